Source: an optimization exercise on an open RTL-to-GDS flow (aim: a short achievable clock period and few clock cycles). Production flows keep margins and buffers that such runs may drop.
Function was checked by simulation only, so behaviour that the tests miss may differ from the original.
Order is by start time. A run may have started before the one above it ended, and the first run may already hold edits.
Some runs may be left out. An edit can pass the tests and still lose a function that they never use.
Power figures rest on the tool's default switching activity, not on a simulated workload.

==> design/flow/design.v <==
`timescale 1ns / 1ps
module rv32i_pc #(
    parameter int WIDTH = 32
) (
    input logic clk,
    rst,
    i_pc_sel,
    input logic [WIDTH-1:0] i_jump_target,
    output logic [WIDTH-1:0] o_pc, o_pc_plus_4
);
    assign o_pc_plus_4 = o_pc + 32'd4;
    always_ff @(posedge clk) begin
        if (rst) o_pc <= 32'd0;
        else o_pc <= (i_pc_sel) ? i_jump_target : o_pc_plus_4;
    end
endmodule
`timescale 1ns / 1ps
module rv32i_decoder (
    input logic [31:0] i_inst,
    output logic [4:0] o_rs1_addr,
    output logic [4:0] o_rs2_addr,
    output logic [4:0] o_rd_addr,
    output logic [31:0] o_imm,
    output logic [2:0] o_funct3,
    output logic [6:0] o_opcode,
    output logic [5-1:0] o_alu_op,
    output logic [5-1:0] o_branch_op
);
    logic [31:0] imm;
    logic [ 6:0] o_funct7;
    always_comb begin
        o_opcode   = i_inst[6:0];
        o_funct3   = i_inst[14:12];
        o_funct7   = i_inst[31:25];
        o_rs1_addr = i_inst[19:15];
        o_rs2_addr = i_inst[24:20];
        o_rd_addr  = i_inst[11:7];
    end
    always_comb begin
        unique case (o_opcode)
            7'b0110111, 7'b0010111: imm = {i_inst[31], i_inst[30:12], {12{1'b0}}};   
            7'b0010011, 7'b0000011, 7'b1100111:
            imm = {{21{i_inst[31]}}, i_inst[30:20]};   
            7'b0100011: imm = {{21{i_inst[31]}}, i_inst[30:25], i_inst[11:7]};   
            7'b1100011:
            imm = {{20{i_inst[31]}}, i_inst[7], i_inst[30:25], i_inst[11:8], 1'b0};   
            7'b1101111:
            imm = {{12{i_inst[31]}}, i_inst[19:12], i_inst[20], i_inst[30:21], 1'b0};   
            7'b1110011, 7'b0001111: imm = 0;
            default: imm = 0;
        endcase
    end
    assign o_imm = imm;
    always_comb begin
        unique case (o_opcode)
            7'b0110011, 7'b0010011: begin
                unique case (o_funct3)
                    3'b000:
                    o_alu_op = (o_funct7[5] && (o_opcode == 7'b0110011)) ? 5'd1 : 5'd0;
                    3'b001: o_alu_op = 5'd7;
                    3'b010: o_alu_op = 5'd2;
                    3'b011: o_alu_op = 5'd3;
                    3'b100: o_alu_op = 5'd4;
                    3'b101: o_alu_op = (o_funct7[5]) ? 5'd9 : 5'd8;
                    3'b110: o_alu_op = 5'd5;
                    3'b111: o_alu_op = 5'd6;
                    default: o_alu_op = 5'd0;   
                endcase
            end
            7'b0110111:   o_alu_op = 5'd16;   
            7'b0010111: o_alu_op = 5'd0;   
            default:       o_alu_op = 5'd0;   
        endcase
    end
    always_comb begin
        if (o_opcode == 7'b1100011) begin
            unique case (o_funct3)
                3'b000:  o_branch_op = 5'd10;
                3'b001: o_branch_op = 5'd11;
                3'b100:  o_branch_op = 5'd12;
                3'b101:  o_branch_op = 5'd13;
                3'b110: o_branch_op = 5'd14;
                3'b111: o_branch_op = 5'd15;
                default:     o_branch_op = 5'd0;   
            endcase
        end else o_branch_op = 'd0;   
    end
endmodule
`timescale 1ns / 1ps
module rv32i_cu (
    input logic [6:0] i_opcode,
    output logic o_reg_write_en,
    o_mem_write_en,
    o_mem_read_en,
    o_alu_src_a,
    o_do_branch,
    o_do_jump,
    output logic [1:0] o_wb_sel,
    output logic [1:0] o_alu_src_b
);
    always_comb begin : control_unit
        o_reg_write_en = 0;
        o_mem_write_en = 0;
        o_mem_read_en  = 0;
        o_do_branch    = 0;
        o_do_jump      = 0;
        o_wb_sel       = 2'b00;
        o_alu_src_a    = 1'b0;
        o_alu_src_b    = 2'b00;
        unique case (i_opcode)
            7'b0110011: begin
                o_alu_src_a    = 1'b0;
                o_alu_src_b    = 2'b00;
                o_reg_write_en = 1;
                o_wb_sel       = 2'b00;
            end
            7'b0010011: begin
                o_alu_src_a    = 1'b0;
                o_alu_src_b    = 2'b01;
                o_reg_write_en = 1;
                o_wb_sel       = 2'b00;
            end
            7'b1100011: begin
                o_alu_src_a    = 1'b1;
                o_alu_src_b    = 2'b01;
                o_do_branch    = 1;
            end
            7'b1101111: begin
                o_alu_src_a    = 1'b1;
                o_alu_src_b    = 2'b01;
                o_do_jump      = 1;
                o_reg_write_en = 1;
                o_wb_sel       = 2'b10;  
            end
            7'b1100111: begin
                o_alu_src_a    = 1'b0;
                o_alu_src_b    = 2'b01;
                o_do_jump      = 1;
                o_reg_write_en = 1;
                o_wb_sel       = 2'b10;  
            end
            7'b0110111: begin
                o_alu_src_b    = 2'b01;
                o_reg_write_en = 1;
                o_wb_sel       = 2'b00;  
            end
            7'b0010111: begin
                o_alu_src_a    = 1'b1;
                o_alu_src_b    = 2'b01;
                o_reg_write_en = 1;
                o_wb_sel       = 2'b00;  
            end
            7'b0100011: begin
                o_mem_write_en = 1;
                o_alu_src_a    = 1'b0;
                o_alu_src_b    = 2'b01;
            end
            7'b0000011: begin
                o_alu_src_a    = 1'b0;
                o_alu_src_b    = 2'b01;
                o_reg_write_en = 1;
                o_wb_sel       = 2'b01;  
            end
            default: begin
                o_reg_write_en = 0;
                o_mem_write_en = 0;
                o_mem_read_en  = 0;
                o_do_branch    = 0;
                o_do_jump      = 0;
                o_wb_sel       = 2'b00;  
                o_alu_src_a    = 1'b0;
                o_alu_src_b    = 2'b00;
            end
        endcase
    end
endmodule
`timescale 1ns / 1ps
module rv32i_basereg #(
    parameter int WIDTH = 32,
    parameter int ADDR_WIDTH = 5
) (
    input logic clk,
    rst,
    i_we,
    input logic [ADDR_WIDTH-1:0] i_rs1_addr,
    input logic [ADDR_WIDTH-1:0] i_rs2_addr,
    input logic [ADDR_WIDTH-1:0] i_rd_addr,
    input logic [WIDTH-1:0] i_rd_data,
    output logic [WIDTH-1:0] o_rs1_data,
    output logic [WIDTH-1:0] o_rs2_data
);
    logic [WIDTH-1:0] reg_file[0:31];   
    always_comb begin
        o_rs1_data  = reg_file[i_rs1_addr];
        o_rs2_data  = reg_file[i_rs2_addr];
    end
    always_ff @(posedge clk or posedge rst) begin
        if (rst) begin
            for (int i = 0; i < 32; i++) begin
                reg_file[i] <= 0;
            end
        end else if (i_we && i_rd_addr != 0) begin
            reg_file[i_rd_addr] <= i_rd_data;
        end
        reg_file[0] <= 0;  
    end
endmodule
`timescale 1ns / 1ps
module rv32i_alu #(
    parameter WIDTH = 32
) (
    output logic [WIDTH-1:0] o_result,
    input logic [5-1:0] i_alu_op,
    input logic i_alu_src_a,
    input logic [WIDTH-1:0] i_rs1_data,
    input logic [WIDTH-1:0] i_pc,
    input logic [1:0] i_alu_src_b,
    input logic [WIDTH-1:0] i_rs2_data,
    input logic [WIDTH-1:0] i_imm
);
    logic [WIDTH-1:0] rs1;
    logic [WIDTH-1:0] rs2;
    assign rs1 = (i_alu_src_a) ? i_pc : i_rs1_data;
    always_comb
        unique case (i_alu_src_b)
            2'b01: rs2 = i_imm;
            2'b10: rs2 = 32'd4;
            default:        rs2 = i_rs2_data;
        endcase
    logic [4:0] shamt;
    assign shamt = rs2[4:0];
    always_comb begin
        o_result      = 'd0;   
        unique case (i_alu_op)
            5'd0:  o_result = (rs1 + rs2);
            5'd1:  o_result = (rs1 - rs2);
            5'd7:  o_result = rs1 << shamt;
            5'd2:  o_result = {{WIDTH - 1{1'b0}}, ($signed(rs1) < $signed(rs2))};
            5'd3: o_result = {{WIDTH - 1{1'b0}}, (rs1 < rs2)};
            5'd4:  o_result = rs1 ^ rs2;
            5'd8:  o_result = (rs1 >> shamt);
            5'd9:  o_result = ($signed(rs1) >>> shamt);
            5'd5:   o_result = rs1 | rs2;
            5'd6:  o_result = rs1 & rs2;
            5'd16:  o_result = rs2;   
            default:   o_result = 0;   
        endcase
    end
endmodule
`timescale 1ns / 1ps
module rv32i_branch_unit #(
    parameter WIDTH = 32
) (
    output logic o_pc_sel,
    input logic [5-1:0] i_branch_op,
    input logic [WIDTH-1:0] i_rs1_data,
    input logic [WIDTH-1:0] i_rs2_data,
    input logic i_do_branch,
    i_do_jump
);
	logic o_take_branch;
    logic [WIDTH-1:0] rs1;
    logic [WIDTH-1:0] rs2;
    assign rs1 = i_rs1_data;
    assign rs2 = i_rs2_data;
    always_comb begin
        o_take_branch = 1'b0;   
        unique case (i_branch_op)
            5'd10:  o_take_branch = (rs1 == rs2);
            5'd11: o_take_branch = (rs1 != rs2);
            5'd12:  o_take_branch = ($signed(rs1) < $signed(rs2));
            5'd13:  o_take_branch = ($signed(rs1) >= $signed(rs2));
            5'd14: o_take_branch = (rs1 < rs2);
            5'd15: o_take_branch = (rs1 >= rs2);
            default:  o_take_branch = 1'b0;   
        endcase
    end
	assign o_pc_sel = (i_do_branch && o_take_branch) || i_do_jump;
endmodule
`timescale 1ns / 1ps
module rv32i_write_back_mux #(
    parameter WIDTH = 32
) (
    output logic [WIDTH-1:0] o_wb_data,
    input logic [WIDTH-1:0] i_alu_result,
    input logic [WIDTH-1:0] i_mem_data,
    input logic [WIDTH-1:0] i_pc_plus_4,
    input logic [1:0] i_wb_sel
    );
    always_comb begin
        unique case (i_wb_sel)
            2'b00: o_wb_data = i_alu_result;   
            2'b01: o_wb_data = i_mem_data;     
            2'b10:  o_wb_data = i_pc_plus_4;            
            default:     o_wb_data = 'd0;             
        endcase
    end
endmodule
`timescale 1ns / 1ps
module rv32i_data_mem #(
    parameter int WIDTH = 32,
    parameter int ADDR_WIDTH = 32
) (
    input logic i_dm_we,
    input logic [ADDR_WIDTH-1:0] i_dm_addr,
    input logic [WIDTH-1:0] i_dm_data_in,
    input logic [2:0] i_dm_func3,   
    output logic [WIDTH-1:0] o_dm_data_out,
    input logic [WIDTH-1:0] i_mem_rdata,    
    output logic [WIDTH-1:0] o_mem_wdata,
    output logic [3:0] o_mem_wmask
);
    logic [WIDTH-1:0] LOAD_w;
    logic [15:0] LOAD_hw;
    logic [7:0] LOAD_b;
    logic LOAD_sign;
    always_comb begin
        LOAD_w = i_mem_rdata;   
        LOAD_hw = i_dm_addr[1] ? LOAD_w[31:16] : LOAD_w[15:0];
        LOAD_b = i_dm_addr[0] ? LOAD_hw[15:8] : LOAD_hw[7:0];
        LOAD_sign = !i_dm_func3[2] ? (i_dm_func3[0] ? LOAD_hw[15] : LOAD_b[7]) : 1'b0;
        unique case (i_dm_func3)
            3'b000, 3'b100:
            o_dm_data_out = {{24{LOAD_sign}}, LOAD_b};   
            3'b001, 3'b101:
            o_dm_data_out = {{16{LOAD_sign}}, LOAD_hw};   
            3'b010: o_dm_data_out = LOAD_w;   
            default: o_dm_data_out = '0;   
        endcase
    end
    always_comb begin
        o_mem_wmask = 4'b0000;
        o_mem_wdata = i_dm_data_in;
        if (i_dm_we) begin
            unique case (i_dm_func3)
                3'b010: o_mem_wmask = 4'b1111;   
                3'b001: begin   
                    o_mem_wmask = i_dm_addr[1] ? 4'b1100 : 4'b0011;
                    o_mem_wdata = {2{i_dm_data_in[15:0]}};
                end
                3'b000: begin   
                    o_mem_wmask = 4'b0001 << i_dm_addr[1:0];
                    o_mem_wdata = {4{i_dm_data_in[7:0]}};
                end
                default: ;
            endcase
        end
    end
endmodule
`timescale 1ns / 1ps
module rv32i_core (
    input logic clk,
    rst,
    output logic [31:0] imem_addr,
    input logic [31:0] imem_rdata,
    output logic [31:0] dmem_addr,
    input logic [31:0] dmem_rdata,
    output logic [31:0] dmem_wdata,
    output logic [3:0] dmem_wmask
);
    localparam WIDTH = 32;
    logic [WIDTH-1:0] alu_result;
    logic pc_sel;
    logic [WIDTH-1:0] pc, pc_plus_4;
    rv32i_pc #(
        .WIDTH(WIDTH)
    ) pc_unit (
        .clk(clk),
        .rst(rst),
        .i_jump_target(alu_result),   
        .o_pc(pc),
        .o_pc_plus_4(pc_plus_4),
        .i_pc_sel(pc_sel)   
    );
    logic [WIDTH-1:0] inst;
    assign imem_addr = pc;
    assign inst = imem_rdata;
    logic [4:0] rs1_addr;
    logic [4:0] rs2_addr;
    logic [4:0] rd_addr;
    logic [31:0] imm;
    logic [2:0] funct3;
    logic [6:0] opcode;
    logic [5-1:0] alu_op, branch_op;
    rv32i_decoder decoder (
        .i_inst(inst),
        .o_rs1_addr(rs1_addr),
        .o_rs2_addr(rs2_addr),
        .o_rd_addr(rd_addr),
        .o_imm(imm),
        .o_funct3(funct3),
        .o_opcode(opcode),
        .o_alu_op(alu_op),
        .o_branch_op(branch_op)
    );
    logic reg_write_en;
    logic mem_write_en;
    logic mem_read_en;
    logic alu_src_a;
    logic do_branch, do_jump;
    logic [1:0] alu_src_b, wb_sel;
    rv32i_cu control_unit (
        .i_opcode(opcode),
        .o_reg_write_en(reg_write_en),
        .o_mem_write_en(mem_write_en),
        .o_mem_read_en(mem_read_en),
        .o_alu_src_a(alu_src_a),
        .o_alu_src_b(alu_src_b),
        .o_do_branch(do_branch),
        .o_do_jump(do_jump),
        .o_wb_sel(wb_sel)
    );
    logic [WIDTH-1:0] rs1_data;
    logic [WIDTH-1:0] rs2_data;
    logic [WIDTH-1:0] rd_data;
    rv32i_basereg #(
        .WIDTH(WIDTH)
    ) reg_file (
        .clk(clk),
        .rst(rst),
        .i_we(reg_write_en),
        .i_rs1_addr(rs1_addr),
        .i_rs2_addr(rs2_addr),
        .i_rd_addr(rd_addr),
        .i_rd_data(rd_data),
        .o_rs1_data(rs1_data),
        .o_rs2_data(rs2_data)
    );
    rv32i_alu #(
        .WIDTH(WIDTH)
    ) alu (
        .o_result(alu_result),
        .i_alu_op(alu_op),
        .i_alu_src_a(alu_src_a),
        .i_rs1_data(rs1_data),
        .i_pc(pc),
        .i_alu_src_b(alu_src_b),
        .i_rs2_data(rs2_data),
        .i_imm(imm)
    );
    rv32i_branch_unit #(
        .WIDTH(WIDTH)
    ) branch_unit (
        .o_pc_sel(pc_sel),
        .i_branch_op(branch_op),
        .i_rs1_data(rs1_data),
        .i_rs2_data(rs2_data),
        .i_do_branch(do_branch),
        .i_do_jump(do_jump)
    );
    logic [WIDTH-1:0] dm_data_out;
    rv32i_data_mem #(
        .WIDTH(WIDTH)
    ) data_mem (
        .i_dm_we(mem_write_en),
        .i_dm_addr(alu_result),
        .i_dm_data_in(rs2_data),
        .i_dm_func3(funct3),
        .o_dm_data_out(dm_data_out),
        .i_mem_rdata(dmem_rdata),
        .o_mem_wdata(dmem_wdata),
        .o_mem_wmask(dmem_wmask)
    );
    assign dmem_addr = alu_result;
    rv32i_write_back_mux #(
        .WIDTH(WIDTH)
    ) wb_mux (
        .o_wb_data(rd_data),
        .i_alu_result(alu_result),
        .i_mem_data(dm_data_out),
        .i_pc_plus_4(pc_plus_4),  
        .i_wb_sel(wb_sel)
    );
endmodule
==> design/flow/run.sh <==
#!/bin/bash
# synth_recipe.tcl (not shown) runs the flow's synth.tcl, then flattens the netlist and writes it again
# the make line also repeats each setting of config.mk as NAME=value (left out here)
make -C /OpenROAD-flow-scripts/flow DESIGN_CONFIG=/design/flow/config.mk WORK_HOME=/design/flow/orfs CLKGATE_MAP_FILE= SYNTH_SCRIPT=/design/flow/synth_recipe.tcl finish
==> design/flow/config.mk <==
export PLATFORM = sky130hd
export DESIGN_NAME = rv32i_core
export DESIGN_NICKNAME = rv32i_core
export VERILOG_FILES = /design/flow/design.v
export SDC_FILE = /design/flow/constraint.sdc
export NUM_CORES = 4
export LEC_CHECK = 0
export CAP_MARGIN = 20
export CORE_MARGIN = 2
export CORE_UTILIZATION = 40
export PLACE_DENSITY = 0.6
export SETUP_SLACK_MARGIN = 0.5
export SLEW_MARGIN = 20
==> design/flow/constraint.sdc <==
create_clock -name core_clock -period 13.0 [get_ports {clk}]
set_input_delay 2.6000 -clock core_clock [delete_from_list [all_inputs] [get_ports {clk}]]
set_output_delay 2.6000 -clock core_clock [all_outputs]
set_load 0.01 [all_outputs]
==> impl_metrics.toml, run 1 <==
[status]
status = "complete, no violations"

[clocking]
holdBufCountCts = 0
cts_buffer_depth = 3
cts_tree = "done"
clkSinkCount = 1024
cts_buffers = 117
cts-root-buf = "clkbuf_16"
worstSkewPairLatency_ps = 850
htree_levels = 3
clk_pin_slew_worst_paths_ps = 60

[worst_setup_path]
worst-path-max-fanout = 30
cp-start-kind = "primary input"
arrival_ps = 9960
cp-startpoint = "imem_rdata[21]"
crit_type = "primary input to output port"
crit_required_ps = 10400
reg2reg_from = "reg_file.reg_file[16][2]$_DFFE_PP0P_"
ff2ff_setup_slack_ps = 4920
cp-end-kind = "output port"
r2r-end = "reg_file.reg_file[25][2]$_DFFE_PP0P_"
r2r_cells = 26

[power]
ir_drop_uv = 117
p_per_area_nw_per_um2 = 122
p_leak_uw = 0.0335

[route]
wl_mm = 416
dr.pass1.iters = 15
via_per_inst = 7.17
vias = 71000
drtIter0Drc = 13000
drc = 0
wl_per_cell_um = 42.0
ant_nets = 0

[timing]
final.setup.tns_ps = 0
skew_ps = 111
period_share = 0.966
slew_headroom = 0.231
tightestPinTransition_ps = 1150
final.min_clock_period_ps = 12560
rsz0062_at_grt = "true"
hold_viol = 0
setup_violations = 0
slew_violations = 0
setup_slack_ps = 445
fmax_mhz = 79.6

[floorplanning]
coreArea_um2 = 156000
start_util = 0.402
pin_count = 166
die-width_um = 400
dieArea_um2 = 160000
fp-row-count = 145
die_height_um = 400

[grt]
grt_pass1_vias = 65400
grt_max_degree = 151
gr-total-overflow = 0
grtUsageTotal = 0.507
antenna_found_initial = 33
grt_pass1_wl_mm = 559

[min_path]
worstHoldStart = "reg_file.reg_file[5][24]$_DFFE_PP0P_"
hold_path.class = "flop to flop"
min_path_cells = 2
holdPathEnd = "reg_file.reg_file[5][24]$_DFFE_PP0P_"

[finish]
nets = 7919
nFillCells = 15100
postLayoutCoreUtil = 0.477
syn2layout_area_growth_pct = 18.6
layout-drive-gt1-share = 0.146

[placed_design]
post-place-ws_ps = -227
gp_congestion = 1.09
place_hpwl_mm = 297
portBuffers = 165

[job]
drv_cap = 0

[yosys]
syn_nets = 7730
synth_seq_area_share = 0.406
ys_warn_count = 9
synthArstFlopShare = 0.969
ys_types = 117
avgSynthCellArea_um2 = 8.33
ys.flop_type = "dfrtp_1"
ys_seq_elements = 1024
syn_area_um2 = 62700
synthCells = 7525
synth_edf_count = 0
timing repair:
| item | in CTS | in global routing |
|---|---|---|
| endpoints found under the setup margin | 13 | 11 |
| gates cloned | 0 | 1 |
| buffers inserted | 25 | 14 |
| hold endpoints to repair | 0 | 0 |
| resized for setup | 15 | 42 |
| pin swaps | 11 | 11 |
metrics by stage:
stage / total power, uW / cell area (um^2) / hold slack [ps] / cells
2_1_floorplan: 4440 / 62700 / 462 / 7525
3_3_place_gp: 5340 / 69400 / 483 / 9609
3_5_place_dp: 5340 / 69400 / 490 / 9613
4_1_cts: 8940 / 73900 / 504 / 9860
5_1_grt: 9230 / 74300 / 533 / 9877
6_report: 9060 / 74300 / 507 / 9895
cell type report:
cell class	count	area, um^2	area share
multi-input combinational	5689	35000	0.470
sequential	1024	25500	0.343
timing repair buffer	737	6510	0.0876
clock buffer	156	3270	0.0441
tap	2058	2570	0.0347
clock inverter	66	926	0.0125
inverter	145	551	0.00741
antenna	20	50.0	0.000674
flip-flops by register name (all words and copies together) (netlist names):
name,count
reg_file.reg_file,992
pc_unit.o_pc,32
cells in the mapped netlist (all sizes together), types with 93 or more instances:
library cell | count | area share
clkbuf | 451 | 0.027
mux2i | 101 | 0.016
o21ai | 631 | 0.051
nand4 | 107 | 0.011
nor2 | 875 | 0.053
ha | 137 | 0.027
a2111oi | 93 | 0.015
a22oi | 613 | 0.073
nand3 | 172 | 0.014
dfrtp | 992 | 0.40
inv | 144 | 0.0087
a21oi | 684 | 0.058
nand2 | 900 | 0.054
buf | 216 | 0.018
and3 | 356 | 0.036
power breakdown:
part	leakage [uW]	switching, uW	internal [uW]
registers	0.0140	198	3330
clock network	0.00202	1580	2070
logic	0.0175	1330	558
total	0.0335	3100	5960
per-layer routing:
layer  up-vias  global-route usage  part of all wire
met5         -             0.00757            0.0011
met4        40               0.365             0.092
met3      1985               0.204              0.14
met2      6529               0.701              0.40
met1     34400               0.636              0.37
li1      28000                   -                 -
how the worst max path moves through the flow:
stage / end / slack, ps / depth (start not counted)
global placement: dmem_addr[25] / -330 / 23
detailed placement: dmem_addr[25] / -230 / 23
floorplan: pc_unit.o_pc[10]$_SDFF_PP0_ / -4980 / 3
finish: dmem_addr[30] / 440 / 28
CTS: dmem_addr[25] / 500 / 27
global route: dmem_addr[30] / 320 / 28
logic make-up (layout without fill, tap and decap cells):
| logic type | count (synthesis) | count (layout) | share of synthesized area |
|---|---|---|---|
| other cells | 0 | 20 | 0 |
| flops | 1024 | 1024 | 0.406 |
| buf+inv | 812 | 1104 | 0.0543 |
| xor+xnor | 54 | 54 | 0.00755 |
| mux | 152 | 152 | 0.0260 |
| simple gates | 2751 | 2751 | 0.204 |
| compound gates | 2593 | 2593 | 0.273 |
| fa+ha+maj | 139 | 139 | 0.0280 |
cells in the final DEF, fill, tap and decap left out, types with 28 or more instances in the layout:
cell type,instances
dfxtp_1,32
dfrtp_1,992
clkbuf_16,118
buf_4,526
nand3_1,169
o211ai_1,34
mux2_2,44
a31oi_1,36
nor4_1,34
o22ai_1,47
o21ai_0,611
inv_1,135
nor2_4,79
a21o_1,37
xnor2_1,39
buf_12,43
clkdlybuf4s50_1,156
a222oi_1,33
ha_1,136
a21oi_1,630
a22o_1,77
nand2_1,874
a21oi_2,50
nor3_1,73
a221oi_1,54
and3_1,353
nor2b_1,28
mux2i_1,101
a2111oi_0,75
nor2_1,776
a22oi_1,612
nand4_1,107
and4_1,29
critical path, cell delays in order:
cell	delay, ps
clkdlybuf4s50_1	510
buf_12	210
or3b_2	610
nor2_4	260
buf_4	270
buf_4	350
buf_4	290
a22oi_1	130
nand2_1	90
nor4_1	50
nand2_1	280
a221o_1	350
ha_1	420
a21oi_1	450
o21bai_1	160
a21o_1	210
a21oi_1	160
nor2b_1	70
o21ai_0	340
a31oi_1	200
a2111oi_1	460
a221oi_1	110
xnor2_1	180
nor2_1	90
a2111oi_4	280
buf_4	170
inv_1	80
clkdlybuf4s50_1	490
Testbench counts, summed over its fixed seeds: cycles 182,828.
==> run 2, diff against run 1 <==
==> design/flow/design.v (replaced) <==
`timescale 1ns / 1ps
module rv32i_core (
    input logic clk,
    rst,
    output logic [31:0] imem_addr,
    input logic [31:0] imem_rdata,
    output logic [31:0] dmem_addr,
    input logic [31:0] dmem_rdata,
    output logic [31:0] dmem_wdata,
    output logic [3:0] dmem_wmask
);
    function automatic logic [32:0] padd(input logic [31:0] a, input logic [31:0] b, input logic cin);
        logic [31:0] g, p, G, P, Gn, Pn;
        logic [32:0] r;
        g = a & b;
        p = a ^ b;
        G = g;
        P = p;
        G[0] = g[0] | (p[0] & cin);
        for (int d = 1; d < 32; d = d * 2) begin
            Gn = G;
            Pn = P;
            for (int i = d; i < 32; i++) begin
                Gn[i] = G[i] | (P[i] & G[i-d]);
                Pn[i] = P[i] & P[i-d];
            end
            G = Gn;
            P = Pn;
        end
        r[0] = p[0] ^ cin;
        for (int i = 1; i < 32; i++) r[i] = p[i] ^ G[i-1];
        r[32] = G[31];
        padd = r;
    endfunction
    localparam int NBTB = 4;
    logic [31:0] pc;
    logic [31:0] pc_o;           
    logic [31:0] a_o;            
    logic [NBTB-1:0] bv;
    logic [29:0]     btag [NBTB];
    logic [29:0]     btgt [NBTB];
    logic [1:0]      bptr;
    logic            bi_v;       
    logic [29:0]     bi_tag, bi_tgt;
    logic        xv;             
    logic [31:0] x_pc, x_pc4, x_imm;
    logic [31:0] x_a, x_b;       
    logic [31:0] x_bimm;         
    logic        x_fwdb;         
    logic        x_fwd1, x_fwd2; 
    logic        x_lu;           
    logic [4:0]  x_rdw;          
    logic        x_load, x_store, x_branch, x_jal, x_jalr, x_pred, x_back;
    logic        x_useimm, x_inv, x_sra;
    logic [2:0]  x_f3;
    logic        x_r_add, x_r_slt, x_r_sltu, x_r_xor, x_r_or, x_r_and;
    logic        x_r_sll, x_r_sr, x_r_imm, x_r_pcimm, x_r_pc4;
    logic        mv;
    logic [4:0]  m_rdw;
    logic        m_load;
    logic [2:0]  m_f3;
    logic [31:0] m_res;
    logic [31:0] m_wdata;
    logic [3:0]  m_wmask;
    logic [31:0] rf[1:31];
    logic [31:0] inst;
    assign inst = imem_rdata;
    assign imem_addr = pc_o;
    logic [4:0] opc;
    assign opc = inst[6:2];
    logic f_load, f_store, f_branch, f_jal, f_jalr, f_op, f_opimm, f_lui, f_auipc;
    assign f_load   = (opc == 5'b00000);
    assign f_store  = (opc == 5'b01000);
    assign f_branch = (opc == 5'b11000);
    assign f_jalr   = (opc == 5'b11001);
    assign f_jal    = (opc == 5'b11011);
    assign f_opimm  = (opc == 5'b00100);
    assign f_op     = (opc == 5'b01100);
    assign f_lui    = (opc == 5'b01101);
    assign f_auipc  = (opc == 5'b00101);
    logic [4:0] f_rs1, f_rs2, f_rd;
    assign f_rs1 = inst[19:15];
    assign f_rs2 = inst[24:20];
    assign f_rd  = inst[11:7];
    logic [2:0] f_f3;
    assign f_f3 = inst[14:12];
    logic [31:0] imm_i, imm_s, imm_b, imm_u, imm_j, f_imm;
    assign imm_i = {{21{inst[31]}}, inst[30:20]};
    assign imm_s = {{21{inst[31]}}, inst[30:25], inst[11:7]};
    assign imm_b = {{20{inst[31]}}, inst[7], inst[30:25], inst[11:8], 1'b0};
    assign imm_u = {inst[31:12], 12'b0};
    assign imm_j = {{12{inst[31]}}, inst[19:12], inst[20], inst[30:21], 1'b0};
    always_comb begin
        if (f_store) f_imm = imm_s;
        else if (f_branch) f_imm = imm_b;
        else if (f_lui | f_auipc) f_imm = imm_u;
        else if (f_jal) f_imm = imm_j;
        else f_imm = imm_i;
    end
    logic [NBTB-1:0] bhit;
    logic f_pred;
    logic [29:0] f_btgt;
    always_comb begin
        f_btgt = 30'd0;
        for (int k = 0; k < NBTB; k++) begin
            bhit[k] = bv[k] & (btag[k] == pc[31:2]);
            f_btgt = f_btgt | (btgt[k] & {30{bhit[k]}});
        end
        f_pred = |bhit;
    end
    logic [31:0] f_pc4;
    assign f_pc4 = pc + 32'd4;
    logic f_use1, f_use2;
    assign f_use1 = ~(f_lui | f_auipc | f_jal);
    assign f_use2 = f_op | f_store | f_branch;
    logic f_wr;
    assign f_wr = ~(f_store | f_branch);
    logic f_fwd1, f_fwd2, f_lu;
    logic x_wr_ok;
    assign x_wr_ok = xv & (x_rdw != 5'd0);
    assign f_fwd1 = x_wr_ok & ~x_load & (x_rdw == f_rs1);
    assign f_fwd2 = x_wr_ok & ~x_load & (x_rdw == f_rs2);
    assign f_lu   = x_wr_ok & x_load & ((f_use1 & (x_rdw == f_rs1)) | (f_use2 & (x_rdw == f_rs2)));
    logic f_inv;
    assign f_inv = (f_op & inst[30] & (f_f3 == 3'b000)) | f_branch
                 | ((f_op | f_opimm) & (f_f3[2:1] == 2'b01));
    logic [31:0] wb_v;
    logic [31:0] rd1, rd2, f_a, f_b;
    always_comb begin
        rd1 = 32'd0;
        rd2 = 32'd0;
        for (int i = 1; i < 32; i++) begin
            rd1 = rd1 | (rf[i] & {32{f_rs1 == 5'(i)}});
            rd2 = rd2 | (rf[i] & {32{f_rs2 == 5'(i)}});
        end
    end
    logic m_wr_ok;
    assign m_wr_ok = mv & (m_rdw != 5'd0);
    assign f_a = (m_wr_ok & (m_rdw == f_rs1)) ? wb_v : rd1;
    assign f_b = (m_wr_ok & (m_rdw == f_rs2)) ? wb_v : rd2;
    logic [31:0] opa, rs2v, opb, opbx;
    assign opa  = x_fwd1 ? m_res : x_a;
    assign rs2v = x_fwd2 ? m_res : x_b;
    assign opb  = x_useimm ? x_imm : rs2v;
    assign opbx = x_useimm ? x_bimm : (x_fwdb ? (m_res ^ {32{x_inv}}) : (x_b ^ {32{x_inv}}));
    logic [32:0] add_r;
    logic [31:0] sum;
    assign add_r = padd(opa, opbx, x_inv);
    assign sum = add_r[31:0];
    logic [31:0] sll_r, sr_r;
    assign sll_r = opa << opb[4:0];
    logic signed [32:0] sr_in, sr_out;
    assign sr_in  = {x_sra & opa[31], opa};
    assign sr_out = sr_in >>> opb[4:0];
    assign sr_r   = sr_out[31:0];
    logic [31:0] pc_imm;
    logic [32:0] pc_imm_r;
    assign pc_imm_r = padd(x_pc, x_imm, 1'b0);
    assign pc_imm = pc_imm_r[31:0];
    logic [31:0] x_res;
    assign x_res = ({32{x_r_add}}   & sum)
                 | ({32{x_r_slt}}   & {31'd0, lt_s})
                 | ({32{x_r_sltu}}  & {31'd0, lt_u})
                 | ({32{x_r_xor}}   & (opa ^ opb))
                 | ({32{x_r_or}}    & (opa | opb))
                 | ({32{x_r_and}}   & (opa & opb))
                 | ({32{x_r_sll}}   & sll_r)
                 | ({32{x_r_sr}}    & sr_r)
                 | ({32{x_r_imm}}   & x_imm)
                 | ({32{x_r_pcimm}} & pc_imm)
                 | ({32{x_r_pc4}}   & x_pc4);
    function automatic logic [2:0] cmp(input logic [31:0] a, input logic [31:0] b);
        logic lu;
        lu = (a < b);
        cmp = {a == b, lu, (a[31] ^ b[31]) ? a[31] : lu};
    endfunction
    function automatic logic br_cond(input logic [2:0] f3, input logic [2:0] c);
        case (f3)
            3'b000:  br_cond = c[2];
            3'b001:  br_cond = ~c[2];
            3'b100:  br_cond = c[0];
            3'b101:  br_cond = ~c[0];
            3'b110:  br_cond = c[1];
            3'b111:  br_cond = ~c[1];
            default: br_cond = 1'b0;
        endcase
    endfunction
    logic [2:0] c_ab, c_mb, c_am, c_mm, c_ai, c_mi, c_sel;
    assign c_ab = cmp(x_a, x_b);
    assign c_mb = cmp(m_res, x_b);
    assign c_am = cmp(x_a, m_res);
    assign c_mm = 3'b100;
    assign c_ai = cmp(x_a, x_imm);
    assign c_mi = cmp(m_res, x_imm);
    assign c_sel = x_useimm ? (x_fwd1 ? c_mi : c_ai)
                            : (x_fwd1 ? (x_fwd2 ? c_mm : c_mb) : (x_fwd2 ? c_am : c_ab));
    logic taken, lt_s, lt_u;
    assign lt_u = c_sel[1];
    assign lt_s = c_sel[0];
    logic t_ab, t_mb, t_am, t_mm;
    assign t_ab = br_cond(x_f3, c_ab);
    assign t_mb = br_cond(x_f3, c_mb);
    assign t_am = br_cond(x_f3, c_am);
    assign t_mm = br_cond(x_f3, c_mm);
    assign taken = x_fwd1 ? (x_fwd2 ? t_mm : t_mb) : (x_fwd2 ? t_am : t_ab);
    logic [32:0] jt_a, jt_m;
    assign jt_a = padd(x_a, x_imm, 1'b0);
    assign jt_m = padd(m_res, x_imm, 1'b0);
    logic x_go;           
    assign x_go = xv & ~x_lu;
    logic x_replay;       
    assign x_replay = xv & x_lu;
    logic x_redirect;
    always_comb begin
        x_redirect = 1'b0;
        if (x_jalr) begin
            x_redirect = 1'b1;
        end else if (x_jal) begin
            x_redirect = ~x_pred;
        end else if (x_branch) begin
            x_redirect = taken ^ x_pred;
        end else begin
            x_redirect = x_pred;
        end
        x_redirect = (x_redirect & x_go) | x_replay;
    end
    logic b_ins;
    assign b_ins = x_go & ~x_pred & (x_jal | (x_branch & x_back & taken));
    logic [3:0] st_mask;
    logic [31:0] st_data;
    always_comb begin
        case (x_f3[1:0])
            2'b00: begin
                st_mask = 4'b0001 << sum[1:0];
                st_data = {4{rs2v[7:0]}};
            end
            2'b01: begin
                st_mask = sum[1] ? 4'b1100 : 4'b0011;
                st_data = {2{rs2v[15:0]}};
            end
            default: begin
                st_mask = 4'b1111;
                st_data = rs2v;
            end
        endcase
    end
    assign dmem_addr  = a_o;
    assign dmem_wdata = m_wdata;
    assign dmem_wmask = m_wmask;
    logic [15:0] ld_h;
    logic [7:0]  ld_b;
    logic [31:0] ld_v;
    always_comb begin
        ld_h = m_res[1] ? dmem_rdata[31:16] : dmem_rdata[15:0];
        ld_b = m_res[0] ? ld_h[15:8] : ld_h[7:0];
        case (m_f3)
            3'b000:  ld_v = {{24{ld_b[7]}}, ld_b};
            3'b100:  ld_v = {24'd0, ld_b};
            3'b001:  ld_v = {{16{ld_h[15]}}, ld_h};
            3'b101:  ld_v = {16'd0, ld_h};
            default: ld_v = dmem_rdata;
        endcase
    end
    assign wb_v = m_load ? ld_v : m_res;
    logic [31:0] f_next, pc_other, pc_t1, pc_t0, pc_n;
    logic x_brgo;
    always_comb begin
        if (f_pred) f_next = {f_btgt, 2'b00};
        else f_next = f_pc4;
        if (x_replay) pc_other = x_pc;
        else if (x_go & x_jalr) pc_other = x_fwd1 ? {jt_m[31:1], 1'b0} : {jt_a[31:1], 1'b0};
        else if (x_go & ~x_branch & x_pred & ~x_jal) pc_other = x_pc4;
        else if (x_go & x_jal & ~x_pred) pc_other = pc_imm;
        else pc_other = f_next;
        pc_t1 = x_pred ? f_next : pc_imm;
        pc_t0 = x_pred ? x_pc4 : f_next;
    end
    assign x_brgo = x_go & x_branch;
    assign pc_n = x_brgo ? (taken ? pc_t1 : pc_t0) : pc_other;
    always_ff @(posedge clk or posedge rst) begin
        if (rst) begin
            for (int i = 1; i < 32; i++) rf[i] <= 32'd0;
        end else if (mv) begin
            for (int i = 1; i < 32; i++) if (m_rdw == 5'(i)) rf[i] <= wb_v;
        end
    end
    always_ff @(posedge clk or posedge rst) begin
        if (rst) begin
            pc <= 32'd0;
            xv <= 1'b0;
            mv <= 1'b0;
            bv <= '0;
            bptr <= 2'd0;
            bi_v <= 1'b0;
        end else begin
            pc <= pc_n;
            xv <= ~x_redirect;
            mv <= x_go;
            bi_v <= b_ins;
            if (bi_v) begin
                bv[bptr] <= 1'b1;
                bptr <= bptr + 2'd1;
            end
        end
    end
    always_ff @(posedge clk) begin
        bi_tag <= x_pc[31:2];
        bi_tgt <= pc_imm[31:2];
        if (bi_v) begin
            btag[bptr] <= bi_tag;
            btgt[bptr] <= bi_tgt;
        end
        x_lu <= f_lu;
        x_fwd1 <= f_fwd1;
        x_fwd2 <= f_fwd2;
        x_fwdb <= f_fwd2 & (f_op | f_branch);
        x_a <= f_a;
        x_b <= f_b;
        x_pc <= pc;
        x_pc4 <= f_pc4;
        x_imm <= f_imm;
        x_rdw <= f_wr ? f_rd : 5'd0;
        x_load <= f_load;
        x_store <= f_store;
        x_branch <= f_branch;
        x_jal <= f_jal;
        x_jalr <= f_jalr;
        x_pred <= f_pred;
        x_back <= inst[31];
        x_useimm <= ~(f_op | f_branch);
        x_inv <= f_inv;
        x_bimm <= f_imm ^ {32{f_inv}};
        x_sra <= inst[30];
        x_f3 <= f_f3;
        x_r_add <= ((f_op | f_opimm) & (f_f3 == 3'b000)) | f_load | f_store;
        x_r_slt <= (f_op | f_opimm) & (f_f3 == 3'b010);
        x_r_sltu <= (f_op | f_opimm) & (f_f3 == 3'b011);
        x_r_xor <= (f_op | f_opimm) & (f_f3 == 3'b100);
        x_r_or <= (f_op | f_opimm) & (f_f3 == 3'b110);
        x_r_and <= (f_op | f_opimm) & (f_f3 == 3'b111);
        x_r_sll <= (f_op | f_opimm) & (f_f3 == 3'b001);
        x_r_sr <= (f_op | f_opimm) & (f_f3 == 3'b101);
        x_r_imm <= f_lui;
        x_r_pcimm <= f_auipc;
        x_r_pc4 <= f_jal | f_jalr;
        if (rst) pc_o <= 32'd0;
        else pc_o <= pc_n;
        a_o <= sum;
        m_rdw <= x_rdw;
        m_load <= x_load;
        m_f3 <= x_f3;
        m_res <= x_res;
        m_wdata <= st_data;
        m_wmask <= (x_go & x_store) ? st_mask : 4'd0;
    end
endmodule
==> design/flow/flow/run.sh (new file) <==
#!/bin/bash
set -euo pipefail
MARGIN=$(cat flow/margin.txt)
sed -E "s/SETUP_SLACK_MARGIN=[0-9.]+/SETUP_SLACK_MARGIN=${MARGIN}/" standard.sh > standard_margin.sh
grep -q "SETUP_SLACK_MARGIN=${MARGIN}" standard_margin.sh
bash standard_margin.sh synth > log_synth.txt 2>&1
bash standard_margin.sh floorplan > log_floorplan.txt 2>&1
bash standard_margin.sh place > log_place.txt 2>&1
bash standard_margin.sh cts > log_cts.txt 2>&1
bash standard_margin.sh route > log_route.txt 2>&1
bash standard_margin.sh finish > log_finish.txt 2>&1
==> design/flow/flow/margin.txt (new file) <==
9
==> design/flow/standard.sh (new file) <==
#!/bin/bash
# synth_recipe.tcl (not shown) runs the flow's synth.tcl, then flattens the netlist and writes it again
# the make line also repeats each setting of config.mk as NAME=value (left out here)
make -C /OpenROAD-flow-scripts/flow DESIGN_CONFIG=/design/flow/config.mk WORK_HOME=/design/flow/orfs CLKGATE_MAP_FILE= SYNTH_SCRIPT=/design/flow/synth_recipe.tcl "${@:-finish}"
--- a/design/flow/config.mk
+++ b/design/flow/config.mk
@@ -6,8 +6,9 @@
 export NUM_CORES = 4
 export LEC_CHECK = 0
+export ABC_CLOCK_PERIOD_IN_PS = 3000
 export CAP_MARGIN = 20
 export CORE_MARGIN = 2
 export CORE_UTILIZATION = 40
 export PLACE_DENSITY = 0.6
-export SETUP_SLACK_MARGIN = 0.5
+export SETUP_SLACK_MARGIN = 5
 export SLEW_MARGIN = 20
removed: design/flow/run.sh
==> impl_metrics.toml, run 2 <==
[finish]
layout_common_cells = "nand2_1, o21ai_0, dfrtp_1"
layout-drive-gt1-share = 0.200
final_common_cell = "nand2_1"
largest_register_ff_count = 992
top_register = "rf"
syn2layout_area_growth_pct = 27.0
nets = 10400
reg_top3 = "rf: 992 flops, btag: 120 flops, btgt: 120 flops"

[grt]
use_met3 = 0.194
grt_use_met1 = 0.498
gr-total-overflow = 0
grtUsageTotal = 0.432
antenna_found_initial = 48
grt_pass1_vias = 83500
busiest_layer = "met2"
grt_max_degree = 94
grt_pass1_wl_mm = 678
grt_use_met2 = 0.599

[yosys]
avgSynthCellArea_um2 = 9.28
ys_types = 98
synth_xor_area_frac = 0.0318
ys_seq_elements = 1696
synth_top_area_frac = 0.292
synth_compound_area_frac = 0.241
ys_warn_count = 2
synth_edf_count = 240
synthArstFlopShare = 0.609
synthAdderAreaFrac = 0.0510
synth.top_cells.by_count = "nand2_1, o21ai_0, dfrtp_1"
yosysMostFrequentCell = "nand2_1"
synth_seq_area_share = 0.469
synth_area_leaders = "dfrtp_1, dfxtp_1, edfxtp_1"
synthCells = 9541
synth_top_family_by_area = "compound AO/OA/AOI/OAI gates"
syn_area_um2 = 88600
ys.flop_type = "dfrtp_1"
syn_nets = 9965
synth_mux_area_frac = 0.0309
synthSimpleGateAreaFrac = 0.132
synth_top_cell_by_area = "dfrtp_1"

[status]
status = "complete, no violations"

[timing]
final.setup.tns_ps = 0
tightestPinTransition_ps = 1380
slew_headroom = 0.0793
setup_slack_ps = 8760
hold_viol = 0
slew_violations = 0
rsz0062_at_grt = "true"
period_share = 0.326
skew_ps = 81.4
final.min_clock_period_ps = 4240
setup_violations = 0
fin_hold_ws_ps = 383
fmax_mhz = 236

[clocking]
cts-root-buf = "clkbuf_16"
cts_buffers = 186
holdBufCountCts = 0
htree_levels = 4
clkSinkCount = 1696
cts_buffer_depth = 3
worstSkewPairLatency_ps = 910
cts_tree = "done"
clk_pin_slew_worst_paths_ps = 60

[job]
drv_cap = 0

[floorplanning]
start_util = 0.403
dieArea_um2 = 225000
die-width_um = 475
fp-row-count = 172
pin_count = 166
die_height_um = 475
coreArea_um2 = 220000

[route]
wl_per_cell_um = 38.9
dr.pass1.iters = 17
ant_nets = 0
wl_mm = 512
vias = 91800
via_per_inst = 6.98
drtIter0Drc = 18100
drc = 0

[placed_design]
portBuffers = 163
place_hpwl_mm = 303
gp_congestion = 1.06
post-place-ws_ps = 6260

[worst_setup_path]
slowest_delay_ps = 390
worst-path-max-fanout = 14
path_common_cell = "buf_12"
cp_cell_sequence = "buf_6 > buf_12 > nand2b_4 > buf_12 > buf_6 > buf_12 > nor2_4 > buf_12 > bufbuf_16 > a22oi_1 > nand4_1 > nor3_4 > mux2i_1"
arrival_ps = 4980
cp-start-kind = "primary input"
crit_type = "primary input to flop"
crit_required_ps = 13740
cp_slowest_cell = "nor3_4"
cp-end-kind = "flop"

[power]
ir_drop_uv = 153
p_leak_uw = 0.0471
p_per_area_nw_per_um2 = 184

[min_path]
hold_path.class = "flop to flop"
==> run 2: final cells by class <==
cell class,count,area [um^2]
clock inverter,66,773
sequential,1696,41700
clock buffer,280,5500
fill,19800,107000
antenna,61,153
multi-input combinational,6834,47800
inverter,266,1050
timing repair buffer,997,11800
tap,2958,3700
==> run 2: timing repair <==
action                                  in CTS  in global routing
cloned                                      57                 21
resized for setup                         1369                402
endpoints found under the setup margin    2003               1001
buffers inserted                           299                183
pin swaps                                  212                239
==> run 2: final timing paths <==
check / cells past startpoint / start / end / slack [ps]
worst min register to register: 0 / pc[0]$_DFF_PP0_ / x_pc4[0]$_DFF_P_ / 380
min in group asynchronous: 3 / rst / pc[6]$_DFF_PP0_ / 2320
max in group asynchronous: 6 / rst / rf[27][1]$_DFFE_PP0P_ / 9110
worst max register to register: 18 / m_res[31]$_DFF_P_ / pc_o[31]$_SDFF_PP0_ / 8770
worst max-delay path: 13 / imem_rdata[18] / x_a[13]$_DFF_P_ / 8760
worst min-delay path: 0 / pc[0]$_DFF_PP0_ / x_pc4[0]$_DFF_P_ / 380
==> run 2: power by group <==
part           total, uW  switching (uW)  internal (uW)
sequential          8750            1860           6890
combinational       6450            4170           2280
clock               5510            2440           3070
==> run 2: per-stage QoR <==
step	power [uW]	util	instances	cell area (um^2)
finish	20700	0.511	13200	112000
global route	21300	0.511	13100	112000
CTS	20000	0.492	12900	108000
detailed placement	14200	0.428	12200	94200
global placement	14000	0.428	12200	94100
floorplan	11200	-	9541	89000
==> run 2: worst max-delay path, delay by kind of cell <==
family	cells	cell delay, ps
buffers and inverters	7	1050
and+or+nand+nor	4	860
AOI/OAI and AO/OA	1	280
muxes	1	130
==> run 2: kinds of logic after synthesis <==
group | after synthesis
mux | 268
compound gates | 3236
buf+inv | 1020
flops | 1696
xor+xnor | 322
simple gates | 2641
fa+ha+maj | 358
==> run 2: routing by layer <==
layer	wire, um	part of all wire
met5	1070	0.0021
met4	61300	0.12
met2	202000	0.39
met1	173000	0.34
met3	74700	0.15
Testbench counts for the RTL of run 2, summed over its fixed seeds: cycles 205,746.
==> run 3, diff against run 2 <==
==> design/flow/run.sh (new file) <==
#!/bin/bash
# synth_recipe.tcl (not shown) runs the flow's synth.tcl, then flattens the netlist and writes it again
# the make line also repeats each setting of config.mk as NAME=value (left out here)
make -C /OpenROAD-flow-scripts/flow DESIGN_CONFIG=/design/flow/config.mk WORK_HOME=/design/flow/orfs CLKGATE_MAP_FILE= SYNTH_SCRIPT=/design/flow/synth_recipe.tcl finish
--- a/design/flow/config.mk
+++ b/design/flow/config.mk
@@ -6,5 +6,4 @@
 export NUM_CORES = 4
 export LEC_CHECK = 0
-export ABC_CLOCK_PERIOD_IN_PS = 3000
 export CAP_MARGIN = 20
 export CORE_MARGIN = 2
removed: design/flow/flow/run.sh
removed: design/flow/flow/margin.txt
removed: design/flow/standard.sh
==> impl_metrics.toml, run 3 <==
[clocking]
cts_buffer_depth = 3
cts_buffers = 181
clkSinkCount = 1696
holdBufCountCts = 0
clk_pin_slew_worst_paths_ps = 70
cts_setup_buffers = 0
cts_resized = 0
cts-root-buf = "clkbuf_16"
htree_levels = 4
worstSkewPairLatency_ps = 900
cts_tree = "done"

[yosys]
syn_nets = 9965
synthArstFlopShare = 0.609
synthCells = 9541
yosysMostFrequentCell = "nand2_1"
avgSynthCellArea_um2 = 9.28
ys.flop_type = "dfrtp_1"
ys_warn_count = 2
synth_area_leaders = "dfrtp_1, dfxtp_1, edfxtp_1"
ys_types = 98
synth.top_cells.by_count = "nand2_1, o21ai_0, dfrtp_1"
synth_seq_area_share = 0.469
ys_seq_elements = 1696
synth_top_cell_by_area = "dfrtp_1"
synth_top_area_frac = 0.292
synth_edf_count = 240
syn_area_um2 = 88600

[floorplanning]
fp-row-count = 172
start_util = 0.403
dieArea_um2 = 225000
pin_count = 166
die_height_um = 475
coreArea_um2 = 220000
die-width_um = 475

[worst_setup_path]
worst-path-max-fanout = 19
cp-end-kind = "flop"
cp-endpoint = "x_a[0]$_DFF_P_"
ff2ff_setup_slack_ps = 6500
cp_slowest_cell = "nor3_1"
r2r-end = "pc_o[29]$_SDFF_PP0_"
r2r_cells = 15
slowest_delay_ps = 930
cp-start-kind = "primary input"
reg2reg_from = "m_res[30]$_DFF_P_"
cp_cell_sequence = "clkdlybuf4s50_1 > nand2b_1 > nor2_4 > buf_4 > a22o_1 > a221oi_1 > nand4_1 > nor3_1 > mux2i_1"
cp-startpoint = "imem_rdata[18]"
crit_required_ps = 13620
arrival_ps = 7190
crit_type = "primary input to flop"

[grt]
gr-total-overflow = 0
grt_pass1_vias = 78700
grt_pass1_wl_mm = 620
grt_max_degree = 179
antenna_found_initial = 38
grtUsageTotal = 0.390

[min_path]
hold_path.class = "flop to flop"

[finish]
reg_top3 = "rf: 992 flops, btag: 120 flops, btgt: 120 flops"
nets = 9805
top_register = "rf"
layout_common_cells = "nand2_1, o21ai_0, dfrtp_1"
syn2layout_area_growth_pct = 13.3
largest_register_ff_count = 992
final_common_cell = "nand2_1"
layout-drive-gt1-share = 0.0815

[route]
wl_mm = 451
wl_per_cell_um = 36.1
drc = 0
dr.pass1.iters = 14
drtIter0Drc = 16200
vias = 84600
via_per_inst = 6.76
ant_nets = 0

[timing]
rsz0062_at_grt = "false"
tightestPinTransition_ps = 1510
period_share = 0.505
final.setup.tns_ps = 0
slew_violations = 3
hold_viol = 0
fin_hold_ws_ps = 374
slew_headroom = -0.0105
fmax_mhz = 152
final.min_clock_period_ps = 6570
skew_ps = 75.7
setup_violations = 0

[power]
p_per_area_nw_per_um2 = 198
ir_drop_uv = 133
p_leak_uw = 0.0417

[status]
violations = "capacitance limit, slew limit"
status = "failed layout checks"

[placed_design]
place_hpwl_mm = 292
gp_congestion = 1.12
portBuffers = 163

[job]
drv_cap = 1
-- run 3: changes by cell type in the layout (fill, tap and decap cells not counted), sizes merged, moves of 2 or more --
cell and change:
diode -45, bufinv +11, buf -651, dlygate4sd2 -7, o21a -2, clkbuf -56, clkdlybuf4s50 +122, clkinv +10
dlymetal6s2s -2, bufbuf -23, o21ai -6, clkinvlp -2
-- run 3: logic make-up after synthesis --
logic type | count (synthesis) | share of synthesized area
AOI/OAI and AO/OA | 3236 | 0.241
xor gates and xnor gates | 322 | 0.0318
adders and majority gates | 358 | 0.0510
buffers and inverters | 1020 | 0.0443
DFF | 1696 | 0.469
muxes | 268 | 0.0309
and+or+nand+nor | 2641 | 0.132
-- run 3: worst max-delay path: cells and delay by family --
family	cells	cell delay [ps]
buffers and inverters	2	1210
multiplexers	1	500
AO/OA/AOI/OAI	2	530
AND/OR/NAND/NOR	4	2300
-- run 3: where the power goes --
group	leakage [uW]	total (uW)	internal, uW	switching [uW]
clock network	0.00308	5530	3150	2380
registers	0.0187	8650	6880	1770
logic	0.0199	5660	1930	3730
total	0.0417	19800	12000	7870
-- run 3: worst min-delay path by stage --
stage / from / to / slack, ps / cells past startpoint
finish: pc[0]$_DFF_PP0_ / x_pc4[0]$_DFF_P_ / 370 / 0
CTS: pc[0]$_DFF_PP0_ / x_pc4[0]$_DFF_P_ / 370 / 0
detailed placement: pc[0]$_DFF_PP0_ / x_pc4[0]$_DFF_P_ / 360 / 0
floorplan: x_f3[0]$_DFF_P_ / m_f3[0]$_DFF_P_ / 330 / 0
global route: pc[0]$_DFF_PP0_ / x_pc4[0]$_DFF_P_ / 390 / 0
global placement: pc[0]$_DFF_PP0_ / x_pc4[0]$_DFF_P_ / 350 / 0
-- run 3: routing by layer --
layer	vias up	wire length [um]	GRT usage
met5	-	529	0.00130
met4	36	46300	0.310
met3	2200	61800	0.139
met2	7022	184000	0.559
met1	40600	159000	0.471
li1	34800	-	-
-- run 3: stage by stage --
stage	power, uW	utilization	cells	worst slack (ps)	instance area (um^2)
finish	19800	0.456	12500	6430	100000
global route	20400	0.456	12500	6500	100000
CTS	19500	0.455	12500	6780	100000
detailed placement	14000	0.427	12200	6070	93900
global placement	13900	0.427	12200	6130	93800
floorplan	11200	-	9541	6590	88600
-- run 3: area by class of cell --
cell class / instances / area (um^2)
Sequential cell: 1696 / 41500
Tap cell: 2958 / 3700
Multi-Input combinational cell: 6825 / 44200
Clock buffer: 248 / 5180
Inverter: 266 / 1010
Fill cell: 21000 / 120000
Antenna cell: 16 / 40.0
Clock inverter: 85 / 1100
Timing Repair Buffer: 411 / 3570
==> run 4, diff against run 3 <==
--- a/design/flow/design.v
+++ b/design/flow/design.v
@@ -33,5 +33,5 @@
         padd = r;
     endfunction
-    localparam int NBTB = 4;
+    localparam int NBTB = 8;
     logic [31:0] pc;
     logic [31:0] pc_o;           
@@ -40,6 +40,9 @@
     logic [29:0]     btag [NBTB];
     logic [29:0]     btgt [NBTB];
-    logic [1:0]      bptr;
+    logic [2:0]      bptr;
     logic            bi_v;       
+    logic            bd_v;       
+    logic [NBTB-1:0] bd_sel;
+    logic [NBTB-1:0] x_bhit;     
     logic [29:0]     bi_tag, bi_tgt;
     logic        xv;             
@@ -171,7 +174,16 @@
                  | ({32{x_r_pc4}}   & x_pc4);
     function automatic logic [2:0] cmp(input logic [31:0] a, input logic [31:0] b);
+        logic [31:0] l, e;
         logic lu;
-        lu = (a < b);
-        cmp = {a == b, lu, (a[31] ^ b[31]) ? a[31] : lu};
+        l = ~a & b;
+        e = ~(a ^ b);
+        for (int w = 1; w < 32; w = w * 2) begin
+            for (int k = 0; k < 32; k = k + 2 * w) begin
+                l[k] = l[k+w] | (e[k+w] & l[k]);
+                e[k] = e[k+w] & e[k];
+            end
+        end
+        lu = l[0];
+        cmp = {e[0], lu, (a[31] ^ b[31]) ? a[31] : lu};
     endfunction
     function automatic logic br_cond(input logic [2:0] f3, input logic [2:0] c);
@@ -225,6 +237,7 @@
         x_redirect = (x_redirect & x_go) | x_replay;
     end
-    logic b_ins;
-    assign b_ins = x_go & ~x_pred & (x_jal | (x_branch & x_back & taken));
+    logic b_ins, b_del;
+    assign b_ins = x_go & ~x_pred & (x_jal | (x_branch & taken));
+    assign b_del = x_go & x_pred & x_branch & ~x_back & ~taken;
     logic [3:0] st_mask;
     logic [31:0] st_data;
@@ -291,6 +304,7 @@
             mv <= 1'b0;
             bv <= '0;
-            bptr <= 2'd0;
+            bptr <= 3'd0;
             bi_v <= 1'b0;
+            bd_v <= 1'b0;
         end else begin
             pc <= pc_n;
@@ -298,7 +312,9 @@
             mv <= x_go;
             bi_v <= b_ins;
+            bd_v <= b_del;
+            if (bd_v) bv <= bv & ~bd_sel;
             if (bi_v) begin
                 bv[bptr] <= 1'b1;
-                bptr <= bptr + 2'd1;
+                bptr <= bptr + 3'd1;
             end
         end
@@ -306,4 +322,6 @@
     always_ff @(posedge clk) begin
         bi_tag <= x_pc[31:2];
+        bd_sel <= x_bhit;
+        x_bhit <= bhit;
         bi_tgt <= pc_imm[31:2];
         if (bi_v) begin
==> design/flow/flow/run.sh (new file) <==
#!/bin/bash
set -euo pipefail
MARGIN=$(cat flow/margin.txt)
sed -E "s/SETUP_SLACK_MARGIN=[0-9.]+/SETUP_SLACK_MARGIN=${MARGIN}/" standard.sh > standard_margin.sh
grep -q "SETUP_SLACK_MARGIN=${MARGIN}" standard_margin.sh
bash standard_margin.sh synth > log_synth.txt 2>&1
bash standard_margin.sh floorplan > log_floorplan.txt 2>&1
bash standard_margin.sh place > log_place.txt 2>&1
bash standard_margin.sh cts > log_cts.txt 2>&1
bash standard_margin.sh route > log_route.txt 2>&1
bash standard_margin.sh finish > log_finish.txt 2>&1
==> design/flow/flow/margin.txt (new file) <==
9
==> design/flow/standard.sh (new file) <==
#!/bin/bash
# synth_recipe.tcl (not shown) runs the flow's synth.tcl, then flattens the netlist and writes it again
# the make line also repeats each setting of config.mk as NAME=value (left out here)
make -C /OpenROAD-flow-scripts/flow DESIGN_CONFIG=/design/flow/config.mk WORK_HOME=/design/flow/orfs CLKGATE_MAP_FILE= SYNTH_SCRIPT=/design/flow/synth_recipe.tcl "${@:-finish}"
--- a/design/flow/config.mk
+++ b/design/flow/config.mk
@@ -6,4 +6,5 @@
 export NUM_CORES = 4
 export LEC_CHECK = 0
+export ABC_CLOCK_PERIOD_IN_PS = 3000
 export CAP_MARGIN = 20
 export CORE_MARGIN = 2
removed: design/flow/run.sh
==> impl_metrics.toml, run 4 <==
[status]
status = "complete, no violations"

[worst_setup_path]
crit_type = "flop to flop"
worst-path-buf-inv = 4
r2r_cells = 21
crit_required_ps = 13810
worst-path-max-fanout = 4
crit_family = "compound AO/OA/AOI/OAI gates"
cp_slowest_cell = "dfxtp_4"
cp-start-kind = "flop"
cp-end-kind = "flop"
arrival_ps = 5070
slowest_delay_ps = 360
cp_cell_sequence = "mux2i_1 > xnor2_1 > nor2_1 > a21oi_2 > fa_2 > inv_2 > fa_2 > a21o_1 > a21oi_2 > o21bai_2 > a2111oi_4 > buf_4 > o31ai_4 > buf_6 > o41ai_4 > buf_6 > o31ai_4 > a31oi_4 > nor4b_2 > a41oi_2 > nand3_1"
path_depth = 21

[grt]
grt_use_met2 = 0.564
antenna_found_initial = 62
busiest_layer = "met2"
gr-total-overflow = 0
grt_pass1_vias = 87500
grt_use_met1 = 0.494
grt_max_degree = 144
use_met3 = 0.162
grt_pass1_wl_mm = 710
grtUsageTotal = 0.403

[clocking]
cts-root-buf = "clkbuf_16"
cts_tree = "done"
worstSkewPairLatency_ps = 940
clkSinkCount = 1958
cts_buffers = 207
htree_levels = 4
clk_pin_slew_worst_paths_ps = 70
cts_buffer_depth = 3
holdBufCountCts = 0

[yosys]
syn_nets = 10500
avgSynthCellArea_um2 = 9.79
synthArstFlopShare = 0.531
synthAdderAreaFrac = 0.0452
synthSimpleGateAreaFrac = 0.126
ys_types = 99
synth_seq_area_share = 0.497
synth_top_cell_by_area = "dfrtp_1"
synth_mux_area_frac = 0.0320
ys_warn_count = 2
synth_edf_count = 480
yosysMostFrequentCell = "nand2_1"
synth_area_leaders = "dfrtp_1, edfxtp_1, dfxtp_1"
synth_top_area_frac = 0.262
synth_top_family_by_area = "compound AO/OA/AOI/OAI gates"
ys_seq_elements = 1958
synth.top_cells.by_count = "nand2_1, o21ai_0, dfrtp_1"
synth_xor_area_frac = 0.0398
ys.flop_type = "dfrtp_1"
synthCells = 10100
synth_compound_area_frac = 0.219
syn_area_um2 = 99000

[floorplanning]
dieArea_um2 = 252000
die-width_um = 502
fp-row-count = 182
start_util = 0.402
die_height_um = 502
coreArea_um2 = 246000
pin_count = 166

[finish]
postLayoutCoreUtil = 0.509
layoutNonFillerInstCount = 14100
nFillCells = 21700
top_register = "rf"
final_common_cell = "nand2_1"
largest_register_ff_count = 992
multi_input_area_um2 = 50900
reg_top3 = "rf: 992 flops, btag: 240 flops, btgt: 240 flops"
layout-drive-gt1-share = 0.210
layout_common_cells = "nand2_1, o21ai_0, dfrtp_1"
syn2layout_area_growth_pct = 26.5
seqCellArea_um2 = 49500
nets = 11000

[power]
p_int_uw = 14300
seq_power_share = 0.426
p_leak_uw = 0.0513
combPwrFrac = 0.305
p_per_area_nw_per_um2 = 190
switching_share = 0.399
pwr-share-clk = 0.269
ir_drop_uv = 146
switchingPower_uw = 9520

[timing]
final.min_clock_period_ps = 4260
rsz0062_at_grt = "true"
tightestPinTransition_ps = 1360
final.setup.tns_ps = 0
slew_violations = 0
setup_violations = 0
period_share = 0.328
slew_headroom = 0.0874
fmax_mhz = 235
hold_viol = 0
skew_ps = 107

[min_path]
hold_path.class = "flop to flop"
min_path_cells = 0

[route]
dr.pass1.iters = 14
drc = 0
wl_mm = 537
wl_per_cell_um = 38.0
drtIter0Drc = 17300
vias = 96800
ant_nets = 0
via_per_inst = 6.85

[placed_design]
portBuffers = 163
post-place-cells = 13100
place_hpwl_mm = 313
gp_congestion = 1.01

[job]
drv_cap = 0
## run 4: cell types whose count changed after synthesis, moves of 24 or more
cell	before	now
nand4_1	202	246
a221oi_1	268	297
xnor2_1	266	392
edfxtp_1	240	480
mux2_2	26	58
a21o_1	97	73
o21ai_0	1335	1245
buf_4	3	37
a22oi_1	430	475
nand3_1	227	183
a22o_1	247	276
and3_1	39	75
nand2_1	1419	1480
## run 4: repair_timing
action / in CTS / in global routing
gates cloned: 54 / 36
buffers inserted: 287 / 209
pin swaps: 178 / 284
setup endpoints to repair: 1749 / 1082
resized for setup: 1411 / 533
## run 4: power groups by stage
stage          clock, uW  sequential [uW]  combinational, uW
6_report            6410            10200               7280
5_1_grt             6650            10200               7630
4_1_cts             6410             9990               6550
3_5_place_dp           0            10000               6000
3_3_place_gp           0            10000               5910
2_1_floorplan          0             8940               3700
## run 4: cell type report
type,instances,share of cell area
multi-input cells,7141,0.406
flip-flops and latches,1958,0.395
repair buffers,1019,0.0970
clock buffers,293,0.0486
well taps,3312,0.0331
clock inverters,97,0.0104
inverters,255,0.00829
diodes,55,0.00110
repair inverters,1,0.0000699
## run 4: path summary, 6_finish.rpt
check	from	endpoint	slack, ps
max	x_fwdb$_DFF_P_	m_res[30]$_DFF_P_	8740
min	x_bhit[1]$_DFF_P_	bd_sel[1]$_DFF_P_	330
max reg2reg	x_fwdb$_DFF_P_	m_res[30]$_DFF_P_	8740
min reg2reg	x_bhit[1]$_DFF_P_	bd_sel[1]$_DFF_P_	330
max in group asynchronous	rst	rf[6][7]$_DFFE_PP0P_	9030
min in group asynchronous	rst	pc[0]$_DFF_PP0_	2270
## run 4: metrics by stage
stage                     worst slack, ps  total power, uW  instance area, um^2  hold slack (ps)
final                                8740            23800               125000              326
after global routing                 8610            24500               125000              334
after CTS                            8830            22900               120000              328
after detailed placement             6060            16000               105000              312
after global placement               6090            15900               105000              312
after floorplan                      6940            12600                99100              310
## run 4: routing by layer
layer | vias up | share of wire
met4 | 59 | 0.10
met3 | 2923 | 0.14
met2 | 8638 | 0.40
li1 | 38400 | -
met5 | - | 0.0027
met1 | 46700 | 0.36
## run 4: cell families (layout without fill, tap and decap cells)
kind of cell / after synthesis / after routing
AOI/OAI and AO/OA: 3248 / 3251
xor gates and xnor gates: 449 / 449
adders and majority gates: 355 / 355
buffers and inverters: 1029 / 1665
DFF: 1958 / 1958
muxes: 308 / 309
other: 0 / 55
and+or+nand+nor: 2773 / 2777
## run 4: worst reg2reg max path, cell delays in order, from the launching register on
cell and delay [ps]:
dfxtp_4 360, mux2i_1 220, xnor2_1 130, nor2_1 70, a21oi_2 150, fa_2 250
inv_2 50, fa_2 340, a21o_1 170, a21oi_2 180, o21bai_2 140, a2111oi_4 360
buf_4 190, o31ai_4 60, buf_6 140, o41ai_4 340, buf_6 190, o31ai_4 100
a31oi_4 260, nor4b_2 90, a41oi_2 240, nand3_1 130
Testbench counts for the RTL of run 4, summed over its fixed seeds: cycles 200,637.
==> run 5, diff against run 4 <==
==> design/flow/run.sh (new file) <==
#!/bin/bash
# synth_recipe.tcl (not shown) runs the flow's synth.tcl, then flattens the netlist and writes it again
# the make line also repeats each setting of config.mk as NAME=value (left out here)
make -C /OpenROAD-flow-scripts/flow DESIGN_CONFIG=/design/flow/config.mk WORK_HOME=/design/flow/orfs CLKGATE_MAP_FILE= SYNTH_SCRIPT=/design/flow/synth_recipe.tcl finish
--- a/design/flow/config.mk
+++ b/design/flow/config.mk
@@ -6,9 +6,8 @@
 export NUM_CORES = 4
 export LEC_CHECK = 0
-export ABC_CLOCK_PERIOD_IN_PS = 3000
-export CAP_MARGIN = 20
+export CAP_MARGIN = 30
 export CORE_MARGIN = 2
 export CORE_UTILIZATION = 40
 export PLACE_DENSITY = 0.6
 export SETUP_SLACK_MARGIN = 5
-export SLEW_MARGIN = 20
+export SLEW_MARGIN = 30
removed: design/flow/flow/run.sh
removed: design/flow/flow/margin.txt
removed: design/flow/standard.sh
==> impl_metrics.toml, run 5 <==
[clocking]
worstSkewPairLatency_ps = 930
cts_buffers = 209
cts-root-buf = "clkbuf_16"
cts_setup_buffers = 0
clk_pin_slew_worst_paths_ps = 70
holdBufCountCts = 0
cts_tree = "done"
cts_buffer_depth = 3
htree_levels = 4
clkSinkCount = 1958
cts_resized = 0

[worst_setup_path]
cp-startpoint = "imem_rdata[19]"
r2r_cells = 13
cp-end-kind = "flop"
r2r-end = "pc_o[30]$_SDFF_PP0_"
crit_type = "primary input to flop"
cp-start-kind = "primary input"
reg2reg_from = "x_imm[1]$_DFF_P_"
ff2ff_setup_slack_ps = 6690
arrival_ps = 7100
crit_required_ps = 13690
worst-path-max-fanout = 22

[finish]
layout-drive-gt1-share = 0.0922
top_register = "rf"
layout_common_cells = "nand2_1, o21ai_0, dfrtp_1"
nets = 10400
finalInstanceArea_um2 = 113000
layoutNonFillerInstCount = 13500
nFillCells = 23000
syn2layout_area_growth_pct = 14.2
seqCellArea_um2 = 49200
largest_register_ff_count = 992
multi_input_area_um2 = 47200
final_common_cell = "nand2_1"
reg_top3 = "rf: 992 flops, btag: 240 flops, btgt: 240 flops"

[yosys]
ys.flop_type = "dfrtp_1"
synth_top_cell_by_area = "dfrtp_1"
synth_edf_count = 480
yosysMostFrequentCell = "nand2_1"
synth_seq_area_share = 0.497
ys_warn_count = 2
synthCells = 10100
synth_top_area_frac = 0.262
ys_types = 99
ys_seq_elements = 1958
syn_area_um2 = 99000
synth.top_cells.by_count = "nand2_1, o21ai_0, dfrtp_1"
synth_area_leaders = "dfrtp_1, edfxtp_1, dfxtp_1"
syn_nets = 10500
avgSynthCellArea_um2 = 9.79
synthArstFlopShare = 0.531

[route]
top_layer = "met5"
dr_wl_met2_mm = 201
ant_nets = 0
dr.pass1.iters = 10
wl_mm = 485
met1Wirelength_mm = 182
met3_length_mm = 62.0
vias = 89900
wl_per_cell_um = 35.9
via_per_inst = 6.65
drc = 0
drtIter0Drc = 15600

[timing]
slew_violations = 0
skew_ps = 99.2
tightestPinTransition_ps = 1250
period_share = 0.494
rsz0062_at_grt = "false"
hold_viol = 0
fmax_mhz = 156
setup_violations = 0
final.setup.tns_ps = 0
slew_headroom = 0.161
final.min_clock_period_ps = 6420

[power]
ir_drop_uv = 136
finalPower_uw = 22800
p_per_area_nw_per_um2 = 201
p_leak_uw = 0.0458

[placed_design]
post-place-cells = 13100
portBuffers = 163
gp_congestion = 1.01
place_hpwl_mm = 312
place_area_um2 = 105000

[min_path]
min_path_cells = 0
worstHoldStart = "pc[0]$_DFF_PP0_"
hold_path.class = "flop to flop"
holdPathEnd = "x_pc4[0]$_DFF_P_"

[grt]
antenna_found_initial = 42
grt_pass1_wl_mm = 667
grt_max_degree = 183
grtUsageTotal = 0.376
gr-total-overflow = 0
grt_pass1_vias = 84100

[floorplanning]
pin_count = 166
fp-row-count = 182
die-width_um = 502
coreArea_um2 = 246000
start_util = 0.402
dieArea_um2 = 252000
die_height_um = 502

[job]
drv_cap = 0

[status]
status = "complete, no violations"
run 5: through the flow:
stage	worst slack, ps	util	hold slack, ps
5_1_grt	6730	0.459	332
6_report	6580	0.459	322
2_1_floorplan	6810	-	310
3_5_place_dp	6020	0.427	312
3_3_place_gp	6030	0.426	311
4_1_cts	6920	0.458	321
run 5: report_power, final:
part	internal (uW)	switching, uW	total [uW]
combinational	2210	4170	6380
clock	3680	2780	6460
sequential	7930	2010	9940
total	13800	8960	22800
run 5: critical path, stage by stage:
cell	delay, ps
clkdlybuf4s50_1	1050
nand2b_1	780
nor2_4	350
buf_4	470
a22o_1	280
a221oi_1	230
nand4_1	170
nor3_1	910
mux2i_1	220
run 5: cell type report:
cell class,instances,share of cell area
Timing Repair Buffer,446,0.0359
Clock buffer,286,0.0530
Clock inverter,110,0.0134
Multi-Input combinational cell,7133,0.417
Antenna cell,14,0.000310
Inverter,255,0.00854
Sequential cell,1958,0.435
Tap cell,3312,0.0366
run 5: cell families (layout without fill, tap and decap cells):
logic type	after synthesis	in the layout	share of synthesized area
buf+inv	1029	1097	0.0410
simple gates	2773	2773	0.126
compound gates	3248	3248	0.219
fa+ha+maj	355	355	0.0452
other cells	0	14	0
flops	1958	1958	0.497
xor+xnor	449	449	0.0398
mux	308	308	0.0320
run 5: worst max path at each step:
stage / to / slack [ps] / cells after the start
floorplan: bd_v$_DFF_PP0_ / 6810 / 2
global placement: x_a[25]$_DFF_P_ / 6030 / 9
detailed placement: x_a[18]$_DFF_P_ / 6020 / 9
CTS: x_a[18]$_DFF_P_ / 6920 / 9
global route: m_res[31]$_DFF_P_ / 6730 / 17
finish: x_a[14]$_DFF_P_ / 6580 / 9
run 5: layer usage:
| metal | GRT usage | vias up |
|---|---|---|
| li1 | - | 37100 |
| met1 | 0.478 | 43800 |
| met2 | 0.546 | 6962 |
| met3 | 0.124 | 1992 |
| met4 | 0.240 | 32 |
| met5 | 0.000386 | - |
==> run 6, diff against run 5 <==
==> design/flow/flow/run.sh (new file) <==
#!/bin/bash
set -euo pipefail
MARGIN=$(cat flow/margin.txt)
sed -E "s/SETUP_SLACK_MARGIN=[0-9.]+/SETUP_SLACK_MARGIN=${MARGIN}/" standard.sh > standard_margin.sh
grep -q "SETUP_SLACK_MARGIN=${MARGIN}" standard_margin.sh
bash standard_margin.sh synth > log_synth.txt 2>&1
bash standard_margin.sh floorplan > log_floorplan.txt 2>&1
bash standard_margin.sh place > log_place.txt 2>&1
bash standard_margin.sh cts > log_cts.txt 2>&1
bash standard_margin.sh route > log_route.txt 2>&1
bash standard_margin.sh finish > log_finish.txt 2>&1
==> design/flow/flow/margin.txt (new file) <==
9
==> design/flow/standard.sh (new file) <==
#!/bin/bash
# synth_recipe.tcl (not shown) runs the flow's synth.tcl, then flattens the netlist and writes it again
# the make line also repeats each setting of config.mk as NAME=value (left out here)
make -C /OpenROAD-flow-scripts/flow DESIGN_CONFIG=/design/flow/config.mk WORK_HOME=/design/flow/orfs CLKGATE_MAP_FILE= SYNTH_SCRIPT=/design/flow/synth_recipe.tcl "${@:-finish}"
removed: design/flow/run.sh
==> impl_metrics.toml, run 6 <==
[timing]
slew_headroom = 0.313
tightestPinTransition_ps = 1030
final.setup.tns_ps = 0
hold_viol = 0
rsz0062_at_grt = "true"
setup_violations = 0
skew_ps = 96.7
period_share = 0.325
slew_violations = 0
fmax_mhz = 237
final.min_clock_period_ps = 4220

[finish]
nFillCells = 21700
top_register = "rf"
multi_input_area_um2 = 50900
seqCellArea_um2 = 49500
layout_common_cells = "nand2_1, o21ai_0, dfrtp_1"
nets = 11100
final_common_cell = "nand2_1"
layout-drive-gt1-share = 0.211
syn2layout_area_growth_pct = 26.8
largest_register_ff_count = 992
reg_top3 = "rf: 992 flops, btag: 240 flops, btgt: 240 flops"
postLayoutCoreUtil = 0.510

[clocking]
holdBufCountCts = 0
cts_tree = "done"
clkSinkCount = 1958
cts_buffers = 206
clk_pin_slew_worst_paths_ps = 70
cts-root-buf = "clkbuf_16"
cts_buffer_depth = 3
htree_levels = 4
worstSkewPairLatency_ps = 940

[grt]
gr-total-overflow = 0
grt_use_met1 = 0.497
grt_use_met2 = 0.566
use_met3 = 0.155
grtUsageTotal = 0.402
antenna_found_initial = 58
grt_pass1_vias = 87100
grt_pass1_wl_mm = 708
busiest_layer = "met2"
grt_max_degree = 144

[yosys]
ys_warn_count = 2
synthArstFlopShare = 0.531
syn_area_um2 = 99000
avgSynthCellArea_um2 = 9.79
ys.flop_type = "dfrtp_1"
synth_top_area_frac = 0.262
synth_seq_area_share = 0.497
synth_top_cell_by_area = "dfrtp_1"
syn_nets = 10500
ys_types = 99
synth.top_cells.by_count = "nand2_1, o21ai_0, dfrtp_1"
synth_area_leaders = "dfrtp_1, edfxtp_1, dfxtp_1"
ys_seq_elements = 1958
synthCells = 10100
synth_edf_count = 480
yosysMostFrequentCell = "nand2_1"

[floorplanning]
die-width_um = 502
start_util = 0.402
pin_count = 166
coreArea_um2 = 246000
fp-row-count = 182
die_height_um = 502
dieArea_um2 = 252000

[route]
wl_per_cell_um = 37.7
wl_mm = 535
drc = 0
ant_nets = 0
via_per_inst = 6.82
vias = 96700
dr.pass1.iters = 13
drtIter0Drc = 17500

[worst_setup_path]
crit_family = "compound AO/OA/AOI/OAI gates"
worst-path-max-fanout = 4
arrival_ps = 4970
cp-start-kind = "flop"
worst-path-buf-inv = 7
slowest_delay_ps = 390
crit_type = "flop to flop"
cp_slowest_cell = "fa_2"
path_common_cell = "buf_6"
cp_cell_sequence = "buf_12 > buf_12 > buf_6 > nand2_2 > a21boi_4 > fa_2 > inv_2 > fa_2 > a21o_1 > a21oi_2 > o21bai_2 > a2111oi_4 > buf_4 > o31ai_4 > buf_6 > o41ai_4 > buf_6 > o31ai_4 > a31oi_4 > nor4b_2 > a41oi_2 > nand3_1"
cp-end-kind = "flop"
crit_required_ps = 13750

[placed_design]
portBuffers = 163
gp_congestion = 1.01
place_hpwl_mm = 314

[job]
drv_cap = 0

[status]
status = "complete, no violations"

[min_path]
hold_path.class = "flop to flop"

[power]
p_leak_uw = 0.0514
ir_drop_uv = 132
p_per_area_nw_per_um2 = 190
[run 6: changes by cell type in the layout (fill, tap and decap cells not counted), sizes merged, moves of 3 or more]
cell           delta
buf             +689
dlygate4sd2       +3
clkdlybuf4s15     +3
bufinv            +6
clkbuf           +20
inv              -13
bufbuf           +29
clkinv           +12
clkdlybuf4s50   -119
diode            +37
[run 6: kinds of logic after synthesis]
group                      count (synthesis)  share of synthesized area
AOI/OAI and AO/OA                       3248                      0.219
and+or+nand+nor                         2773                      0.126
DFF                                     1958                      0.497
buffers and inverters                   1029                     0.0410
xor gates and xnor gates                 449                     0.0398
adders and majority gates                355                     0.0452
muxes                                    308                     0.0320
[run 6: final timing paths]
| path | start | endpoint | slack, ps | depth (start not counted) |
|---|---|---|---|---|
| worst min register to register | x_bhit[1]$_DFF_P_ | bd_sel[1]$_DFF_P_ | 330 | 0 |
| max in group asynchronous | rst | rf[2][17]$_DFFE_PP0P_ | 9090 | 5 |
| worst min-delay path | x_bhit[1]$_DFF_P_ | bd_sel[1]$_DFF_P_ | 330 | 0 |
| worst max-delay path | x_fwd1$_DFF_P_ | m_res[30]$_DFF_P_ | 8780 | 22 |
| worst max register to register | x_fwd1$_DFF_P_ | m_res[30]$_DFF_P_ | 8780 | 22 |
| min in group asynchronous | rst | pc[1]$_DFF_PP0_ | 2290 | 3 |
[run 6: area by class of cell]
| type | instances | area share |
|---|---|---|
| clock buffer | 276 | 0.0458 |
| timing repair buffer | 1082 | 0.0997 |
| antenna | 51 | 0.00102 |
| sequential | 1958 | 0.394 |
| multi-input combinational | 7136 | 0.406 |
| clock inverter | 113 | 0.0125 |
| inverter | 255 | 0.00821 |
| timing repair inverter | 1 | 0.0000697 |
| tap | 3312 | 0.0330 |
[run 6: power breakdown]
part	switching, uW	internal, uW	leakage (uW)
Combinational	4590	2750	0.0267
Clock	2730	3660	0.00357
Sequential	2150	7970	0.0211
Total	9470	14400	0.0514
[run 6: per-layer routing]
metal  wire length, um  vias to the layer above
met1            189000                    46500
met3             76800                     2862
met2            214000                     8716
li1                  -                    38600
met5              1320                        -
met4             53700                       52
[run 6: through the flow]
step / setup WS [ps] / area (um^2) / hold WS [ps] / instances / total power, uW
6_report: 8780 / 126000 / 328 / 14200 / 23800
4_1_cts: 8760 / 120000 / 327 / 13800 / 23000
5_1_grt: 8670 / 126000 / 330 / 14100 / 24500
3_3_place_gp: 6090 / 105000 / 312 / 13100 / 15900
2_1_floorplan: 6940 / 99100 / 310 / 10100 / 12600
3_5_place_dp: 6090 / 105000 / 313 / 13100 / 16100
[run 6: timing repair]
item,in CTS,in global routing
pin swaps,216,283
setup endpoints to repair,1748,1105
gates resized for setup,1382,503
setup buffers,299,272
hold endpoints to repair,0,0
cloned,47,26

## re-timing with driven ports
The flow's constraints put no driver on any port. The routed layouts listed below were extracted and timed again, unchanged, in two steps.
Step 1: set_driving_cell puts a clkbuf_16 on clk and a buf_2 on each other input, an assumption about the parent block.
Step 2 adds t to the input delays and takes it off the output delays; t is the mean of the earliest and latest rising clock arrival at the registers after step 1. Input paths then give back, and output paths get back, about the clock's delay inside the block.
a / b / c = ideal ports / drivers / drivers and shift; a / b = the first two.
run	t (ns)	setup slack, ns	hold WS [ns]	worst slew at a driven data input, ns
run 1	0.871	0.445 / 0.422 / 0.422	0.507 / 0.507 / 0.507	0.18
run 2	0.982	8.760 / 8.714 / 7.732	0.383 / 0.383 / 0.383	0.15
run 3	0.956	6.432 / 6.500 / 5.545	0.374 / 0.374 / 0.374	0.20
run 4	0.995	8.737 / 8.712 / 7.717	0.326 / 0.326 / 0.326	0.34
run 5	0.984	6.583 / 6.652 / 5.669	0.322 / 0.322 / 0.322	0.26
run 6	0.994	8.778 / 8.692 / 7.698	0.328 / 0.328 / 0.328	0.30
For run 6, which loses most, drivers alone change the setup slack by -0.086 ns; drivers and shift together by -1.080 ns.
